Source: an optimization exercise on an open RTL-to-GDS flow (aim: small area). Production flows keep margins and buffers that such runs may drop. Where RTL was checked, it was by simulation tests only, not by an equivalence proof against the original. Order is by start time. A run may have started before the one above it ended, and the first run may already hold edits. Not every run is shown, and edits may drop behaviour that the tests do not exercise. No functional check of the RTL was part of run 2.

<file path="run.sh">
#!/bin/bash
# synth_recipe.tcl (not shown) runs the flow's synth.tcl, then flattens the netlist and writes it again
# the make line also repeats each setting of config.mk as NAME=value (left out here)
make -C /OpenROAD-flow-scripts/flow DESIGN_CONFIG=/design/flow/config.mk WORK_HOME=/design/flow/orfs CLKGATE_MAP_FILE= SYNTH_SCRIPT=/design/flow/synth_recipe.tcl finish
</file>
<file path="config.mk">
export PLATFORM = sky130hd
export DESIGN_NAME = phase1
export DESIGN_NICKNAME = phase1
export VERILOG_FILES = /design/flow/design.v
export SDC_FILE = /design/flow/constraint.sdc
export NUM_CORES = 4
export LEC_CHECK = 0
export CAP_MARGIN = 20
export CORE_MARGIN = 2
export CORE_UTILIZATION = 40
export SLEW_MARGIN = 20
</file>
<file path="constraint.sdc">
create_clock -name core_clock -period 10.0 [get_ports {clk}]
set_input_delay 2.0000 -clock core_clock [delete_from_list [all_inputs] [get_ports {clk}]]
set_output_delay 2.0000 -clock core_clock [all_outputs]
set_load 0.01 [all_outputs]
</file>
<file path="design.v">
module sigmoid_LUT(z, c);
    input  [7:0] z;
    output reg [6:0] c;
    always @(*) begin
        case (z)
      8'd0: c = 7'd123;
      8'd1: c = 7'd0;
      8'd2: c = 7'd1;
      8'd3: c = 7'd2;
      8'd4: c = 7'd3;
      8'd5: c = 7'd4;
      8'd6: c = 7'd5;
      8'd7: c = 7'd6;
      8'd8: c = 7'd7;
      8'd9: c = 7'd8;
      8'd10: c = 7'd9;
      8'd11: c = 7'd10;
      8'd12: c = 7'd11;
      8'd13: c = 7'd12;
      8'd14: c = 7'd13;
      8'd15: c = 7'd14;
      8'd16: c = 7'd15;
      8'd17: c = 7'd16;
      8'd18: c = 7'd17;
      8'd19: c = 7'd18;
      8'd20: c = 7'd19;
      8'd21: c = 7'd20;
      8'd22: c = 7'd21;
      8'd23: c = 7'd22;
      8'd24: c = 7'd23;
      8'd25: c = 7'd24;
      8'd26: c = 7'd25;
      8'd27: c = 7'd26;
      8'd28: c = 7'd27;
      8'd29: c = 7'd28;
      8'd30: c = 7'd29;
      8'd31: c = 7'd30;
      8'd32: c = 7'd31;
      8'd33: c = 7'd32;
      8'd34: c = 7'd33;
      8'd35: c = 7'd34;
      8'd36: c = 7'd35;
      8'd37: c = 7'd36;
      8'd38: c = 7'd36;
      8'd39: c = 7'd37;
      8'd40: c = 7'd38;
      8'd41: c = 7'd39;
      8'd42: c = 7'd40;
      8'd43: c = 7'd41;
      8'd44: c = 7'd42;
      8'd45: c = 7'd43;
      8'd46: c = 7'd44;
      8'd47: c = 7'd44;
      8'd48: c = 7'd45;
      8'd49: c = 7'd46;
      8'd50: c = 7'd47;
      8'd51: c = 7'd48;
      8'd52: c = 7'd49;
      8'd53: c = 7'd50;
      8'd54: c = 7'd51;
      8'd55: c = 7'd51;
      8'd56: c = 7'd52;
      8'd57: c = 7'd53;
      8'd58: c = 7'd54;
      8'd59: c = 7'd55;
      8'd60: c = 7'd55;
      8'd61: c = 7'd56;
      8'd62: c = 7'd57;
      8'd63: c = 7'd58;
      8'd64: c = 7'd59;
      8'd65: c = 7'd59;
      8'd66: c = 7'd60;
      8'd67: c = 7'd61;
      8'd68: c = 7'd62;
      8'd69: c = 7'd63;
      8'd70: c = 7'd63;
      8'd71: c = 7'd64;
      8'd72: c = 7'd65;
      8'd73: c = 7'd65;
      8'd74: c = 7'd66;
      8'd75: c = 7'd67;
      8'd76: c = 7'd68;
      8'd77: c = 7'd68;
      8'd78: c = 7'd69;
      8'd79: c = 7'd70;
      8'd80: c = 7'd70;
      8'd81: c = 7'd71;
      8'd82: c = 7'd72;
      8'd83: c = 7'd73;
      8'd84: c = 7'd73;
      8'd85: c = 7'd74;
      8'd86: c = 7'd75;
      8'd87: c = 7'd75;
      8'd88: c = 7'd76;
      8'd89: c = 7'd76;
      8'd90: c = 7'd77;
      8'd91: c = 7'd78;
      8'd92: c = 7'd78;
      8'd93: c = 7'd79;
      8'd94: c = 7'd80;
      8'd95: c = 7'd80;
      8'd96: c = 7'd81;
      8'd97: c = 7'd81;
      8'd98: c = 7'd82;
      8'd99: c = 7'd83;
      8'd100: c = 7'd83;
      8'd101: c = 7'd84;
      8'd102: c = 7'd84;
      8'd103: c = 7'd85;
      8'd104: c = 7'd85;
      8'd105: c = 7'd86;
      8'd106: c = 7'd86;
      8'd107: c = 7'd87;
      8'd108: c = 7'd88;
      8'd109: c = 7'd88;
      8'd110: c = 7'd89;
      8'd111: c = 7'd89;
      8'd112: c = 7'd90;
      8'd113: c = 7'd90;
      8'd114: c = 7'd91;
      8'd115: c = 7'd91;
      8'd116: c = 7'd92;
      8'd117: c = 7'd92;
      8'd118: c = 7'd93;
      8'd119: c = 7'd93;
      8'd120: c = 7'd93;
      8'd121: c = 7'd94;
      8'd122: c = 7'd94;
      8'd123: c = 7'd95;
      8'd124: c = 7'd95;
      8'd125: c = 7'd96;
      8'd126: c = 7'd96;
      8'd127: c = 7'd97;
      8'd128: c = 7'd97;
      8'd129: c = 7'd97;
      8'd130: c = 7'd98;
      8'd131: c = 7'd98;
      8'd132: c = 7'd99;
      8'd133: c = 7'd99;
      8'd134: c = 7'd99;
      8'd135: c = 7'd100;
      8'd136: c = 7'd100;
      8'd137: c = 7'd101;
      8'd138: c = 7'd101;
      8'd139: c = 7'd101;
      8'd140: c = 7'd102;
      8'd141: c = 7'd102;
      8'd142: c = 7'd102;
      8'd143: c = 7'd103;
      8'd144: c = 7'd103;
      8'd145: c = 7'd103;
      8'd146: c = 7'd104;
      8'd147: c = 7'd104;
      8'd148: c = 7'd104;
      8'd149: c = 7'd105;
      8'd150: c = 7'd105;
      8'd151: c = 7'd105;
      8'd152: c = 7'd106;
      8'd153: c = 7'd106;
      8'd154: c = 7'd106;
      8'd155: c = 7'd107;
      8'd156: c = 7'd107;
      8'd157: c = 7'd107;
      8'd158: c = 7'd108;
      8'd159: c = 7'd108;
      8'd160: c = 7'd108;
      8'd161: c = 7'd108;
      8'd162: c = 7'd109;
      8'd163: c = 7'd109;
      8'd164: c = 7'd109;
      8'd165: c = 7'd109;
      8'd166: c = 7'd110;
      8'd167: c = 7'd110;
      8'd168: c = 7'd110;
      8'd169: c = 7'd110;
      8'd170: c = 7'd111;
      8'd171: c = 7'd111;
      8'd172: c = 7'd111;
      8'd173: c = 7'd111;
      8'd174: c = 7'd112;
      8'd175: c = 7'd112;
      8'd176: c = 7'd112;
      8'd177: c = 7'd112;
      8'd178: c = 7'd113;
      8'd179: c = 7'd113;
      8'd180: c = 7'd113;
      8'd181: c = 7'd113;
      8'd182: c = 7'd113;
      8'd183: c = 7'd114;
      8'd184: c = 7'd114;
      8'd185: c = 7'd114;
      8'd186: c = 7'd114;
      8'd187: c = 7'd114;
      8'd188: c = 7'd115;
      8'd189: c = 7'd115;
      8'd190: c = 7'd115;
      8'd191: c = 7'd115;
      8'd192: c = 7'd115;
      8'd193: c = 7'd116;
      8'd194: c = 7'd116;
      8'd195: c = 7'd116;
      8'd196: c = 7'd116;
      8'd197: c = 7'd116;
      8'd198: c = 7'd116;
      8'd199: c = 7'd117;
      8'd200: c = 7'd117;
      8'd201: c = 7'd117;
      8'd202: c = 7'd117;
      8'd203: c = 7'd117;
      8'd204: c = 7'd117;
      8'd205: c = 7'd118;
      8'd206: c = 7'd118;
      8'd207: c = 7'd118;
      8'd208: c = 7'd118;
      8'd209: c = 7'd118;
      8'd210: c = 7'd118;
      8'd211: c = 7'd118;
      8'd212: c = 7'd119;
      8'd213: c = 7'd119;
      8'd214: c = 7'd119;
      8'd215: c = 7'd119;
      8'd216: c = 7'd119;
      8'd217: c = 7'd119;
      8'd218: c = 7'd119;
      8'd219: c = 7'd119;
      8'd220: c = 7'd120;
      8'd221: c = 7'd120;
      8'd222: c = 7'd120;
      8'd223: c = 7'd120;
      8'd224: c = 7'd120;
      8'd225: c = 7'd120;
      8'd226: c = 7'd120;
      8'd227: c = 7'd120;
      8'd228: c = 7'd120;
      8'd229: c = 7'd121;
      8'd230: c = 7'd121;
      8'd231: c = 7'd121;
      8'd232: c = 7'd121;
      8'd233: c = 7'd121;
      8'd234: c = 7'd121;
      8'd235: c = 7'd121;
      8'd236: c = 7'd121;
      8'd237: c = 7'd121;
      8'd238: c = 7'd121;
      8'd239: c = 7'd122;
      8'd240: c = 7'd122;
      8'd241: c = 7'd122;
      8'd242: c = 7'd122;
      8'd243: c = 7'd122;
      8'd244: c = 7'd122;
      8'd245: c = 7'd122;
      8'd246: c = 7'd122;
      8'd247: c = 7'd122;
      8'd248: c = 7'd122;
      8'd249: c = 7'd122;
      8'd250: c = 7'd122;
      8'd251: c = 7'd123;
      8'd252: c = 7'd123;
      8'd253: c = 7'd123;
      8'd254: c = 7'd123;
      8'd255: c = 7'd123;
            default: c = 7'd0;
        endcase
    end
endmodule
`timescale 1ns/1ps
module MBGD_SIGMOID_CALC
  (
      input  wire       clk,
      input  wire       resetn,
      input  wire       enable,
      input  wire [6:0] c,
      output reg  [7:0] h
  );
  reg [6:0] s1, s2;
  always @ (posedge clk or negedge resetn)
  begin
    if (!resetn) begin
      s1 <= 7'd123;
      s2 <= 7'd123;
      h  <= 8'd0;
    end
    else if (enable == 1) begin
      s1 <= c;
      s2 <= s1;
      h  <= {1'b1, s2};
    end
  end
endmodule
`timescale 1ns/1ps
module MBGD_DOT_PROD_CALC
  #(parameter
      N = 8,
      DW = 8
  )
  (
      input  wire [DW*N-1:0] inp1,
      input  wire [DW*N-1:0] inp2,
      output wire [2*DW+2:0] sum
  );
  assign sum = inp1[ 7: 0] * inp2[ 7: 0] + inp1[15: 8] * inp2[15: 8]
             + inp1[23:16] * inp2[23:16] + inp1[31:24] * inp2[31:24]
             + inp1[39:32] * inp2[39:32] + inp1[47:40] * inp2[47:40]
             + inp1[55:48] * inp2[55:48] + inp1[63:56] * inp2[63:56];
endmodule
`timescale 1ns/1ps
`timescale 1ns / 1ps
module phase1(clk,resetn,enable,x,teta,h);
    parameter DW =8;
    parameter N =8;
    parameter N_bit = 3;
    input clk;
    input resetn;
    input enable;
    input [DW*N - 1:0] x;
    input [DW*N - 1:0] teta;
    output [DW -1:0] h;
    wire [2*DW + N_bit -1:0] inner_product;
    wire [DW -1:0] z;
    wire [6:0] c;
    MBGD_DOT_PROD_CALC MBGD_DOT_PROD_CALC(.inp1(x), .inp2(teta), .sum(inner_product));
    assign z = inner_product[2*DW + N_bit -1:(DW + N_bit)];   
    sigmoid_LUT isigmoid_LUT (.z(z), .c(c));
    MBGD_SIGMOID_CALC iMBGD_SIGMOID_CALC (.clk(clk), .resetn(resetn),.enable(enable), .c(c), .h(h));
endmodule
</file>
==> summary.txt, run 1 <==
* Fmax at 0.0998 GHz
* Sink Count at 22
* Gate Count Post-Synth at 2373
* GP Congestion at 0.903
* Largest net degree at the start of global routing at 28
* Main synth FF type: dfstp_2
* Final Util at 55.7%
* Total global-route track usage at 21.9%
* Tmin final at 10.02 ns
* DRT iter0 DRCs at 807
* CP arrival at 10.21 ns
* Synth area leaders: fa_1 (36%), ha_1 (19%), and2_1 (12%), inv_1 (8.8%), nand2_1 (3.3%)
* Unrepaired setup endpoints after global routing: true
* # nets final at 3858
* Slew @ Worst Pin at 0.501 ns
* Die Ht at between 200 and 250 um
* Area Overhead vs Synth at 38.4%
* Clk slew on worst S/H paths at 0.06 ns
* Die outline area at 54500 um^2
* Area share of the leading cell type in the synthesized netlist at 36.2%
* Post-synthesis register bit count at 22
* Outcome: finished with violations
* Initial antenna violation count at 0
* Layout cell share with drive strength beyond 1 at between 30% and 40%
* Worst Setup Slack, final at -0.0165 ns
* Leading area contributor after synthesis: fa_1
* Placeable Area at 52300 um^2
* DPL Wire Length at 50.4 mm
* CP Max Fanout at 6
* Nature of the critical path startpoint: input pin
* ANT cells at 0
* Root buffer cell: clkbuf_16
* EDFF count, synth at 0
* First-pass DRT Iterations at 5
* Final Skew at 0.00193 ns
* Critical Path Max Stage Delay at 0.59 ns
* Routed vias/inst at just under 5
* Hold Vio Cnt, Final at 0
* DR vias at 18.2k
* H-tree depth at 1
* CTS Buffer Depth at 2
* Blocking Checks: setup timing
* Synth warnings at 2
* Final WL at 58.2 mm
* Die span in x at 234 um
* Post-route DRC at 0
* Post-synthesis cell area at roughly 21000 um^2
* CTS Buf Count at 3
* CTS tree: built
* Most Frequent Cell on Critical Path: fa_1
* Final std cells w/o fill at 3716
* Average wire per standard cell at 15.7 um
* Tcrit/Tclk final at 100%
* Sequential cell area fraction in the yosys report at under 10%
* WS Path Type: in -> reg
* Syn avg cell area at 8.88 um^2
* GR Overflow Total at 0
* Synth cell types at 82
* Hold Path Class: reg -> reg
* PortBufs at 138
* Placed Cells at 3657
* Slew Viols, Final at 0
* Synth cell count leaders: inv_1 (493), and2_1 (388), fa_1 (381), ha_1 (317), nand2_1 (187)
* Clock Latency Late Sink at 0.25 ns
* Finish-stage setup viols at 2
* Vias in the first global route at 20.3k
* Max-slew headroom at 66.5%
* Top-level port count at roughly 140
* Most numerous cell in the Yosys netlist: inv_1
* Remaining antenna violation count at 0
* Row cnt at 84
* Async SR Flop Fraction at 100%
* CP max stage cell: fa_2
* First-pass GRT wire length at 97.8 mm
* Max Cap Violations at 0
* Starting Density at 40.3%
* Worst path required time at 10.19 ns
* Crit path capture type: register
cell families after synthesis:
group | share of synthesized area [%]
xor+xnor | 4.29
buf+inv | 9.49
compound gates | 8.92
fa+ha+maj | 55.0
simple gates | 18.7
mux | 0.897
flops | 2.68
path summary, 6_finish.rpt:
check                                                startpoint                              endpoint  slack [ns]  cells after the start
min reg2reg                 iMBGD_SIGMOID_CALC.h[7]$_DFFE_PN0P_   iMBGD_SIGMOID_CALC.h[7]$_DFFE_PN0P_        0.50                      1
min                         iMBGD_SIGMOID_CALC.h[7]$_DFFE_PN0P_   iMBGD_SIGMOID_CALC.h[7]$_DFFE_PN0P_        0.50                      1
max                                                       x[19]  iMBGD_SIGMOID_CALC.s1[0]$_DFFE_PN1P_       -0.02                     37
max in group asynchronous                                resetn  iMBGD_SIGMOID_CALC.s1[0]$_DFFE_PN1P_        7.94                      1
min in group asynchronous                                resetn   iMBGD_SIGMOID_CALC.h[5]$_DFFE_PN0P_        1.70                      1
max reg2reg                iMBGD_SIGMOID_CALC.s1[3]$_DFFE_PN1P_  iMBGD_SIGMOID_CALC.s1[3]$_DFFE_PN1P_        9.03                      3
repair_timing:
item                                    in CTS  in global routing
gates cloned                                 1                  0
buffers inserted                            44                 22
hold buffers                                 0                  0
endpoints found under the setup margin       7                  7
pin swaps                                  168                172
resized for setup                          503                251
stage by stage:
stage | hold slack (ns) | instance area (um^2) | worst slack, ns | TNS [ns]
2_1_floorplan | 0.465 | 21100 | 0.00381 | 0
3_3_place_gp | 0.448 | 26900 | -0.953 | -6.11
3_5_place_dp | 0.487 | 26900 | -0.936 | -6.19
4_1_cts | 0.500 | 28200 | -0.0912 | -0.242
5_1_grt | 0.507 | 29200 | -0.294 | -1.59
6_report | 0.501 | 29200 | -0.0165 | -0.0241
sequential cells by signal, indices dropped and copies added, names as in the netlist:
name / flops
iMBGD_SIGMOID_CALC.h: 8
iMBGD_SIGMOID_CALC.s1: 7
iMBGD_SIGMOID_CALC.s2: 7
layout by cell type, fill, tap and decap left out, types with 11 or more instances in the layout:
cell type        count
dlygate4sd2_1       25
a21o_1              14
ha_1               266
nor2_1              67
xnor2_1             46
nand3_1             16
nand2_1            176
fa_2                16
inv_1              451
dfstp_2             12
mux2_2              14
ha_4                47
buf_6               56
and2_4              58
nor2_2              14
a21oi_1             36
clkdlybuf4s50_1     30
o21ai_0             13
inv_2               43
nor3_1              21
o21ai_2             13
fa_1               365
xor2_1              28
a21oi_2             43
buf_4              491
o21ai_1             16
o21bai_1            25
clkbuf_2            12
dlymetal6s2s_1      11
and2_1             329
buf_2               33
cell type report:
class,count,area (um^2)
clock buffers,3,75.1
clock inverters,1,30.0
fillers,4661,23200
inverters,496,1880
multi-input cells,1826,20200
flip-flops and latches,22,566
well taps,688,861
repair buffers,680,5510
metal layers:
metal	part of all wire, %	track usage, %
met1	43	28.1
met4	1.9	3.52
met5	0	0
met2	52	40.7
met3	3.3	1.65
worst max-delay path, delay by kind of cell:
family,cells,cell delay [ns]
and+or+nand+nor,6,0.68
buffers and inverters,9,0.80
adders and majority gates,11,4.67
AOI/OAI and AO/OA,10,1.88
xor gates and xnor gates,1,0.16
Power of run 1 is not shown: default switching activity piles up to over one toggle a cycle in this logic, so the estimate is an artifact.
--- run 2: outline of the changes from run 1 ---
design.v: 325 -> 1867 lines; modules unchanged: 2
  MBGD_DOT_PROD_CALC: edited, 15 -> 1546 lines, shown in part
  MBGD_FA: new, 11 lines
  phase1: edited, 18 -> 18 lines
==> module MBGD_DOT_PROD_CALC, changes in run 2, first 49 of 1558 lines <==
@@ -1,15 +1,1546 @@
 module MBGD_DOT_PROD_CALC
-  #(parameter
-      N = 8,
-      DW = 8
-  )
   (
-      input  wire [DW*N-1:0] inp1,
-      input  wire [DW*N-1:0] inp2,
-      output wire [2*DW+2:0] sum
+      input  wire [63:0] inp1,
+      input  wire [63:0] inp2,
+      output wire [18:0] nsum
   );
-  assign sum = inp1[ 7: 0] * inp2[ 7: 0] + inp1[15: 8] * inp2[15: 8]
-             + inp1[23:16] * inp2[23:16] + inp1[31:24] * inp2[31:24]
-             + inp1[39:32] * inp2[39:32] + inp1[47:40] * inp2[47:40]
-             + inp1[55:48] * inp2[55:48] + inp1[63:56] * inp2[63:56];
+  wire p0_0_0 = ~(inp1[0] & inp2[0]);
+  wire p0_0_1 = ~(inp1[0] & inp2[1]);
+  wire p0_0_2 = ~(inp1[0] & inp2[2]);
+  wire p0_0_3 = ~(inp1[0] & inp2[3]);
+  wire p0_0_4 = ~(inp1[0] & inp2[4]);
+  wire p0_0_5 = ~(inp1[0] & inp2[5]);
+  wire p0_0_6 = ~(inp1[0] & inp2[6]);
+  wire p0_0_7 = ~(inp1[0] & inp2[7]);
+  wire p0_1_0 = ~(inp1[1] & inp2[0]);
+  wire p0_1_1 = ~(inp1[1] & inp2[1]);
+  wire p0_1_2 = ~(inp1[1] & inp2[2]);
+  wire p0_1_3 = ~(inp1[1] & inp2[3]);
+  wire p0_1_4 = ~(inp1[1] & inp2[4]);
+  wire p0_1_5 = ~(inp1[1] & inp2[5]);
+  wire p0_1_6 = ~(inp1[1] & inp2[6]);
+  wire p0_1_7 = ~(inp1[1] & inp2[7]);
+  wire p0_2_0 = ~(inp1[2] & inp2[0]);
+  wire p0_2_1 = ~(inp1[2] & inp2[1]);
+  wire p0_2_2 = ~(inp1[2] & inp2[2]);
+  wire p0_2_3 = ~(inp1[2] & inp2[3]);
+  wire p0_2_4 = ~(inp1[2] & inp2[4]);
+  wire p0_2_5 = ~(inp1[2] & inp2[5]);
+  wire p0_2_6 = ~(inp1[2] & inp2[6]);
+  wire p0_2_7 = ~(inp1[2] & inp2[7]);
+  wire p0_3_0 = ~(inp1[3] & inp2[0]);
+  wire p0_3_1 = ~(inp1[3] & inp2[1]);
+  wire p0_3_2 = ~(inp1[3] & inp2[2]);
+  wire p0_3_3 = ~(inp1[3] & inp2[3]);
+  wire p0_3_4 = ~(inp1[3] & inp2[4]);
+  wire p0_3_5 = ~(inp1[3] & inp2[5]);
+  wire p0_3_6 = ~(inp1[3] & inp2[6]);
==> module MBGD_FA as of run 2 <==
module MBGD_FA
  (
      input  wire a,
      input  wire b,
      input  wire c,
      output wire s,
      output wire co
  );
  assign s  = a ^ b ^ c;
  assign co = (a & b) | (a & c) | (b & c);
endmodule
==> module phase1 as of run 2 <==
module phase1(clk,resetn,enable,x,teta,h);
    parameter DW =8;
    parameter N =8;
    parameter N_bit = 3;
    input clk;
    input resetn;
    input enable;
    input [DW*N - 1:0] x;
    input [DW*N - 1:0] teta;
    output [DW -1:0] h;
    wire [2*DW + N_bit -1:0] ninner_product;   
    wire [DW -1:0] z;
    wire [6:0] c;
    MBGD_DOT_PROD_CALC MBGD_DOT_PROD_CALC(.inp1(x), .inp2(teta), .nsum(ninner_product));
    assign z = ~ninner_product[2*DW + N_bit -1:(DW + N_bit)];   
    sigmoid_LUT isigmoid_LUT (.z(z), .c(c));
    MBGD_SIGMOID_CALC iMBGD_SIGMOID_CALC (.clk(clk), .resetn(resetn),.enable(enable), .c(c), .h(h));
endmodule
--- a/config.mk
+++ b/config.mk
@@ -10,2 +10,3 @@
 export CORE_UTILIZATION = 40
 export SLEW_MARGIN = 20
+export SYNTH_HIERARCHICAL = 1
==> run 2 against run 1 <==
  * The layout still fails its checks (setup timing)
  * Hold slack got worse by 0.034 ns
  * Non-clock buffer count is 233 lower
  * Highest routed layer unchanged
  * First-iteration DRC count grew 33%
  * Final cell count shrank 40%
  * Core utilization shrank 5.4 points
  * Synthesized area fell by 25%
  * Global-route usage grew 4.4 points
==> summary.txt, run 2 <==
* Outcome: finished with violations
* Blocking Checks: setup timing
* Hold Vio Cnt, Final at 0
* Initial antenna violation count at 0
* DPL Wire Length at 46.7 mm
* Largest register by flop count: iMBGD_SIGMOID_CALC.h
* Starting Density at 40.7%
* H-tree depth at 1
* Worst Setup Slack, final at -1.16 ns
* Max-slew headroom at 33.1%
* Clk slew on worst S/H paths at ~0.06 ns
* ANT cells at 0
* Most frequent cells in the layout: nand2_1 (483), fa_1 (353), buf_4 (235)
* Final WL at between 50 and 60 mm
* Hold Path Class: reg -> reg
* Fill cell count at 3561
* Die outline area at 41100 um^2
* Most common cell after layout, fill and taps aside: nand2_1
* Syn avg cell area at ~11 um^2
* Post-route DRC at 0
* Post-synthesis cell area at 15800 um^2
* Met1 Resource Use GR at 36.2%
* Slew Viols, Final at 0
* R2R depth at 1
* Routed vias/inst at 5.19
* CTS Buffer Depth at 2
* CP arrival at 11.34 ns
* Slew @ Worst Pin at 1.00 ns
* Synth warnings at 8
* Largest regs: iMBGD_SIGMOID_CALC.h: 8 flops, iMBGD_SIGMOID_CALC.s1: 7 flops, iMBGD_SIGMOID_CALC.s2: 7 flops
* Most Frequent Cell on Critical Path: fa_2
* Met3 GRT Util at under 10%
* First-pass DRT Iterations at 7
* PortBufs at 138
* WS Path Type: in -> reg
* CTS tree: built
* Vias in the first global route at 13.4k
* DR vias at 11.6k
* Final Util at between 50 and 60%
* Unrepaired setup endpoints after global routing: true
* Critical Path Max Stage Delay at 0.61 ns
* Largest net degree at the start of global routing at 25
* Area Overhead vs Synth at 23.7%
* # nets final at between 2k and 2.5k
* Sink Count at 22
* Max reg flops at 8
* CTS Buf Count at 3
* Met2 usage at 42.2%
* Die Ht at between 200 and 250 um
* Critical path startpoint: x[22]
* Reg-to-Reg Start: iMBGD_SIGMOID_CALC.h[1]$_DFFE_PN0P_
* Hold_sp: iMBGD_SIGMOID_CALC.h[7]$_DFFE_PN0P_
* Die span in x at 203 um
* Average wire per standard cell at ~23 um
* Tcrit/Tclk final at 112%
* CP max stage cell: fa_1
* Total global-route track usage at 26.3%
* Placeable Area at between 30000 and 40000 um^2
* First-pass GRT wire length at about 79 mm
* Placed Cells at around 2.2k
* CP Max Fanout at 9
* DRT iter0 DRCs at 1072
* Cts hold-fix bufs at 0
* Final Skew at 0.00150 ns
* Layer with the highest usage: met2
* Crit path capture type: register
* Layout cell share with drive strength beyond 1 at about two fifths
* Tmin final at 11.16 ns
* Clock Latency Late Sink at 0.25 ns
* Fmax at 0.0896 GHz
* Max Cap Violations at 0
* Nature of the critical path startpoint: input pin
* Gate Count Post-Synth at around 1.4k
* Worst path required time at 10.18 ns
* GP Congestion at slightly above 0.9
* Remaining antenna violation count at 0
* Hold path depth at 1
* Row cnt at 72
* Root buffer cell: clkbuf_16
* GR Overflow Total at 0
* Finish-stage setup viols at 7
* Top-level port count at 139
* Final std cells w/o fill at 2245
run 2: timing repair:
| action | 4_1_cts | 5_1_grt |
|---|---|---|
| gates cloned | 1 | 0 |
| gates resized for setup | 575 | 86 |
| pin swaps | 110 | 32 |
| setup endpoints to repair | 7 | 7 |
| setup buffers | 42 | 5 |
run 2: metal layers:
metal  vias up  share of wire (%)
li1       4919                  -
met1      5989                 39
met2       663                 47
met3        71                 11
met4         0                2.8
met5         -                  0
run 2: critical path, delay by kind of cell:
family / cells / cell delay [ns]
muxes: 1 / 0.26
buffers and inverters: 6 / 0.69
and+or+nand+nor: 2 / 0.14
AOI/OAI and AO/OA: 3 / 0.57
adders and majority gates: 19 / 7.65
run 2: worst paths after layout:
kind                                                   endpoint  slack (ns)
hold / removal              iMBGD_SIGMOID_CALC.h[7]$_DFFE_PN0P_        0.47
min in group asynchronous   iMBGD_SIGMOID_CALC.h[3]$_DFFE_PN0P_        2.28
hold reg to reg             iMBGD_SIGMOID_CALC.h[7]$_DFFE_PN0P_        0.47
setup reg to reg            iMBGD_SIGMOID_CALC.h[1]$_DFFE_PN0P_        9.20
max in group asynchronous   iMBGD_SIGMOID_CALC.h[5]$_DFFE_PN0P_        7.14
setup / recovery           iMBGD_SIGMOID_CALC.s1[1]$_DFFE_PN1P_       -1.16
run 2: area by class of cell:
cell class / instances / area (um^2) / share of cell area (%)
multi-input cells: 1221 / 14100 / 72.3
clock buffers: 4 / 88.8 / 0.454
inverters: 33 / 133 / 0.679
well taps: 518 / 648 / 3.32
flip-flops and latches: 22 / 566 / 2.89
repair buffers: 447 / 3990 / 20.4
run 2: per-stage QoR:
step	instance area, um^2	setup slack [ns]	hold WS, ns	TNS, ns
after global routing	19500	-1.37	0.507	-8.62
after detailed placement	18800	-1.96	0.462	-12.68
after CTS	19500	-1.12	0.474	-6.92
after floorplan	16000	-0.946	0.475	-5.83
final	19500	-1.16	0.467	-7.00
after global placement	18800	-1.93	0.451	-12.37
Power of run 2 is left out for the same reason.
==> run 3: too many edits to list; what changed since run 2 <==
design.v: 1867 -> 1816 lines; modules unchanged: 2
  MBGD_SIGMOID_CALC: edited, 23 -> 26 lines
  MBGD_DOT_PROD_CALC: edited, 1546 -> 1494 lines, shown in part
  phase1: edited, 18 -> 16 lines
==> module MBGD_SIGMOID_CALC as of run 3 <==
module MBGD_SIGMOID_CALC
  (
      input  wire       clk,
      input  wire       resetn,
      input  wire       enable,
      input  wire [7:0] z,
      output reg  [7:0] h
  );
  reg  [7:0] s1;
  reg  [6:0] s2;
  wire [6:0] c;
  sigmoid_LUT isigmoid_LUT (.z(s1), .c(c));
  always @ (posedge clk or negedge resetn)
  begin
    if (!resetn) begin
      s1 <= 8'd0;
      s2 <= 7'd123;
      h  <= 8'd0;
    end
    else if (enable == 1) begin
      s1 <= z;
      s2 <= c;
      h  <= {1'b1, s2};
    end
  end
endmodule
==> module MBGD_DOT_PROD_CALC, changes in run 3, first 43 of 1390 lines <==
@@ -3,5 +3,5 @@
       input  wire [63:0] inp1,
       input  wire [63:0] inp2,
-      output wire [18:0] nsum
+      output wire [18:0] sum
   );
   wire p0_0_0 = ~(inp1[0] & inp2[0]);
@@ -523,6 +523,4 @@
   wire fs2, fc2;
   MBGD_FA fa2 (.a(p6_0_0), .b(p7_0_0), .c(fs0), .s(fs2), .co(fc2));
-  wire hs0 = ~(fs1 ^ fs2);
-  wire hc0 = fs1 | fs2;
   wire fs3, fc3;
   MBGD_FA fa3 (.a(p0_0_1), .b(p0_1_0), .c(p1_0_1), .s(fs3), .co(fc3));
@@ -542,7 +540,5 @@
   MBGD_FA fa10 (.a(fs6), .b(fs7), .c(fc2), .s(fs10), .co(fc10));
   wire fs11, fc11;
-  MBGD_FA fa11 (.a(fs8), .b(fs9), .c(hc0), .s(fs11), .co(fc11));
-  wire hs1 = ~(fs10 ^ fs11);
-  wire hc1 = fs10 | fs11;
+  MBGD_FA fa11 (.a(fs8), .b(fs9), .c(fs10), .s(fs11), .co(fc11));
   wire fs12, fc12;
   MBGD_FA fa12 (.a(p0_0_2), .b(p0_1_1), .c(p0_2_0), .s(fs12), .co(fc12));
@@ -577,6 +573,4 @@
   wire fs27, fc27;
   MBGD_FA fa27 (.a(fs25), .b(fc11), .c(fs26), .s(fs27), .co(fc27));
-  wire hs2 = ~(hc1 ^ fs27);
-  wire hc2 = hc1 | fs27;
   wire fs28, fc28;
   MBGD_FA fa28 (.a(p0_0_3), .b(p0_1_2), .c(p0_2_1), .s(fs28), .co(fc28));
@@ -626,921 +620,875 @@
   MBGD_FA fa50 (.a(fc26), .b(fs48), .c(fs49), .s(fs50), .co(fc50));
   wire fs51, fc51;
-  MBGD_FA fa51 (.a(fc27), .b(fs50), .c(hc2), .s(fs51), .co(fc51));
+  MBGD_FA fa51 (.a(p0_0_4), .b(p0_1_3), .c(p0_2_2), .s(fs51), .co(fc51));
   wire fs52, fc52;
-  MBGD_FA fa52 (.a(p0_0_4), .b(p0_1_3), .c(p0_2_2), .s(fs52), .co(fc52));
+  MBGD_FA fa52 (.a(p0_3_1), .b(p0_4_0), .c(p1_0_4), .s(fs52), .co(fc52));
   wire fs53, fc53;
-  MBGD_FA fa53 (.a(p0_3_1), .b(p0_4_0), .c(p1_0_4), .s(fs53), .co(fc53));
+  MBGD_FA fa53 (.a(p1_1_3), .b(p1_2_2), .c(p1_3_1), .s(fs53), .co(fc53));
   wire fs54, fc54;
-  MBGD_FA fa54 (.a(p1_1_3), .b(p1_2_2), .c(p1_3_1), .s(fs54), .co(fc54));
==> module phase1 as of run 3 <==
module phase1(clk,resetn,enable,x,teta,h);
    parameter DW =8;
    parameter N =8;
    parameter N_bit = 3;
    input clk;
    input resetn;
    input enable;
    input [DW*N - 1:0] x;
    input [DW*N - 1:0] teta;
    output [DW -1:0] h;
    wire [2*DW + N_bit -1:0] inner_product;
    wire [DW -1:0] z;
    MBGD_DOT_PROD_CALC MBGD_DOT_PROD_CALC(.inp1(x), .inp2(teta), .sum(inner_product));
    assign z = inner_product[2*DW + N_bit -1:(DW + N_bit)];   
    MBGD_SIGMOID_CALC iMBGD_SIGMOID_CALC (.clk(clk), .resetn(resetn),.enable(enable), .z(z), .h(h));
endmodule
--- a/config.mk
+++ b/config.mk
@@ -6,7 +6,8 @@
 export NUM_CORES = 4
 export LEC_CHECK = 0
+export ABC_AREA = 1
 export CAP_MARGIN = 20
 export CORE_MARGIN = 2
-export CORE_UTILIZATION = 40
+export CORE_UTILIZATION = 50
 export SLEW_MARGIN = 20
 export SYNTH_HIERARCHICAL = 1
==> run 3 against run 2 <==
  * Critical path type unchanged
  * Via count increased by 1.0%
  * Highest routed layer unchanged
  * The run now finishes clean
  * Non-clock buffer count decreased by 226
  * Critical path depth decreased by 8
==> summary.txt, run 3 <==
* Post-route DRC at 0
* Critical path startpoint: teta[9]
* Max Cap Violations at 0
* Die Ht at ~180 um
* Die span in x at 177 um
* Initial antenna violation count at 0
* Crit path capture type: register
* Row cnt at 63
* Fmax at approximately 0.11 GHz
* CP Max Fanout at 8
* Starting Density at ~51%
* CTS tree: built
* CTS Buf Count at 3
* Outcome: no timing/DRC/antenna violations
* Hold_sp: iMBGD_SIGMOID_CALC.s2[3]$_DFFE_PN1P_
* Post-CTS setup buffer count at 0
* Hold Vio Cnt, Final at 0
* Clock Latency Late Sink at 0.25 ns
* Worst path required time at between 10 and 15 ns
* Gate Count Post-Synth at 1637
* Die outline area at 31400 um^2
* Detail Route met2 WL at around 23 mm
* Met3 routed WL at 5.53 mm
* Root buffer cell: clkbuf_16
* Worst Setup Slack, final at 0.540 ns
* CP arrival at 9.60 ns
* WS Path Type: in -> reg
* CTS Buffer Depth at 2
* Tcrit/Tclk final at a little over nine tenths
* DPL Wire Length at 47.6 mm
* Area Overhead vs Synth at 13.1%
* Unrepaired setup endpoints after global routing: false
* Slew Viols, Final at 0
* Routed vias/inst at between 5 and 6
* Max layer used: met4
* Final WL at 51.8 mm
* Vias in the first global route at roughly 13k
* Synth warnings at 8
* Hold Path Class: reg -> reg
* Syn avg cell area at 9.16 um^2
* Top-level port count at about 140
* Tmin final at 9.46 ns
* Finish-stage setup viols at 0
* First-pass DRT Iterations at 7
* ANT cells at 0
* Placeable Area at 29600 um^2
* Wl on met1 at 21.9 mm
* CTS resizes at 0
* Remaining antenna violation count at 0
* GP Congestion at 0.967
* DRT iter0 DRCs at around 1.3k
* Max-slew headroom at 45.3%
* Post-synthesis cell area at 15000 um^2
* Nature of the critical path startpoint: input pin
* H-tree depth at 1
* Most common cell after layout, fill and taps aside: nand2_1
* DR vias at 11.8k
* Sink Count at 23
* GR Overflow Total at 0
* Dpl ws at 0.294 ns
* Total global-route track usage at 34.9%
* Most frequent cells in the layout: nand2_1 (744), fa_1 (486), clkdlybuf4s50_1 (137)
* Layout cell share with drive strength beyond 1 at under 10%
* First-pass GRT wire length at 77.9 mm
* Largest regs: iMBGD_SIGMOID_CALC.h: 8 flops, iMBGD_SIGMOID_CALC.s1: 8 flops, iMBGD_SIGMOID_CALC.s2: 7 flops
* Slew @ Worst Pin at 0.817 ns
* Reg-to-Reg Start: iMBGD_SIGMOID_CALC.s1[5]$_DFFE_PN0P_
* TNS Setup at 0 ns
* Largest net degree at the start of global routing at 27
* Cts hold-fix bufs at 0
* Average wire per standard cell at 24.6 um
* PortBufs at 138
* Clk slew on worst S/H paths at approximately 0.060 ns
* # nets final at 2357
* Final Skew at 0.00280 ns
[run 3: changes by cell type in the layout (fill, tap and decap cells not counted), moves of 28 or more]
cell and delta:
buf_2 -38, buf_4 -152, buf_6 -66, clkdlybuf4s50_1 +126, dlygate4sd2_1 -32, fa_1 +133
fa_2 -140, inv_1 +28, nand2_1 +261, nand2_2 -34, nand3_1 +45, nor2_1 +30
[run 3: area by class of cell]
| class | count | area, um^2 |
|---|---|---|
| clock buffers | 4 | 78.8 |
| fillers | 2713 | 12600 |
| inverters | 61 | 229 |
| multi-input cells | 1407 | 13600 |
| flip-flops and latches | 23 | 583 |
| well taps | 390 | 488 |
| repair buffers | 221 | 2000 |
[run 3: worst paths after layout]
check,to,slack [ns],cells after the start
setup reg to reg,iMBGD_SIGMOID_CALC.s2[0]$_DFFE_PN1P_,7.50,12
setup / recovery,iMBGD_SIGMOID_CALC.s1[5]$_DFFE_PN0P_,0.54,23
max in group asynchronous,iMBGD_SIGMOID_CALC.s2[3]$_DFFE_PN1P_,7.93,1
min in group asynchronous,iMBGD_SIGMOID_CALC.s1[6]$_DFFE_PN0P_,1.71,1
hold / removal,iMBGD_SIGMOID_CALC.s2[3]$_DFFE_PN1P_,0.46,2
hold reg to reg,iMBGD_SIGMOID_CALC.s2[3]$_DFFE_PN1P_,0.46,2
[run 3: through the flow]
step | hold slack, ns | cell area (um^2) | util [%] | std cells
detailed placement | 0.454 | 16900 | 57.1 | 2102
global route | 0.483 | 17000 | 57.4 | 2106
CTS | 0.463 | 17000 | 57.4 | 2106
finish | 0.461 | 17000 | 57.4 | 2106
global placement | 0.451 | 16900 | 57.1 | 2102
floorplan | 0.442 | 15000 | - | 1637
[run 3: routing by layer]
metal,track usage [%],vias up
met2,51.6,643
met4,8.23,0
met5,0,-
li1,-,5007
met1,52.5,6060
met3,8.46,54
[run 3: worst max-delay path, stage by stage]
cell	delay [ns]
clkdlybuf4s50_1	0.72
nand2_1	0.14
fa_1	0.54
fa_1	0.54
fa_1	0.55
fa_1	0.44
fa_1	0.42
fa_1	0.43
fa_1	0.45
fa_1	0.43
fa_1	0.42
fa_1	0.40
fa_1	0.39
fa_1	0.39
fa_1	0.52
nor2_1	0.20
nand2_1	0.11
nor3_1	0.14
nand2_1	0.11
nand3_1	0.08
nand2_1	0.06
nand2_1	0.06
nand2_1	0.07
Power of run 3 is left out for the same reason.
==> run 4, diff against run 3 <==
--- a/config.mk
+++ b/config.mk
@@ -9,5 +9,5 @@
 export CAP_MARGIN = 20
 export CORE_MARGIN = 2
-export CORE_UTILIZATION = 50
+export CORE_UTILIZATION = 70
 export SLEW_MARGIN = 20
 export SYNTH_HIERARCHICAL = 1
==> run 4 against run 3 <==
  * Die area shrank 28%
  * Hold slack gained 0.0024 ns
  * Clock skew shrank 0.0014 ns
  * Non-clock buffer count shrank 22
  * Design area shrank 1.8%
  * Synthesized area is the same
  * Fmax shrank 2.4%
  * Routed wire length grew 8.1%
  * Setup slack lost 0.23 ns
  * Critical path type unchanged
==> summary.txt, run 4 <==
* WS Path Type: in -> reg
* DPL Wire Length at 48.2 mm
* Sink Count at 23
* Clk slew on worst S/H paths at approximately 0.06 ns
* Vias in the first global route at 14.5k
* Most frequent cells in the layout: nand2_1 (744), fa_1 (486), clkdlybuf4s50_1 (138)
* Hold Vio Cnt, Final at 0
* Most common cell after layout, fill and taps aside: nand2_1
* Placed Cells at between 1.5k and 2k
* CTS tree: built
* Row cnt at 53
* CP Max Fanout at 8
* Routed vias/inst at 6.75
* GR Overflow Total at 0
* Slew Viols, Final at 0
* CP arrival at 9.88 ns
* Gate Count Post-Synth at ~1.6k
* Layout cell share with drive strength beyond 1 at under 10%
* Die span in x at 150 um
* Critical Path Max Stage Delay at 0.74 ns
* Max Cap Violations at 0
* Nature of the critical path startpoint: input pin
* Detail Route met2 WL at 23.1 mm
* Tcrit/Tclk final at 96.9%
* ANT cells at 0
* Met3 routed WL at just over 10 mm
* DR vias at ~13k
* Initial antenna violation count at 0
* Reg-to-Reg Start: iMBGD_SIGMOID_CALC.s1[2]$_DFFE_PN0P_
* Slew @ Worst Pin at between 0.9 and 1 ns
* First-pass DRT Iterations at 11
* CP top delay family: adder cells
* Final Skew at 0.00137 ns
* R2R depth at 10
* Root buffer cell: clkbuf_16
* Total global-route track usage at a little over half
* CTS resizes at 0
* Hold endpoint: iMBGD_SIGMOID_CALC.s2[3]$_DFFE_PN1P_
* Post-route DRC at 0
* Crit path buf inv count at 3
* Post-synthesis cell area at 15000 um^2
* Cts hold-fix bufs at 0
* Wl on met1 at 17.0 mm
* Final std cells w/o fill at 1969
* Placeable Area at ~21000 um^2
* Final WL at 56.0 mm
* Synth warnings at 8
* PortBufs at 138
* Fmax at 0.103 GHz
* Worst path required time at slightly above 10 ns
* Hold path depth at 2
* Max-slew headroom at 35.1%
* Die outline area at ~23000 um^2
* Average wire per standard cell at 28.4 um
* # nets final at 2335
* Die Ht at 150 um
* Hold_sp: iMBGD_SIGMOID_CALC.s2[3]$_DFFE_PN1P_
* Top-level port count at 139
* First-pass GRT wire length at about 84 mm
* CTS Buffer Depth at 2
* TNS Setup at 0 ns
* Largest regs: iMBGD_SIGMOID_CALC.h: 8 flops, iMBGD_SIGMOID_CALC.s1: 8 flops, iMBGD_SIGMOID_CALC.s2: 7 flops
* Clock Latency Late Sink at 0.26 ns
* Post-CTS setup buffer count at 0
* Largest net degree at the start of global routing at 27
* CP max stage cell: clkdlybuf4s50_1
* Syn avg cell area at between 9 and 10 um^2
* Tmin final at ~9.7 ns
* Area Overhead vs Synth at 11.1%
* Outcome: no timing/DRC/antenna violations
* R2R Setup Slk at ~7.4 ns
* Remaining antenna violation count at 0
* GP Congestion at approximately 1.1
* Finish-stage setup viols at 0
* Reg-to-reg endpoint: iMBGD_SIGMOID_CALC.s2[0]$_DFFE_PN1P_
* Starting Density at 71.4%
* Crit path capture type: register
* H-tree depth at 1
* Unrepaired setup endpoints after global routing: false
* Max layer used: met5
* Most Frequent Cell on Critical Path: fa_1
* CTS Buf Count at 3
* DRT iter0 DRCs at 1854
* Hold Path Class: reg -> reg
==> run 4: metal layers <==
metal / global-route usage [%] / vias to the layer above
met3: 25.0 / 485
met1: 65.3 / 6356
met2: 73.8 / 1496
li1: - / 4958
met5: 2.05 / -
met4: 36.6 / 2
==> run 4: worst max-delay path by stage <==
stage / from / end / cells after the start
after CTS: x[24] / iMBGD_SIGMOID_CALC.s1[6]$_DFFE_PN0P_ / 27
final: x[32] / iMBGD_SIGMOID_CALC.s1[6]$_DFFE_PN0P_ / 27
after floorplan: teta[3] / iMBGD_SIGMOID_CALC.s1[6]$_DFFE_PN0P_ / 27
after global placement: teta[9] / iMBGD_SIGMOID_CALC.s1[6]$_DFFE_PN0P_ / 27
after detailed placement: x[24] / iMBGD_SIGMOID_CALC.s1[6]$_DFFE_PN0P_ / 27
after global routing: x[32] / iMBGD_SIGMOID_CALC.s1[6]$_DFFE_PN0P_ / 27
==> run 4: area by class of cell <==
type | instances | area, um^2
clock buffers | 3 | 75.1
well taps | 275 | 344
fillers | 1310 | 4360
repair buffers | 199 | 1840
inverters | 61 | 229
clock inverters | 1 | 5.00
flip-flops and latches | 23 | 583
multi-input cells | 1407 | 13600
==> run 4: metrics by stage <==
stage	setup WS, ns	utilization (%)	hold WS (ns)	area [um^2]
CTS	0.385	79.3	0.464	16700
floorplan	1.18	-	0.442	15000
global route	0.0924	79.3	0.486	16700
finish	0.311	79.3	0.463	16700
detailed placement	0.146	78.9	0.453	16600
global placement	0.355	78.9	0.451	16600
==> run 4: worst register-to-register path: stages (launching register included) <==
cell	delay, ns
dfrtp_1	0.93
inv_2	0.34
ha_1	0.32
a21oi_1	0.33
nand3_1	0.12
nand3_1	0.09
nand2_1	0.08
nand3_1	0.07
nand2_1	0.08
nand2_1	0.12
nand2_1	0.08
Power of run 4 is left out for the same reason.
==> run 5, diff against run 4 <==
--- a/design.v
+++ b/design.v
@@ -1,266 +1,281 @@
 module sigmoid_LUT(z, c);
-    input  [7:0] z;
-    output reg [6:0] c;
-    always @(*) begin
-        case (z)
-      8'd0: c = 7'd123;
-      8'd1: c = 7'd0;
-      8'd2: c = 7'd1;
-      8'd3: c = 7'd2;
-      8'd4: c = 7'd3;
-      8'd5: c = 7'd4;
-      8'd6: c = 7'd5;
-      8'd7: c = 7'd6;
-      8'd8: c = 7'd7;
-      8'd9: c = 7'd8;
-      8'd10: c = 7'd9;
-      8'd11: c = 7'd10;
-      8'd12: c = 7'd11;
-      8'd13: c = 7'd12;
-      8'd14: c = 7'd13;
-      8'd15: c = 7'd14;
-      8'd16: c = 7'd15;
-      8'd17: c = 7'd16;
-      8'd18: c = 7'd17;
-      8'd19: c = 7'd18;
-      8'd20: c = 7'd19;
-      8'd21: c = 7'd20;
-      8'd22: c = 7'd21;
-      8'd23: c = 7'd22;
-      8'd24: c = 7'd23;
-      8'd25: c = 7'd24;
-      8'd26: c = 7'd25;
-      8'd27: c = 7'd26;
-      8'd28: c = 7'd27;
-      8'd29: c = 7'd28;
-      8'd30: c = 7'd29;
-      8'd31: c = 7'd30;
-      8'd32: c = 7'd31;
-      8'd33: c = 7'd32;
-      8'd34: c = 7'd33;
-      8'd35: c = 7'd34;
-      8'd36: c = 7'd35;
-      8'd37: c = 7'd36;
-      8'd38: c = 7'd36;
-      8'd39: c = 7'd37;
-      8'd40: c = 7'd38;
-      8'd41: c = 7'd39;
-      8'd42: c = 7'd40;
-      8'd43: c = 7'd41;
-      8'd44: c = 7'd42;
-      8'd45: c = 7'd43;
-      8'd46: c = 7'd44;
-      8'd47: c = 7'd44;
-      8'd48: c = 7'd45;
-      8'd49: c = 7'd46;
-      8'd50: c = 7'd47;
-      8'd51: c = 7'd48;
-      8'd52: c = 7'd49;
-      8'd53: c = 7'd50;
-      8'd54: c = 7'd51;
-      8'd55: c = 7'd51;
-      8'd56: c = 7'd52;
-      8'd57: c = 7'd53;
-      8'd58: c = 7'd54;
-      8'd59: c = 7'd55;
-      8'd60: c = 7'd55;
-      8'd61: c = 7'd56;
-      8'd62: c = 7'd57;
-      8'd63: c = 7'd58;
-      8'd64: c = 7'd59;
-      8'd65: c = 7'd59;
-      8'd66: c = 7'd60;
-      8'd67: c = 7'd61;
-      8'd68: c = 7'd62;
-      8'd69: c = 7'd63;
-      8'd70: c = 7'd63;
-      8'd71: c = 7'd64;
-      8'd72: c = 7'd65;
-      8'd73: c = 7'd65;
-      8'd74: c = 7'd66;
-      8'd75: c = 7'd67;
-      8'd76: c = 7'd68;
-      8'd77: c = 7'd68;
-      8'd78: c = 7'd69;
-      8'd79: c = 7'd70;
-      8'd80: c = 7'd70;
-      8'd81: c = 7'd71;
-      8'd82: c = 7'd72;
-      8'd83: c = 7'd73;
-      8'd84: c = 7'd73;
-      8'd85: c = 7'd74;
-      8'd86: c = 7'd75;
-      8'd87: c = 7'd75;
-      8'd88: c = 7'd76;
-      8'd89: c = 7'd76;
-      8'd90: c = 7'd77;
-      8'd91: c = 7'd78;
-      8'd92: c = 7'd78;
-      8'd93: c = 7'd79;
-      8'd94: c = 7'd80;
-      8'd95: c = 7'd80;
-      8'd96: c = 7'd81;
-      8'd97: c = 7'd81;
-      8'd98: c = 7'd82;
-      8'd99: c = 7'd83;
-      8'd100: c = 7'd83;
-      8'd101: c = 7'd84;
-      8'd102: c = 7'd84;
-      8'd103: c = 7'd85;
-      8'd104: c = 7'd85;
-      8'd105: c = 7'd86;
-      8'd106: c = 7'd86;
-      8'd107: c = 7'd87;
-      8'd108: c = 7'd88;
-      8'd109: c = 7'd88;
-      8'd110: c = 7'd89;
-      8'd111: c = 7'd89;
-      8'd112: c = 7'd90;
-      8'd113: c = 7'd90;
-      8'd114: c = 7'd91;
-      8'd115: c = 7'd91;
-      8'd116: c = 7'd92;
-      8'd117: c = 7'd92;
-      8'd118: c = 7'd93;
-      8'd119: c = 7'd93;
-      8'd120: c = 7'd93;
-      8'd121: c = 7'd94;
-      8'd122: c = 7'd94;
-      8'd123: c = 7'd95;
-      8'd124: c = 7'd95;
-      8'd125: c = 7'd96;
-      8'd126: c = 7'd96;
-      8'd127: c = 7'd97;
-      8'd128: c = 7'd97;
-      8'd129: c = 7'd97;
-      8'd130: c = 7'd98;
-      8'd131: c = 7'd98;
-      8'd132: c = 7'd99;
-      8'd133: c = 7'd99;
-      8'd134: c = 7'd99;
-      8'd135: c = 7'd100;
-      8'd136: c = 7'd100;
-      8'd137: c = 7'd101;
-      8'd138: c = 7'd101;
-      8'd139: c = 7'd101;
-      8'd140: c = 7'd102;
-      8'd141: c = 7'd102;
-      8'd142: c = 7'd102;
-      8'd143: c = 7'd103;
-      8'd144: c = 7'd103;
-      8'd145: c = 7'd103;
-      8'd146: c = 7'd104;
-      8'd147: c = 7'd104;
-      8'd148: c = 7'd104;
-      8'd149: c = 7'd105;
-      8'd150: c = 7'd105;
-      8'd151: c = 7'd105;
-      8'd152: c = 7'd106;
-      8'd153: c = 7'd106;
-      8'd154: c = 7'd106;
-      8'd155: c = 7'd107;
-      8'd156: c = 7'd107;
-      8'd157: c = 7'd107;
-      8'd158: c = 7'd108;
-      8'd159: c = 7'd108;
-      8'd160: c = 7'd108;
-      8'd161: c = 7'd108;
-      8'd162: c = 7'd109;
-      8'd163: c = 7'd109;
-      8'd164: c = 7'd109;
-      8'd165: c = 7'd109;
-      8'd166: c = 7'd110;
-      8'd167: c = 7'd110;
-      8'd168: c = 7'd110;
-      8'd169: c = 7'd110;
-      8'd170: c = 7'd111;
-      8'd171: c = 7'd111;
-      8'd172: c = 7'd111;
-      8'd173: c = 7'd111;
-      8'd174: c = 7'd112;
-      8'd175: c = 7'd112;
-      8'd176: c = 7'd112;
-      8'd177: c = 7'd112;
-      8'd178: c = 7'd113;
-      8'd179: c = 7'd113;
-      8'd180: c = 7'd113;
-      8'd181: c = 7'd113;
-      8'd182: c = 7'd113;
-      8'd183: c = 7'd114;
-      8'd184: c = 7'd114;
-      8'd185: c = 7'd114;
-      8'd186: c = 7'd114;
-      8'd187: c = 7'd114;
-      8'd188: c = 7'd115;
-      8'd189: c = 7'd115;
-      8'd190: c = 7'd115;
-      8'd191: c = 7'd115;
-      8'd192: c = 7'd115;
-      8'd193: c = 7'd116;
-      8'd194: c = 7'd116;
-      8'd195: c = 7'd116;
-      8'd196: c = 7'd116;
-      8'd197: c = 7'd116;
-      8'd198: c = 7'd116;
-      8'd199: c = 7'd117;
-      8'd200: c = 7'd117;
-      8'd201: c = 7'd117;
-      8'd202: c = 7'd117;
-      8'd203: c = 7'd117;
-      8'd204: c = 7'd117;
-      8'd205: c = 7'd118;
-      8'd206: c = 7'd118;
-      8'd207: c = 7'd118;
-      8'd208: c = 7'd118;
-      8'd209: c = 7'd118;
-      8'd210: c = 7'd118;
-      8'd211: c = 7'd118;
-      8'd212: c = 7'd119;
-      8'd213: c = 7'd119;
-      8'd214: c = 7'd119;
-      8'd215: c = 7'd119;
-      8'd216: c = 7'd119;
-      8'd217: c = 7'd119;
-      8'd218: c = 7'd119;
-      8'd219: c = 7'd119;
-      8'd220: c = 7'd120;
-      8'd221: c = 7'd120;
-      8'd222: c = 7'd120;
-      8'd223: c = 7'd120;
-      8'd224: c = 7'd120;
-      8'd225: c = 7'd120;
-      8'd226: c = 7'd120;
-      8'd227: c = 7'd120;
-      8'd228: c = 7'd120;
-      8'd229: c = 7'd121;
-      8'd230: c = 7'd121;
-      8'd231: c = 7'd121;
-      8'd232: c = 7'd121;
-      8'd233: c = 7'd121;
-      8'd234: c = 7'd121;
-      8'd235: c = 7'd121;
-      8'd236: c = 7'd121;
-      8'd237: c = 7'd121;
-      8'd238: c = 7'd121;
-      8'd239: c = 7'd122;
-      8'd240: c = 7'd122;
-      8'd241: c = 7'd122;
-      8'd242: c = 7'd122;
-      8'd243: c = 7'd122;
-      8'd244: c = 7'd122;
-      8'd245: c = 7'd122;
-      8'd246: c = 7'd122;
-      8'd247: c = 7'd122;
-      8'd248: c = 7'd122;
-      8'd249: c = 7'd122;
-      8'd250: c = 7'd122;
-      8'd251: c = 7'd123;
-      8'd252: c = 7'd123;
-      8'd253: c = 7'd123;
-      8'd254: c = 7'd123;
-      8'd255: c = 7'd123;
-            default: c = 7'd0;
-        endcase
-    end
+  input  [7:0] z;
+  output [6:0] c;
+  wire new_n16, new_n17, new_n18, new_n19, new_n20, new_n21, new_n22,
+    new_n23, new_n24, new_n25, new_n26, new_n27, new_n28, new_n29, new_n30,
+    new_n31, new_n32, new_n33, new_n34, new_n35, new_n36, new_n37, new_n38,
+    new_n39, new_n40, new_n41, new_n42, new_n43, new_n44, new_n45, new_n46,
+    new_n47, new_n48, new_n49, new_n50, new_n51, new_n52, new_n53, new_n54,
+    new_n55, new_n56, new_n57, new_n58, new_n59, new_n60, new_n61, new_n62,
+    new_n63, new_n65, new_n66, new_n67, new_n68, new_n69, new_n70, new_n71,
+    new_n73, new_n74, new_n75, new_n76, new_n77, new_n78, new_n79, new_n80,
+    new_n81, new_n82, new_n83, new_n84, new_n85, new_n86, new_n87, new_n88,
+    new_n89, new_n90, new_n91, new_n92, new_n93, new_n94, new_n95, new_n97,
+    new_n98, new_n99, new_n100, new_n101, new_n102, new_n103, new_n104,
+    new_n105, new_n106, new_n107, new_n108, new_n109, new_n110, new_n111,
+    new_n112, new_n113, new_n114, new_n115, new_n116, new_n117, new_n118,
+    new_n120, new_n121, new_n122, new_n123, new_n124, new_n125, new_n126,
+    new_n127, new_n128, new_n129, new_n130, new_n131, new_n132, new_n133,
+    new_n134, new_n135, new_n136, new_n137, new_n138, new_n139, new_n141,
+    new_n142, new_n143, new_n144, new_n145, new_n146, new_n147, new_n148,
+    new_n149, new_n150, new_n151, new_n152, new_n153, new_n154, new_n155,
+    new_n156, new_n157, new_n158, new_n159, new_n160, new_n161, new_n162,
+    new_n163, new_n164, new_n165, new_n166, new_n167, new_n168, new_n169,
+    new_n170, new_n171, new_n172, new_n173, new_n174, new_n175, new_n176,
+    new_n177, new_n178, new_n179, new_n180, new_n181, new_n182, new_n183,
+    new_n184, new_n185, new_n186, new_n187, new_n188, new_n189, new_n190,
+    new_n191, new_n192, new_n193, new_n194, new_n195, new_n196, new_n197,
+    new_n198, new_n199, new_n200, new_n201, new_n202, new_n203, new_n204,
+    new_n205, new_n206, new_n207, new_n208, new_n209, new_n210, new_n211,
+    new_n212, new_n213, new_n214, new_n215, new_n216, new_n218, new_n219,
+    new_n220, new_n221, new_n222, new_n223, new_n224, new_n225, new_n226,
+    new_n227, new_n228, new_n229, new_n230, new_n231, new_n232, new_n233,
+    new_n234, new_n235, new_n236, new_n237, new_n238, new_n239, new_n240,
+    new_n241, new_n242, new_n243, new_n244, new_n245, new_n246, new_n247,
+    new_n248, new_n249, new_n250, new_n251, new_n252, new_n253, new_n254,
+    new_n255, new_n256, new_n257;
+  assign new_n16 = z[7] & z[3];
+  assign new_n17 = z[4] & new_n16;
+  assign new_n18 = z[2] & ~z[1];
+  assign new_n19 = z[5] & ~z[1];
+  assign new_n20 = ~z[7] & z[0];
+  assign new_n21 = ~z[3] & new_n20;
+  assign new_n22 = new_n19 & ~new_n21;
+  assign new_n23 = ~z[6] & ~z[1];
+  assign new_n24 = ~new_n20 & new_n23;
+  assign new_n25 = ~new_n22 & ~new_n24;
+  assign new_n26 = ~new_n18 & new_n25;
+  assign new_n27 = ~new_n17 & ~new_n26;
+  assign new_n28 = z[5] & z[4];
+  assign new_n29 = z[7] & ~z[4];
+  assign new_n30 = ~new_n28 & ~new_n29;
+  assign new_n31 = ~z[6] & new_n30;
+  assign new_n32 = z[2] & z[1];
+  assign new_n33 = new_n31 & ~new_n32;
+  assign new_n34 = ~z[5] & ~z[4];
+  assign new_n35 = z[3] & z[2];
+  assign new_n36 = ~new_n34 & new_n35;
+  assign new_n37 = ~new_n31 & new_n36;
+  assign new_n38 = ~new_n33 & ~new_n37;
+  assign new_n39 = ~new_n27 & ~new_n38;
+  assign new_n40 = ~z[3] & ~z[2];
+  assign new_n41 = ~z[4] & new_n40;
+  assign new_n42 = ~z[7] & new_n41;
+  assign new_n43 = ~new_n39 & new_n42;
+  assign new_n44 = ~z[2] & ~z[0];
+  assign new_n45 = ~z[2] & z[1];
+  assign new_n46 = ~z[1] & ~z[0];
+  assign new_n47 = ~new_n45 & ~new_n46;
+  assign new_n48 = new_n28 & ~new_n47;
+  assign new_n49 = ~new_n44 & new_n48;
+  assign new_n50 = z[1] & z[0];
+  assign new_n51 = ~z[4] & ~new_n50;
+  assign new_n52 = ~z[5] & ~new_n51;
+  assign new_n53 = z[4] & z[2];
+  assign new_n54 = z[5] & ~new_n53;
+  assign new_n55 = z[3] & ~new_n54;
+  assign new_n56 = z[6] & ~new_n55;
+  assign new_n57 = ~new_n52 & new_n56;
+  assign new_n58 = ~new_n49 & ~new_n57;
+  assign new_n59 = ~new_n43 & new_n58;
+  assign new_n60 = ~z[5] & ~new_n59;
+  assign new_n61 = ~z[6] & new_n60;
+  assign new_n62 = z[6] & ~new_n60;
+  assign new_n63 = ~z[7] & ~new_n62;
+  assign c[6] = new_n61 | ~new_n63;
+  assign new_n65 = ~z[7] & ~z[5];
+  assign new_n66 = ~z[7] & z[6];
+  assign new_n67 = ~z[6] & ~z[4];
+  assign new_n68 = ~new_n66 & ~new_n67;
+  assign new_n69 = ~new_n59 & ~new_n68;
+  assign new_n70 = ~new_n65 & ~new_n69;
+  assign new_n71 = ~new_n59 & new_n65;
+  assign c[5] = new_n70 | new_n71;
+  assign new_n73 = ~z[7] & z[2];
+  assign new_n74 = ~z[0] & new_n34;
+  assign new_n75 = new_n73 & new_n74;
+  assign new_n76 = ~z[5] & ~z[1];
+  assign new_n77 = new_n44 & new_n76;
+  assign new_n78 = z[6] & ~z[4];
+  assign new_n79 = z[7] & ~new_n78;
+  assign new_n80 = ~new_n77 & ~new_n79;
+  assign new_n81 = ~z[2] & new_n28;
+  assign new_n82 = new_n80 & ~new_n81;
+  assign new_n83 = ~new_n75 & new_n82;
+  assign new_n84 = ~z[7] & z[3];
+  assign new_n85 = ~z[6] & ~new_n84;
+  assign new_n86 = ~new_n83 & new_n85;
+  assign new_n87 = new_n68 & ~new_n86;
+  assign new_n88 = z[7] & z[5];
+  assign new_n89 = z[4] & new_n88;
+  assign new_n90 = ~z[5] & z[1];
+  assign new_n91 = ~z[7] & ~new_n90;
+  assign new_n92 = ~new_n19 & ~new_n91;
+  assign new_n93 = new_n37 & new_n92;
+  assign new_n94 = ~new_n89 & ~new_n93;
+  assign new_n95 = new_n59 & new_n94;
+  assign c[4] = new_n87 | ~new_n95;
+  assign new_n97 = ~z[2] & new_n66;
+  assign new_n98 = ~new_n68 & ~new_n97;
+  assign new_n99 = z[5] & ~new_n84;
+  assign new_n100 = ~new_n98 & new_n99;
+  assign new_n101 = c[4] & new_n100;
+  assign new_n102 = ~new_n48 & new_n73;
+  assign new_n103 = ~new_n25 & new_n102;
+  assign new_n104 = ~z[3] & new_n45;
+  assign new_n105 = new_n97 & ~new_n104;
+  assign new_n106 = z[0] & new_n32;
+  assign new_n107 = ~z[3] & ~new_n106;
+  assign new_n108 = ~new_n80 & new_n107;
+  assign new_n109 = ~new_n105 & ~new_n108;
+  assign new_n110 = new_n34 & ~new_n109;
+  assign new_n111 = ~new_n103 & ~new_n110;
+  assign new_n112 = ~new_n39 & new_n111;
+  assign new_n113 = ~new_n101 & new_n112;
+  assign new_n114 = ~c[5] & new_n104;
+  assign new_n115 = ~z[3] & z[2];
+  assign new_n116 = ~new_n67 & new_n115;
+  assign new_n117 = ~c[4] & new_n116;
+  assign new_n118 = ~new_n114 & ~new_n117;
+  assign c[2] = new_n113 & new_n118;
+  assign new_n120 = ~new_n34 & ~new_n84;
+  assign new_n121 = c[2] & ~new_n120;
+  assign new_n122 = ~new_n84 & ~c[2];
+  assign new_n123 = ~new_n121 & ~new_n122;
+  assign new_n124 = ~new_n57 & new_n123;
+  assign new_n125 = ~z[5] & new_n78;
+  assign new_n126 = z[6] & z[4];
+  assign new_n127 = ~z[7] & ~new_n35;
+  assign new_n128 = ~new_n126 & new_n127;
+  assign new_n129 = ~new_n125 & ~new_n128;
+  assign new_n130 = ~new_n60 & ~new_n129;
+  assign new_n131 = z[6] & z[5];
+  assign new_n132 = ~new_n30 & ~new_n131;
+  assign new_n133 = ~new_n130 & ~new_n132;
+  assign new_n134 = ~new_n124 & new_n133;
+  assign new_n135 = ~z[7] & ~z[2];
+  assign new_n136 = ~z[3] & ~new_n29;
+  assign new_n137 = ~new_n135 & new_n136;
+  assign new_n138 = ~z[6] & ~new_n137;
+  assign new_n139 = new_n123 & new_n138;
+  assign c[3] = new_n134 | new_n139;
+  assign new_n141 = z[5] & ~new_n73;
+  assign new_n142 = new_n113 & new_n141;
+  assign new_n143 = new_n25 & ~new_n142;
+  assign new_n144 = z[7] & ~z[2];
+  assign new_n145 = ~new_n22 & ~new_n144;
+  assign new_n146 = ~new_n31 & ~new_n145;
+  assign new_n147 = ~new_n117 & ~new_n146;
+  assign new_n148 = ~new_n143 & new_n147;
+  assign new_n149 = ~new_n73 & ~new_n144;
+  assign new_n150 = ~new_n35 & ~c[5];
+  assign new_n151 = ~new_n53 & ~new_n150;
+  assign new_n152 = z[4] & ~z[3];
+  assign new_n153 = new_n46 & ~new_n152;
+  assign new_n154 = ~new_n151 & new_n153;
+  assign new_n155 = ~new_n149 & new_n154;
+  assign new_n156 = ~z[5] & new_n37;
+  assign new_n157 = ~new_n16 & ~new_n152;
+  assign new_n158 = ~z[6] & z[4];
+  assign new_n159 = ~z[5] & ~new_n32;
+  assign new_n160 = ~new_n158 & ~new_n159;
+  assign new_n161 = ~new_n157 & new_n160;
+  assign new_n162 = ~new_n156 & ~new_n161;
+  assign new_n163 = ~new_n101 & new_n162;
+  assign new_n164 = new_n95 & ~new_n163;
+  assign new_n165 = ~new_n18 & ~new_n104;
+  assign new_n166 = z[5] & ~new_n165;
+  assign new_n167 = new_n40 & new_n76;
+  assign new_n168 = z[3] & z[0];
+  assign new_n169 = ~new_n53 & new_n90;
+  assign new_n170 = new_n168 & new_n169;
+  assign new_n171 = ~new_n167 & ~new_n170;
+  assign new_n172 = ~new_n166 & new_n171;
+  assign new_n173 = z[6] & new_n172;
+  assign new_n174 = z[5] & new_n53;
+  assign new_n175 = ~z[3] & ~new_n32;
+  assign new_n176 = z[5] & ~new_n175;
+  assign new_n177 = ~z[7] & ~new_n176;
+  assign new_n178 = ~new_n174 & ~new_n177;
+  assign new_n179 = new_n28 & ~new_n172;
+  assign new_n180 = ~new_n178 & ~new_n179;
+  assign new_n181 = ~new_n173 & new_n180;
+  assign new_n182 = ~new_n110 & ~new_n181;
+  assign new_n183 = z[2] & ~new_n46;
+  assign new_n184 = new_n78 & ~new_n183;
+  assign new_n185 = new_n18 & new_n158;
+  assign new_n186 = new_n45 & ~new_n158;
+  assign new_n187 = ~new_n174 & ~new_n186;
+  assign new_n188 = ~new_n185 & new_n187;
+  assign new_n189 = ~new_n184 & new_n188;
+  assign new_n190 = new_n16 & ~new_n189;
+  assign new_n191 = ~z[0] & ~new_n178;
+  assign new_n192 = z[7] & ~new_n172;
+  assign new_n193 = ~new_n191 & ~new_n192;
+  assign new_n194 = ~z[6] & ~new_n193;
+  assign new_n195 = ~new_n190 & ~new_n194;
+  assign new_n196 = z[1] & new_n195;
+  assign new_n197 = ~new_n182 & new_n196;
+  assign new_n198 = ~new_n41 & ~new_n88;
+  assign new_n199 = z[4] & new_n144;
+  assign new_n200 = z[2] & new_n29;
+  assign new_n201 = ~new_n199 & ~new_n200;
+  assign new_n202 = new_n198 & new_n201;
+  assign new_n203 = new_n17 & ~new_n202;
+  assign new_n204 = ~z[3] & ~new_n83;
+  assign new_n205 = new_n21 & new_n76;
+  assign new_n206 = ~new_n19 & new_n200;
+  assign new_n207 = z[5] & new_n135;
+  assign new_n208 = ~new_n206 & ~new_n207;
+  assign new_n209 = new_n168 & ~new_n208;
+  assign new_n210 = ~new_n205 & ~new_n209;
+  assign new_n211 = ~new_n204 & new_n210;
+  assign new_n212 = z[6] & ~new_n211;
+  assign new_n213 = ~new_n203 & ~new_n212;
+  assign new_n214 = ~new_n197 & new_n213;
+  assign new_n215 = ~new_n164 & new_n214;
+  assign new_n216 = ~new_n155 & new_n215;
+  assign c[1] = new_n148 | ~new_n216;
+  assign new_n218 = ~z[0] & ~new_n90;
+  assign new_n219 = ~c[5] & new_n218;
+  assign new_n220 = c[2] & new_n219;
+  assign new_n221 = ~new_n28 & new_n40;
+  assign new_n222 = z[5] & z[1];
+  assign new_n223 = new_n20 & ~new_n222;
+  assign new_n224 = ~new_n221 & new_n223;
+  assign new_n225 = ~new_n110 & new_n224;
+  assign new_n226 = ~new_n60 & new_n225;
+  assign new_n227 = ~new_n164 & new_n226;
+  assign new_n228 = ~z[5] & ~new_n50;
+  assign new_n229 = new_n183 & ~new_n228;
+  assign new_n230 = z[1] & new_n73;
+  assign new_n231 = ~new_n229 & ~new_n230;
+  assign new_n232 = ~z[4] & ~new_n231;
+  assign new_n233 = ~new_n209 & new_n232;
+  assign new_n234 = ~z[5] & z[4];
+  assign new_n235 = ~new_n35 & new_n234;
+  assign new_n236 = ~new_n40 & new_n235;
+  assign new_n237 = ~new_n20 & ~new_n236;
+  assign new_n238 = ~new_n233 & new_n237;
+  assign new_n239 = z[6] & ~new_n238;
+  assign new_n240 = ~new_n227 & new_n239;
+  assign new_n241 = ~new_n220 & new_n240;
+  assign new_n242 = z[5] & new_n154;
+  assign new_n243 = ~new_n45 & new_n110;
+  assign new_n244 = new_n17 & new_n44;
+  assign new_n245 = ~z[6] & ~z[2];
+  assign new_n246 = new_n222 & ~new_n245;
+  assign new_n247 = ~new_n178 & new_n246;
+  assign new_n248 = ~z[6] & ~new_n218;
+  assign new_n249 = new_n178 & new_n248;
+  assign new_n250 = ~new_n247 & ~new_n249;
+  assign new_n251 = z[1] & new_n35;
+  assign new_n252 = new_n202 & ~new_n251;
+  assign new_n253 = ~new_n250 & new_n252;
+  assign new_n254 = new_n195 & ~new_n253;
+  assign new_n255 = ~new_n244 & ~new_n254;
+  assign new_n256 = ~new_n243 & ~new_n255;
+  assign new_n257 = ~new_n242 & new_n256;
+  assign c[0] = new_n241 | ~new_n257;
 endmodule
 `timescale 1ns/1ps
--- a/config.mk
+++ b/config.mk
@@ -10,4 +10,5 @@
 export CORE_MARGIN = 2
 export CORE_UTILIZATION = 70
+export GPL_TIMING_DRIVEN = 0
 export SLEW_MARGIN = 20
 export SYNTH_HIERARCHICAL = 1
==> run 5 against run 4 <==
  * Synthesized area down 0.72%
  * Routed wire length is 16% lower
  * Register-to-register slack better by 0.12 ns
  * Critical path type unchanged
  * Sequential share of layout area up 0.28 points
  * Design area decreased by 7.5%
  * Critical path depth down 1
==> summary.txt, run 5 <==
* CP top delay family: adder cells
* GR Overflow Total at 0
* Largest net degree at the start of global routing at 24
* Clk slew on worst S/H paths at 0.06 ns
* CTS Buffer Depth at 2
* TNS Setup at 0 ns
* CTS resizes at 0
* Largest regs: iMBGD_SIGMOID_CALC.h: 8 flops, iMBGD_SIGMOID_CALC.s1: 8 flops, iMBGD_SIGMOID_CALC.s2: 7 flops
* Nature of the critical path startpoint: input pin
* Post-route DRC at 0
* Hold Path Class: reg -> reg
* First-pass GRT wire length at 73.5 mm
* Placeable Area at 21000 um^2
* Slew Viols, Final at 0
* Worst hold slack at 0.463 ns
* Crit path buf inv count at 3
* ANT cells at 0
* Layout cell share with drive strength beyond 1 at 6.52%
* Die outline area at 22500 um^2
* Average wire per standard cell at 25.7 um
* Row cnt at 53
* Area Overhead vs Synth at 3.49%
* Final WL at 47.2 mm
* Total global-route track usage at a little under half
* Worst Setup Slack, final at 0.541 ns
* Cts hold-fix bufs at 0
* DR vias at 11.8k
* Clock Latency Late Sink at 0.26 ns
* Crit path capture type: register
* Worst path required time at 10.15 ns
* Synth warnings at 7
* Most Frequent Cell on Critical Path: fa_1
* Fill cell count at 1557
* Starting Density at between 70% and 80%
* Post-CTS setup buffer count at 0
* Top-level port count at 139
* CP arrival at 9.61 ns
* Hold Vio Cnt, Final at 0
* Critical Path Max Stage Delay at between 0.6 and 0.7 ns
* Gate Count Post-Synth at approximately 1.6k
* PortBufs at 10
* Syn avg cell area at 9.61 um^2
* First-pass DRT Iterations at 6
* Die span in x at 150 um
* Outcome: no timing/DRC/antenna violations
* Dpl ws at 0.321 ns
* CTS Buf Count at 3
* Routed vias/inst at 6.44
* Die Ht at 150 um
* WS Path Type: in -> reg
* CP Max Fanout at 8
* Sink Count at 23
* Most common cell after layout, fill and taps aside: nand2_1
* Tcrit/Tclk final at 94.6%
* # nets final at 2194
* Fmax at 0.106 GHz
* DPL Wire Length at 42.3 mm
* Finish-stage setup viols at 0
* Tmin final at 9.46 ns
* Max Cap Violations at 0
* Post-synthesis cell area at 14900 um^2
* H-tree depth at 1
* Slew @ Worst Pin at just over 0.7 ns
* Vias in the first global route at about 13k
* Remaining antenna violation count at 0
* CTS tree: built
* Root buffer cell: clkbuf_16
* Max-slew headroom at 51.6%
* Final Util at 73.5%
* Initial antenna violation count at 1
* Unrepaired setup endpoints after global routing: false
* Most frequent cells in the layout: nand2_1 (651), fa_1 (486), clkbuf_1 (126)
* GP Congestion at 1.00
* DRT iter0 DRCs at roughly 1.2k
* CP max stage cell: fa_1
* Final Skew at between 0.006 and 0.007 ns
==> run 5: per-layer routing <==
metal / global-route usage [%] / routed length, um / vias up
met4: 26.0 / 3450 / 2
met2: 66.3 / 20700 / 1067
met3: 16.1 / 7120 / 203
li1: - / - / 4614
met1: 61.2 / 16000 / 5951
met5: 0 / 13 / -
==> run 5: per-stage QoR <==
stage,std cells,cell area (um^2)
after floorplan,1550,14900
after global placement,1835,15300
after detailed placement,1835,15300
after CTS,1839,15400
after global routing,1839,15400
final,1839,15400
==> run 5: worst paths after layout <==
path	depth (start not counted)	slack, ns	start	end
worst max-delay path	26	0.54	x[27]	iMBGD_SIGMOID_CALC.s1[4]$_DFFE_PN0P_
worst min-delay path	2	0.46	iMBGD_SIGMOID_CALC.s2[5]$_DFFE_PN1P_	iMBGD_SIGMOID_CALC.s2[5]$_DFFE_PN1P_
worst max register to register	17	7.48	iMBGD_SIGMOID_CALC.s1[7]$_DFFE_PN0P_	iMBGD_SIGMOID_CALC.s2[0]$_DFFE_PN1P_
worst min register to register	2	0.46	iMBGD_SIGMOID_CALC.s2[5]$_DFFE_PN1P_	iMBGD_SIGMOID_CALC.s2[5]$_DFFE_PN1P_
max in group asynchronous	1	7.93	resetn	iMBGD_SIGMOID_CALC.s2[4]$_DFFE_PN1P_
min in group asynchronous	1	1.70	resetn	iMBGD_SIGMOID_CALC.h[6]$_DFFE_PN0P_
==> run 5: layout make-up <==
| class | instances | area (um^2) | area share, % |
|---|---|---|---|
| Inverter | 65 | 254 | 1.65 |
| Clock inverter | 1 | 5.00 | 0.0325 |
| Tap cell | 275 | 344 | 2.23 |
| Timing Repair Buffer | 10 | 95.1 | 0.617 |
| Sequential cell | 23 | 583 | 3.78 |
| Clock buffer | 3 | 75.1 | 0.487 |
| Multi-Input combinational cell | 1320 | 13400 | 87.1 |
| Buffer | 142 | 626 | 4.06 |
==> run 5: worst min-delay path, cell delays in order (launching register included) <==
cell and delay (ns):
dfstp_2 0.36, nand2_1 0.05, nand2_1 0.04
Power of run 5 is left out for the same reason.
==> run 6, diff against run 5 <==
==> flow/run.sh (new file) <==
#!/bin/bash
# Layout flow: the standard flow, with two changes after synthesis.
#  - the buffers ABC put into the synthesized netlist are removed at the
#    floorplan (REMOVE_ABC_BUFFERS=1), and
#  - the port buffers that global placement inserts on every input and
#    output are the smallest buffer, buf_1.
# Synthesis itself is the standard one, run unchanged. Each step's full output
# is kept in a log file in this folder.
set -euo pipefail
bash standard.sh synth > synth.log 2>&1
bash standard.sh REMOVE_ABC_BUFFERS=1 \
  'BUFFER_PORTS_ARGS=-buffer_cell sky130_fd_sc_hd__buf_1' finish > layout.log 2>&1
==> standard.sh (new file) <==
#!/bin/bash
# synth_recipe.tcl (not shown) runs the flow's synth.tcl, then flattens the netlist and writes it again
# the make line also repeats each setting of config.mk as NAME=value (left out here)
make -C /OpenROAD-flow-scripts/flow DESIGN_CONFIG=/design/flow/config.mk WORK_HOME=/design/flow/orfs CLKGATE_MAP_FILE= SYNTH_SCRIPT=/design/flow/synth_recipe.tcl "${@:-finish}"
removed: run.sh
==> run 6 against run 5 <==
  * Still clean
  * Critical path depth grew 1
  * Non-clock buffer count shrank 14
  * Synthesized cell count is the same
  * Clock skew shrank 0.00092 ns
  * Global-route usage grew 0.15 points
  * Sequential cell count is the same
  * Fmax shrank 1.4%
  * Via count shrank 0.70%
  * Final cell count shrank 0.76%
  * Design area shrank 1.3%
  * Clock-buffer cell count is the same
  * Largest cell class unchanged
==> summary.txt, run 6 <==
* Outcome: no timing/DRC/antenna violations
* Register area at between 500 and 600 um^2
* Row cnt at 53
* R2R Setup Slk at 7.25 ns
* Final std cells w/o fill at around 1.8k
* Clk slew on worst S/H paths at 0.06 ns
* Area after DPL at 15100 um^2
* Slew @ Worst Pin at 1.02 ns
* Reg-to-Reg Start: iMBGD_SIGMOID_CALC.s1[5]$_DFFE_PN0P_
* Multi-input combinational cell area at 13400 um^2
* First-pass DRT Iterations at 5
* Sink Count at 23
* Final Skew at ~0.0061 ns
* Most common cell after layout, fill and taps aside: nand2_1
* Average wire per standard cell at 25.9 um
* TNS Setup at 0 ns
* Max Cap Violations at 0
* Critical path startpoint: teta[24]
* CP top delay family: adder cells
* Tcrit/Tclk final at 96.0%
* H-tree depth at 1
* Nature of the critical path startpoint: input pin
* Total global-route track usage at a little under half
* Fmax at approximately 0.10 GHz
* First-pass GRT wire length at roughly 74 mm
* Most Frequent Cell on Critical Path: fa_1
* Hold Path Class: reg -> reg
* Die Ht at roughly 150 um
* Crit path buf inv count at 3
* Worst Setup Slack, final at between 0.4 and 0.5 ns
* Synth warnings at 7
* Slew Viols, Final at 0
* DR vias at approximately 12k
* Worst path required time at between 10 and 15 ns
* Vias in the first global route at between 10k and 15k
* CP arrival at 9.79 ns
* CP max stage cell: fa_1
* Finish-stage setup viols at 0
* Syn avg cell area at 9.61 um^2
* Largest regs: iMBGD_SIGMOID_CALC.h: 8 flops, iMBGD_SIGMOID_CALC.s1: 8 flops, iMBGD_SIGMOID_CALC.s2: 7 flops
* Root buffer cell: clkbuf_16
* Placed Cells at 1821
* Hold_sp: iMBGD_SIGMOID_CALC.s2[4]$_DFFE_PN1P_
* DPL Wire Length at 41.6 mm
* Tmin final at 9.60 ns
* PortBufs at 138
* Clock Latency Late Sink at approximately 0.26 ns
* Placeable Area at 21000 um^2
* Largest net degree at the start of global routing at 25
* Post-CTS setup buffer count at 0
* Unrepaired setup endpoints after global routing: false
* Post-route DRC at 0
* CTS resizes at 0
* Routed vias/inst at 6.44
* Gate Count Post-Synth at approximately 1.6k
* GR Overflow Total at 0
* Final WL at 47.2 mm
* Die span in x at about 150 um
* Remaining antenna violation count at 0
* Post-synthesis cell area at roughly 15000 um^2
* Hold Vio Cnt, Final at 0
* ANT cells at 0
* Cts hold-fix bufs at 0
* Most frequent cells in the layout: nand2_1 (651), fa_1 (486), buf_1 (137)
* Reg-to-reg endpoint: iMBGD_SIGMOID_CALC.s2[3]$_DFFE_PN1P_
* R2R depth at 16
* Starting Density at a little under three quarters
* Layout cell share with drive strength beyond 1 at ~5.7%
* CTS Buf Count at 3
* Crit path depth at 27
* Critical Path Max Stage Delay at 0.76 ns
* Top-level port count at 139
* CTS Buffer Depth at 2
* Crit path capture type: register
* Final Cell Area at approximately 15000 um^2
* CTS tree: built
* Area Overhead vs Synth at 2.13%
* Fill cell count at between 1.5k and 2k
* Initial antenna violation count at 0
* CP endpoint: iMBGD_SIGMOID_CALC.s1[4]$_DFFE_PN0P_
* WS Path Type: in -> reg
* Dpl ws at 0.288 ns
* Die outline area at 22500 um^2
* Max-slew headroom at 32.1%
* GP Congestion at 1.04
* DRT iter0 DRCs at 1158
* CP Max Fanout at 8
* # nets final at 2180
run 6: how the worst min path moves through the flow:
stage / to / cells past startpoint
detailed placement: iMBGD_SIGMOID_CALC.s2[3]$_DFFE_PN1P_ / 2
global placement: iMBGD_SIGMOID_CALC.h[7]$_DFFE_PN0P_ / 1
global route: iMBGD_SIGMOID_CALC.s2[6]$_DFFE_PN1P_ / 2
floorplan: iMBGD_SIGMOID_CALC.s2[2]$_DFFE_PN0P_ / 2
CTS: iMBGD_SIGMOID_CALC.s2[6]$_DFFE_PN1P_ / 2
finish: iMBGD_SIGMOID_CALC.s2[4]$_DFFE_PN1P_ / 2
run 6: final cells by class:
type                       instances  share of cell area, %
multi-input combinational       1320                   88.3
sequential                        23                   3.83
timing repair buffer             138                   3.41
tap                              275                   2.26
inverter                          65                   1.67
clock buffer                       3                  0.494
clock inverter                     1                 0.0329
run 6: worst min-delay path, stage by stage, from the launching register on:
cell	delay (ns)
dfstp_2	0.37
nand2_1	0.05
nand2_1	0.05
run 6: through the flow:
step           util [%]  hold slack, ns
6_report           72.6           0.465
5_1_grt            72.6           0.482
4_1_cts            72.6           0.465
3_5_place_dp       72.2           0.455
3_3_place_gp       72.2           0.450
2_1_floorplan         -           0.442
run 6: per-layer routing:
metal	up-vias	GRT usage, %	share of wire [%]
met1	5873	60.2	32
met2	1034	66.4	44
li1	4590	-	-
met5	-	1.36	0
met4	0	33.9	9.9
met3	257	12.8	14
Power of run 6 is left out for the same reason.

static timing again, ports no longer ideal:
How much do the figures lean on ideal ports? The routed layouts below were timed once more, with nothing changed but the port constraints.
Step 1 sets driving cells, clkbuf_16 on the clock port and buf_2 on the other inputs (assumed; they add their load-dependent delay and slew).
Step 2 moves the port delays by t, midway between the first and last clock arrival at a register: inputs arrive t later, outputs are due t later. That takes back most of the time a late clock gives input paths.
a / b / c = ideal / step 1 / step 2; a / b = the first two.
| run | t, ns | slack for setup (ns) | slew at the worst register clock pin (ns) |
|---|---|---|---|
| run 1 | 0.276 | -0.016 / -0.022 / -0.298 | 0.06 / 0.06 |
| run 2 | 0.276 | -1.165 / -1.165 / -1.441 | 0.06 / 0.06 |
| run 3 | 0.279 | 0.540 / 0.544 / 0.266 | 0.06 / 0.06 |
| run 4 | 0.286 | 0.311 / 0.298 / 0.012 | 0.06 / 0.06 |
| run 5 | 0.296 | 0.541 / 0.555 / 0.258 | 0.06 / 0.06 |
| run 6 | 0.285 | 0.403 / 0.402 / 0.117 | 0.06 / 0.06 |
The setup slack of run 4, which loses most, moves by -0.013 ns with the drivers and by -0.299 ns with both steps.
